Background: an optimization exercise with open tools, aiming at a short achievable clock period and few clock cycles. Do not read the settings as production practice. Function was checked by simulation only, so behaviour that the tests miss may differ from the original. Runs are listed by start time; runs that overlapped did not see each other's results, and the first one shown may already differ from the original design. The series may have gaps, and a smaller design here may also do less where the tests do not look. No activity file was given, so power comes from the tool's default toggle rates.

==> flow/run.sh <==
#!/bin/bash
# synth_recipe.tcl (not shown) runs the flow's synth.tcl, then flattens the netlist and writes it again
# the make line also repeats each setting of config.mk as NAME=value (left out here)
make -C /OpenROAD-flow-scripts/flow DESIGN_CONFIG=/design/flow/config.mk WORK_HOME=/design/flow/orfs CLKGATE_MAP_FILE= SYNTH_SCRIPT=/design/flow/synth_recipe.tcl finish
==> flow/config.mk <==
export PLATFORM = sky130hd
export DESIGN_NAME = micro
export DESIGN_NICKNAME = micro
export VERILOG_FILES = /design/flow/design.v
export SDC_FILE = /design/flow/constraint.sdc
export NUM_CORES = 4
export LEC_CHECK = 0
export CAP_MARGIN = 20
export CORE_MARGIN = 2
export CORE_UTILIZATION = 40
export SLEW_MARGIN = 20
==> flow/constraint.sdc <==
create_clock -name core_clock -period 5.0 [get_ports {_iClk}]
set_input_delay 1.0000 -clock core_clock [delete_from_list [all_inputs] [get_ports {_iClk}]]
set_output_delay 1.0000 -clock core_clock [all_outputs]
set_load 0.01 [all_outputs]
==> flow/design.v <==
package cpu_pkg;
    localparam [1:0] OP_TYPE_MEM    = 'h0;
    localparam [1:0] OP_TYPE_ARITH  = 'h1;
    localparam [1:0] OP_TYPE_LOGIC  = 'h2;
    localparam [1:0] OP_TYPE_JUMP   = 'h3;
    localparam [7:0] OP_LOAD    = 'h00;
    localparam [7:0] OP_STORE   = 'h01;
    localparam [7:0] OP_LOADI   = 'h02;
    localparam [7:0] OP_STOREI  = 'h03;
    localparam [7:0] OP_ADD     = 'h40;
    localparam [7:0] OP_SUB     = 'h41;
    localparam [7:0] OP_ADDC    = 'h42;
    localparam [7:0] OP_SUBC    = 'h43;
    localparam [7:0] OP_ADDI    = 'h44;
    localparam [7:0] OP_SUBI    = 'h45;
    localparam [7:0] OP_ADDIC   = 'h46;
    localparam [7:0] OP_SUBIC   = 'h47;
    localparam [7:0] OP_NOR     = 'h80;
    localparam [7:0] OP_NAND    = 'h81;
    localparam [7:0] OP_XOR     = 'h82;
    localparam [7:0] OP_XNOR    = 'h83;
    localparam [7:0] OP_NORI    = 'h84;
    localparam [7:0] OP_NANDI   = 'h85;
    localparam [7:0] OP_XORI    = 'h86;
    localparam [7:0] OP_XNORI   = 'h87;
    localparam [7:0] OP_JUMP    = 'hC0;
    localparam [7:0] OP_JZ      = 'hC1;
    localparam [7:0] OP_JC      = 'hC2;
    localparam [7:0] OP_JN      = 'hC3;
    typedef enum logic [3:0]
    {
        Operation_LOAD = 'd0,
        Operation_STORE,
        Operation_ADD,
        Operation_SUB,
        Operation_NOR,
        Operation_NAND,
        Operation_XOR,
        Operation_XNOR,
        Operation_JUMP,
        Operation_JZ,
        Operation_JC,
        Operation_JN     
    } Operation;
endpackage
module reset_sync
(
    input logic         _iClk,
    input logic         _iReset,
    output logic        _oReset
);
    logic tmp;
    always_ff @(posedge _iClk, posedge _iReset) begin
        if (_iReset) begin
            tmp <= 1;
            _oReset <= 1;
        end
        else begin
            tmp <= 0;
            _oReset <= tmp;
        end
    end
endmodule
import cpu_pkg::*;
module decode
(
    input logic [7:0]   _iInst,
    output cpu_pkg::Operation    _oDecodeOp,
    output logic        _oDecodeValid,
    output logic        _oDecodeImm,
    output logic        _oDecodeCarry,
    output logic        _oDecodeALU
);
    always_comb begin
        _oDecodeValid = 1;
        case (_iInst)
            OP_LOAD, OP_LOADI:                  _oDecodeOp = Operation_LOAD;
            OP_STORE, OP_STOREI:                _oDecodeOp = Operation_STORE;
            OP_ADD, OP_ADDC, OP_ADDI, OP_ADDIC: _oDecodeOp = Operation_ADD;
            OP_SUB, OP_SUBC, OP_SUBI, OP_SUBIC: _oDecodeOp = Operation_SUB;
            OP_NOR, OP_NORI:                    _oDecodeOp = Operation_NOR;
            OP_NAND, OP_NANDI:                  _oDecodeOp = Operation_NAND;
            OP_XOR, OP_XORI:                    _oDecodeOp = Operation_XOR;
            OP_XNOR, OP_XNORI:                  _oDecodeOp = Operation_XNOR;
            OP_JUMP:                            _oDecodeOp = Operation_JUMP;
            OP_JZ:                              _oDecodeOp = Operation_JZ;
            OP_JC:                              _oDecodeOp = Operation_JC;
            OP_JN:                              _oDecodeOp = Operation_JN;
            default: begin
                _oDecodeOp = Operation_NOR;
                _oDecodeValid = 0;
            end
        endcase
        _oDecodeALU = (_iInst[7:6] == OP_TYPE_ARITH) ||
                      (_iInst[7:6] == OP_TYPE_LOGIC);
        case (_iInst)
            OP_LOADI, OP_STOREI,
            OP_ADDI, OP_SUBI, OP_ADDIC, OP_SUBIC,
            OP_NORI, OP_NANDI, OP_XORI, OP_XNORI:   _oDecodeImm = 1;
            default:                                _oDecodeImm = 0;
        endcase
        case (_iInst)
            OP_ADDC, OP_SUBC,
            OP_ADDIC, OP_SUBIC:     _oDecodeCarry = 1;
            default:                _oDecodeCarry = 0;
        endcase
    end
endmodule
import cpu_pkg::*;
module alu
(
    input logic [7:0]   _iA,     
    input logic [7:0]   _iB,     
    input logic         _iC,     
    input cpu_pkg::Operation     _iOp,
    output logic [7:0]  _oResult,
    output logic        _oFlagCarry,
    output logic        _oFlagZero,
    output logic        _oFlagNeg
);
    logic [8:0] tmp;
    always_comb begin
        case (_iOp)
            Operation_ADD: begin
                tmp = _iA + _iB + _iC;
            end
            Operation_SUB: begin
                tmp = _iA - _iB - _iC;
            end
            Operation_NOR: begin
                tmp = {1'b0, ~(_iA | _iB)};
            end
            Operation_NAND: begin
                tmp = {1'b0, ~(_iA & _iB)};
            end
            Operation_XOR: begin
                tmp = {1'b0, (_iA ^ _iB)};
            end
            Operation_XNOR: begin
                tmp = {1'b0, ~(_iA ^ _iB)};
            end
            default: begin
                tmp = 0;
            end
        endcase
        _oResult     = tmp[7:0];
        _oFlagCarry  = tmp[8];
        _oFlagNeg    = tmp[7];
        _oFlagZero   = (tmp[7:0] == 0);
    end
endmodule
import cpu_pkg::*;
module micro
(
    input logic         _iClk,
    input logic         _iReset,
    input  logic [7:0]  _iInstMemData,
    output logic [7:0]  _oInstMemAddr,
    input  logic [7:0]  _iDataMemRData,
    output logic [7:0]  _oDataMemAddr,
    output logic [7:0]  _oDataMemWData,
    output logic        _oDataMemWrite
);
    typedef enum logic [1:0]
    {
        State_IF = 'd0,      
        State_AFD,           
        State_MEM,           
        State_EXWB           
    } State;
    logic rst;
    logic [7:0] aluArgB;
    logic       aluArgC;     
    logic [7:0] aluRes;
    logic       aluFlagCarry;
    logic       aluFlagZero;
    logic       aluFlagNeg;
    logic [7:0] pc;
    logic [7:0] inst;
    logic [7:0] arg;
    logic [7:0] mem;
    logic [7:0] accumulator;
    logic       flagCarry;
    logic       flagZero;
    logic       flagNeg;
    State       state;
    cpu_pkg::Operation   decodeOp;
    logic       decodeValid;
    logic       decodeImm;
    logic       decodeCarry;
    logic       decodeALU;
    reset_sync resetSync
    (
        ._iClk          (_iClk),
        ._iReset        (_iReset),
        ._oReset        (rst)
    );
    decode decodeInst
    (
        ._iInst         (inst),
        ._oDecodeOp     (decodeOp),
        ._oDecodeValid  (decodeValid),
        ._oDecodeImm    (decodeImm),
        ._oDecodeCarry  (decodeCarry),
        ._oDecodeALU    (decodeALU)
    );
    always_ff @(posedge _iClk, posedge rst) begin
        if (rst) begin
            pc          <= 0;
            inst        <= 0;
            arg         <= 0;
            mem         <= 0;
            accumulator <= 0;
            flagCarry   <= 0;
            flagZero    <= 1;  
            flagNeg     <= 0;
            state       <= State_IF;
            _oInstMemAddr   <= 0;
            _oDataMemAddr   <= 0;
            _oDataMemWData  <= 0;
            _oDataMemWrite  <= 0;
        end
        else begin
            _oDataMemWrite <= 0;
            case (state)
                State_IF: begin
                    inst <= _iInstMemData;
                    _oInstMemAddr <= pc | 1'h1;
                    state <= State_AFD;
                end
                State_AFD: begin
                    arg <= _iInstMemData;
                    _oDataMemAddr <= _iInstMemData;
                    pc <= pc + 2'd2;
                    state <= State_MEM;
                end
                State_MEM: begin
                    mem <= _iDataMemRData;
                    if ((decodeOp == Operation_JUMP) ||
                        ((decodeOp == Operation_JZ) && flagZero) ||
                        ((decodeOp == Operation_JC) && flagCarry) ||
                        ((decodeOp == Operation_JN) && flagNeg)) begin
                        pc <= pc + arg;
                    end
                    if (decodeOp == Operation_STORE) begin
                        if (decodeImm) begin
                            _oDataMemAddr <= accumulator;
                            _oDataMemWData <= arg;
                        end
                        else begin
                            _oDataMemAddr <= arg;
                            _oDataMemWData <= accumulator;
                        end
                    end
                    state <= State_EXWB;
                end
                State_EXWB: begin
                    if (decodeOp == Operation_STORE) begin
                        _oDataMemWrite <= 1;
                    end
                    if (decodeOp == Operation_LOAD) begin
                        if (decodeImm) begin
                            accumulator <= arg;
                        end
                        else begin
                            accumulator <= mem;
                        end
                    end
                    else if (decodeALU && decodeValid) begin
                        accumulator <= aluRes;
                        flagCarry   <= aluFlagCarry;
                        flagZero    <= aluFlagZero;
                        flagNeg     <= aluFlagNeg;
                    end
                    _oInstMemAddr <= pc;
                    state <= State_IF;
                end
            endcase
        end
    end
    assign aluArgB = decodeImm   ? arg          : mem;
    assign aluArgC = decodeCarry ? flagCarry    : 0;
    alu aluInst
    (
        ._iA            (accumulator),
        ._iB            (aluArgB),
        ._iC            (aluArgC),
        ._iOp           (decodeOp),
        ._oResult       (aluRes),
        ._oFlagCarry    (aluFlagCarry),
        ._oFlagZero     (aluFlagZero),
        ._oFlagNeg      (aluFlagNeg)
    );
endmodule
==> key figures, run 1 <==
Status
  – Run status: complete, no violations

Floorplanning
  – Core ar.: 12200 sq um
  – Die Area: 13500 sq um
  – IO Pins: 43
  – Initial core utilization: 0.414
  – Die H: 116 um
  – Die width: 116 um
  – Site Rows: 40

Synth
  – Mean Syn Cell Area: 9.49 sq um
  – Sequential fraction of the synthesis area: 0.359
  – Yosys cell types: 65
  – Syn Inst Count: 530
  – Synthesized net count: 599
  – Leading area contributor after synthesis: dfrtp_1
  – Synth area leaders: dfrtp_1, ha_1, mux2_2
  – Syn. warnings: 4
  – Top FF cell, synth: dfrtp_1
  – Mapped Area: 5030 sq um
  – Area share of the largest cell type after synthesis: 0.343
  – Post-synth ARST share: 1.00
  – Post-synth EDFFs: 0
  – Seq cells post-synth: 72

STA
  – Final Cycle Share: 0.907
  – Setup violations, final: 0
  – Final WS setup: 0.465 ns
  – Setup TNS: 0 ns
  – Achievable Freq: 0.221 GHz
  – Rel. slew slack: 0.296
  – Measured slew at the worst slew-check pin: 1.05 ns
  – Tmin final: 4.53 ns
  – Fin. Hold Viols: 0
  – Slew Viols, Final: 0
  – RSZ-0062 raised after global routing: false
  – Post-Route Skew: 0.00792 ns

Route
  – DR DRC count: 0
  – Pre-Repair DR Iteration Count: 4
  – Number of DRC markers in iteration 0: 351
  – WL per Instance: 18.4 um
  – Vias per cell: 5.59
  – Via count: 4157
  – Post-DRT Antenna Nets: 0
  – Final wirelength: 13.7 mm

Finish
  – Most common cell after layout, fill and taps aside: dfrtp_1
  – Filler Cells Inserted: 1158
  – Antenna Cells: 0
  – Layout Utilization: 0.485
  – Layout cells sized above 1: 0.125
  – Nets: 641
  – Area growth from synthesis to layout: 17.2%
  – Design Area, Final: 5900 sq um
  – Commonest non-fill, non-tap cells in the layout: dfrtp_1, inv_1, ha_1, clkdlybuf4s50_1, nor2_1
  – Final std cells w/o fill: 743

Setup path
  – Crit path kind: flip-flop to flip-flop
  – Cell Chain, Critical Path: inv_1, ha_1, nor3b_1, nor3_4, buf_4, mux2i_1, ha_1, nor2b_1, o21bai_1, a211oi_1, o21ai_0, o2111ai_1, or4_1, o41ai_2
  – CP max-delay cell: mux2i_1
  – CP max FO: 21
  – Startpoint types: flip-flop
  – Cell family with most CP delay: simple AND/OR/NAND/NOR gates
  – Worst path most repeated cell: ha_1
  – WP buf/inv: 2
  – Crit end category: flip-flop
  – WP data arrival: 4.78 ns
  – CP Data Required Time: 5.25 ns
  – CP max stage delay: 0.65 ns

Clocking
  – TritonCTS Sinks: 72
  – Worst skew pair latency: 0.34 ns
  – Clock Pin Slew Worst Setup and Hold Paths: 0.06 ns
  – TritonCTS Buffers: 9
  – CTS-repair resized insts: 0
  – Hold-fix buffers, CTS: 0
  – CTS Root Cell: clkbuf_16
  – H-Tree Depth: 3
  – Clk buf depth: 2
  – CTS tree: done
  – Postcts setup bufs: 0

Power and ir drop
  – PD cells: 307 nW/um^2
  – Max IR drop VDD: 0.162 mV
  – Leak: 0.00253 uW

Global route
  – First-pass GRT wire length: 22.7 mm
  – Largest net degree at the start of global routing: 42
  – Total global-route track usage: 0.221
  – Remaining Overflow, GRT: 0
  – GR peak layer: met2
  – Met3 Track Usage GR: 0.0436
  – Initial antenna violation count: 0
  – Met2 Use GR: 0.349
  – GR met1 Demand/Resource: 0.307
  – Number of global-route vias before repair: 4285

Place
  – Cell Area, Placed: 5640 sq um
  – PortBufs: 42
  – Setup WS pre-CTS: 0.463 ns
  – Placed cells: 729
  – HPWL Detailed: 10.4 mm
  – Gpl congestion: 0.916

Hold path
  – Worst hold-check path type: flip-flop to asynchronous set/reset pin

Run
  – Max Cap Viol: 0
## logic make-up (layout without fill, tap and decap cells)
kind of cell,count (synthesis),in the layout,synth area share
AOI/OAI and AO/OA,135,135,0.179
adders and majority gates,51,51,0.133
xor gates and xnor gates,13,13,0.0226
DFF,72,72,0.359
muxes,55,55,0.118
buffers and inverters,65,110,0.0500
other,1,1,0.000746
and+or+nand+nor,138,138,0.137
## metal layers
metal	share of wire	vias up
met3	0.052	25
li1	-	1982
met4	0.022	0
met2	0.45	116
met5	0	-
met1	0.48	2034
## through the flow
stage | power [uW] | hold WS [ns]
2_1_floorplan | 1070 | 0.345
4_1_cts | 1820 | 0.357
6_report | 1810 | 0.339
5_1_grt | 1920 | 0.358
3_5_place_dp | 1240 | 0.350
3_3_place_gp | 1230 | 0.343
## registers in the layout, summed over array words and instances (netlist names)
register / flops
_oDataMemAddr: 8
_oDataMemWData: 8
_oInstMemAddr: 8
accumulator: 8
arg: 8
inst: 8
mem: 8
pc: 8
state: 2
_oDataMemWrite: 1
flagCarry: 1
flagNeg: 1
flagZero: 1
resetSync._oReset: 1
resetSync.tmp: 1
## area by class of cell
| cell class | count | area [sq um] | area share |
|---|---|---|---|
| Clock buffer | 13 | 250 | 0.0424 |
| Inverter | 48 | 180 | 0.0306 |
| Tap cell | 168 | 210 | 0.0357 |
| Clock inverter | 1 | 5.00 | 0.000849 |
| Timing Repair Buffer | 48 | 465 | 0.0789 |
| Multi-Input combinational cell | 393 | 2980 | 0.505 |
| Sequential cell | 72 | 1810 | 0.306 |
## final timing paths
check	startpoint	end	slack, ns	cells after the start
min in group core_clock	resetSync.tmp$_DFF_PP1_	resetSync._oReset$_DFF_PP1_	0.36	0
setup reg to reg	inst[7]$_DFFE_PP0N_	flagZero$_DFFE_PP1P_	0.47	14
hold reg to reg	resetSync._oReset$_DFF_PP1_	_oInstMemAddr[5]$_DFFE_PP0P_	0.34	1
hold / removal	resetSync._oReset$_DFF_PP1_	_oInstMemAddr[5]$_DFFE_PP0P_	0.34	1
setup / recovery	inst[7]$_DFFE_PP0N_	flagZero$_DFFE_PP1P_	0.47	14
max in group asynchronous	resetSync._oReset$_DFF_PP1_	flagZero$_DFFE_PP1P_	3.67	2
## cell usage after synthesis (2+ instances only)
| cell | number |
|---|---|
| o41ai_1 | 2 |
| a211oi_1 | 11 |
| mux2i_1 | 20 |
| buf_1 | 2 |
| nand3_1 | 10 |
| fa_1 | 4 |
| a21o_1 | 6 |
| o21ai_0 | 37 |
| dfstp_2 | 3 |
| nor3_1 | 13 |
| nor3_4 | 2 |
| nor2_1 | 40 |
| a21oi_1 | 36 |
| mux2_2 | 35 |
| buf_2 | 2 |
| nand2b_1 | 6 |
| a221oi_1 | 2 |
| o221ai_1 | 5 |
| a222oi_1 | 4 |
| o21a_1 | 2 |
| nor4_1 | 4 |
| a211o_1 | 3 |
| inv_1 | 48 |
| nand4_1 | 8 |
| o211ai_1 | 2 |
| nand2_1 | 33 |
| ha_1 | 47 |
| clkbuf_1 | 11 |
| nor3b_1 | 3 |
| xor2_1 | 5 |
| or3_1 | 2 |
| o31ai_1 | 4 |
| o21ai_1 | 2 |
| xnor2_1 | 8 |
| or2_2 | 4 |
| a31o_2 | 2 |
| nor2b_1 | 6 |
| dfrtp_1 | 69 |
## report_power, final
part           switching, uW  internal (uW)  leakage, uW  total [uW]
Sequential              58.0            629     0.000877         687
Combinational            307            242      0.00152         549
Clock                    228            343     0.000126         571
Testbench counts, summed over its fixed seeds: cycles 85,404.
==> inputs of run 2 (changes only) <==
==> flow/design.v (replaced) <==
module micro
(
    input  logic        _iClk,
    input  logic        _iReset,
    input  logic [7:0]  _iInstMemData,
    output logic [7:0]  _oInstMemAddr,
    input  logic [7:0]  _iDataMemRData,
    output logic [7:0]  _oDataMemAddr,
    output logic [7:0]  _oDataMemWData,
    output logic        _oDataMemWrite
);
    logic [7:0] romAddr;
    logic       ph;          
    logic       dLd, dSt, dAlu, dImm, dLg;
    logic [1:0] dF;
    logic       dJu, dJc;
    logic       xV, xLd, xAlu, xImm, xLg;
    logic [1:0] xF;
    logic [7:0] xK;
    logic [7:0] acc;
    logic       flagC, flagZ, flagN;
    wire [7:0] op = _iInstMemData;
    wire [7:0] k  = _iInstMemData;
    logic cond, taken;
    always_comb begin
        case (dF)
            2'd1: cond = flagZ;
            2'd2: cond = flagC;
            default: cond = flagN;
        endcase
        taken = dJu || (dJc && cond);
    end
    logic [7:0] aluB;
    logic [8:0] aluRes;
    always_comb begin
        aluB = xImm ? xK : _iDataMemRData;
        if (!xLg) begin
            if (xF[0])
                aluRes = {1'b0, acc} - {1'b0, aluB} - {8'd0, xF[1] & flagC};
            else
                aluRes = {1'b0, acc} + {1'b0, aluB} + {8'd0, xF[1] & flagC};
        end
        else begin
            case (xF)
                2'd0: aluRes = {1'b0, ~(acc | aluB)};
                2'd1: aluRes = {1'b0, ~(acc & aluB)};
                2'd2: aluRes = {1'b0, acc ^ aluB};
                default: aluRes = {1'b0, ~(acc ^ aluB)};
            endcase
        end
    end
    always_ff @(posedge _iClk, posedge _iReset) begin
        if (_iReset) begin
            romAddr        <= 8'd0;
            ph             <= 1'b0;
            xV             <= 1'b0;
            acc            <= 8'd0;
            flagC          <= 1'b0;
            flagZ          <= 1'b1;
            flagN          <= 1'b0;
            _oDataMemWrite <= 1'b0;
        end
        else begin
            ph <= !ph;
            if (!ph)
                romAddr <= romAddr + 8'd1;
            else
                romAddr <= romAddr + 8'd1 + (taken ? k : 8'd0);
            xV             <= ph;
            _oDataMemWrite <= ph && dSt;
            if (xV && xLd)
                acc <= aluB;
            if (xV && xAlu) begin
                acc   <= aluRes[7:0];
                flagC <= aluRes[8];
                flagZ <= (aluRes[7:0] == 8'd0);
                flagN <= aluRes[7];
            end
        end
    end
    always_ff @(posedge _iClk) begin
        if (!ph) begin
            dLd  <= (op == 8'h00) || (op == 8'h02);
            dSt  <= (op == 8'h01) || (op == 8'h03);
            dAlu <= ((op[7:6] == 2'b01) || (op[7:6] == 2'b10)) && (op[5:3] == 3'b000);
            dJu  <= (op == 8'hC0);
            dJc  <= (op[7:2] == 6'b110000) && (op[1:0] != 2'b00);
            dImm <= (op[7:6] == 2'b00) ? op[1] : op[2];
            dLg  <= op[7];
            dF   <= op[1:0];
        end
        else begin
            xLd  <= dLd;
            xAlu <= dAlu;
            xImm <= dImm;
            xLg  <= dLg;
            xF   <= dF;
            xK   <= k;
            _oDataMemAddr  <= (dSt && dImm) ? acc : k;
            _oDataMemWData <= (dSt && dImm) ? k : acc;
        end
    end
    assign _oInstMemAddr = romAddr;
endmodule
--- a/flow/config.mk
+++ b/flow/config.mk
@@ -5,7 +5,9 @@
 export SDC_FILE = /design/flow/constraint.sdc
 export NUM_CORES = 4
 export LEC_CHECK = 0
+export ABC_CLOCK_PERIOD_IN_PS = 1500
 export CAP_MARGIN = 20
 export CORE_MARGIN = 2
 export CORE_UTILIZATION = 40
+export SETUP_SLACK_MARGIN = 3.2
 export SLEW_MARGIN = 20
==> run 2 against run 1 <==
Effect of this change: first-iteration DRC count decreased by 61%; clock power decreased by 38%; sequential cell count decreased by 11; register-to-register slack improved by 1.3 ns; critical path depth decreased by 1; largest cell class unchanged; still clean on timing, DRC and antenna.
==> key figures, run 2 <==
Status
  – Run status: complete, no violations

Synth
  – Simple-gate share of the synthesized area: 0.120 (-0.0169)
  – Post-synth ARST share: 0.361 (-0.639)
  – Syn Inst Count: 423 (-20%)
  – Synth Area in XOR/XNOR: 0.0571 (+0.0345)
  – Synth area leaders: edfxtp_1, ha_1, dfrtp_1
  – Top FF cell, synth: edfxtp_1
  – Mean Syn Cell Area: 10.1 sq um (+6.9%)
  – Largest family of logic cells by synthesized area: compound AO/OA/AOI/OAI gates
  – Adder-cell share of the synthesized area: 0.144 (+0.0112)
  – Yosys cell types: 63 (-3.1%)
  – Syn. warnings: 1 (-3)
  – Leading area contributor after synthesis: edfxtp_1
  – Area share of the largest cell type after synthesis: 0.273 (-0.0704)
  – Synth top cells by count: ha_1, nand2_1, edfxtp_1, inv_1, nor2_1
  – Post-synth EDFFs: 39 (+39)
  – Sequential fraction of the synthesis area: 0.401 (+0.0425)
  – Mapped Area: 4290 sq um (-15%)
  – Seq cells post-synth: 61 (-15%)
  – Synthesized net count: 488 (-19%)
  – Compound-Gate Fraction of Synth Area: 0.170 (-0.00938)
  – Multiplexer share of the synthesized area: 0.0499 (-0.0683)
  – Top-count cell post-synth: ha_1

STA
  – Fin. Hold Viols: 0 (unchanged)
  – Post-Route Skew: 0.00532 ns (-0.00260 ns)
  – Achievable Freq: 0.299 GHz (+36%)
  – Setup TNS: 0 ns (unchanged)
  – RSZ-0062 raised after global routing: true
  – Tmin final: 3.34 ns (-1.20 ns)
  – Rel. slew slack: 0.433 (+0.138)
  – Slew Viols, Final: 0 (unchanged)
  – Setup violations, final: 0 (unchanged)
  – Final Cycle Share: 0.668 (-0.239)
  – WHS: 0.421 ns (+0.0821 ns)
  – Measured slew at the worst slew-check pin: 0.850 ns (-0.199 ns)

Route
  – Number of DRC markers in iteration 0: 138 (-61%)
  – Via count: 3429 (-18%)
  – Vias per cell: 5.33 (-4.7%)
  – Pre-Repair DR Iteration Count: 4 (unchanged)
  – Post-DRT Antenna Nets: 0 (unchanged)
  – WL per Instance: 17.7 um (-3.9%)
  – DR DRC count: 0 (unchanged)
  – Final wirelength: 11.4 mm (-17%)

Run
  – Max Cap Viol: 0 (unchanged)

Floorplanning
  – Site Rows: 37 (-7.5%)
  – IO Pins: 43 (unchanged)
  – Die H: 108 um (-7.4%)
  – Die width: 108 um (-7.4%)
  – Core ar.: 10400 sq um (-15%)
  – Initial core utilization: 0.414 (about the same)
  – Die Area: 11600 sq um (-14%)

Hold path
  – Hold path depth: 0
  – Worst hold endpoint: xLd$_DFFE_PP_
  – Hold path start: dLd$_DFFE_PN_
  – Worst hold-check path type: flip-flop to flip-flop

Global route
  – Number of global-route vias before repair: 3468 (-19%)
  – Largest net degree at the start of global routing: 40 (-4.8%)
  – First-pass GRT wire length: 17.9 mm (-21%)
  – Total global-route track usage: 0.199 (-0.0215)
  – Remaining Overflow, GRT: 0 (unchanged)
  – Initial antenna violation count: 0 (unchanged)

Clocking
  – Worst skew pair latency: 0.33 ns (about the same)
  – Clk buf depth: 2 (unchanged)
  – CTS tree: done
  – CTS Root Cell: clkbuf_8
  – TritonCTS Buffers: 9 (unchanged)
  – Hold-fix buffers, CTS: 0 (unchanged)
  – Clock Pin Slew Worst Setup and Hold Paths: 0.06 ns (about the same)
  – TritonCTS Sinks: 61 (-15%)
  – H-Tree Depth: 3 (unchanged)

Setup path
  – R2R Path End: flagZ$_DFFE_PP1P_
  – Reg2reg start: xImm$_DFFE_PP_
  – Crit end category: flip-flop
  – R2R Setup Slk: 1.78 ns (+1.31 ns)
  – Crit path kind: input port to flip-flop
  – WP data arrival: 3.57 ns (-1.21 ns)
  – CP Data Required Time: 5.23 ns (-0.02 ns)
  – Worst Reg2Reg Path Length in Cells: 10 (-4)
  – CP max FO: 3 (-86%)
  – Startpoint types: input port

Power and ir drop
  – P_int: 1440 uW (+18%)
  – PD cells: 406 nW/um^2 (+32%)
  – Comb power frac: 0.556 (+0.252)
  – Leak: 0.00239 uW (-5.3%)
  – Switching Share: 0.385 (+0.0572)
  – Max IR drop VDD: 0.239 mV (+47%)
  – Switching power total: 902 uW (+52%)
  – Power Total: 2340 uW (+30%)
  – Clock power share: 0.151 (-0.165)
  – Sequential share of power: 0.293 (-0.087)

Finish
  – Layout Utilization: 0.556 (+0.0717)
  – Antenna Cells: 0 (unchanged)
  – Area growth from synthesis to layout: 34.5%
  – Most common cell after layout, fill and taps aside: nand2_1
  – Layout cells sized above 1: 0.355 (+0.230)
  – Final std cells w/o fill: 643 (-13%)
  – Nets: 567 (-12%)
  – Commonest non-fill, non-tap cells in the layout: nand2_1, edfxtp_1, buf_4, inv_1, nor2_1

Place
  – HPWL Detailed: 7.55 mm (-27%)
  – PortBufs: 42 (unchanged)
  – Gpl congestion: 0.831 (-9.3%)
  – Placed cells: 589 (-19%)
## run 2: kinds of logic after synthesis
kind of cell | Yosys count
AOI/OAI and AO/OA | 107
xor gates and xnor gates | 28
adders and majority gates | 47
buffers and inverters | 51
DFF | 61
muxes | 20
and+or+nand+nor | 109
## run 2: cell type report
type                    instances  area [sq um]
clock buffers                  13           139
clock inverters                 3          13.8
fillers                       906          4600
inverters                      37           145
multi-input cells             311          2930
flip-flops and latches         61          1720
well taps                     136           170
repair buffers                 82           651
## run 2: repair_timing
item                                   CTS  global route
buffers inserted                        26            12
resized for setup                      177            56
setup endpoints to repair               71            48
pin swaps                               29            43
endpoints found under the hold margin    0             0
## run 2: power groups by stage
stage / logic (uW) / registers (uW) / clock network (uW)
after floorplan: 652 / 690 / 0
after global placement: 878 / 701 / 0
after detailed placement: 889 / 702 / 0
after CTS: 1100 / 684 / 366
after global routing: 1430 / 696 / 386
final: 1300 / 686 / 353
## run 2: worst max path at each step
| stage | end | slack [ns] | start |
|---|---|---|---|
| 4_1_cts | flagZ$_DFFE_PP1P_ | 1.64 | _iDataMemRData[0] |
| 3_3_place_gp | flagZ$_DFFE_PP1P_ | 0.98 | _iDataMemRData[0] |
| 6_report | flagZ$_DFFE_PP1P_ | 1.66 | _iDataMemRData[0] |
| 5_1_grt | flagZ$_DFFE_PP1P_ | 1.60 | _iDataMemRData[0] |
| 2_1_floorplan | flagZ$_DFFE_PP1P_ | 1.54 | _iDataMemRData[0] |
| 3_5_place_dp | flagZ$_DFFE_PP1P_ | 0.89 | _iDataMemRData[0] |
## run 2: layer usage
metal | vias up | track usage | wire length [um]
li1 | 1664 | - | -
met1 | 1686 | 0.264 | 5040
met2 | 66 | 0.329 | 5760
met3 | 13 | 0.0303 | 406
met4 | 0 | 0.0760 | 161
met5 | - | 0 | 0
## run 2: worst max-delay path: stages
cell and delay (ns):
buf_8 0.10, mux2i_4 0.17, inv_2 0.08, xnor2_2 0.13, ha_2 0.17, a21o_1 0.19
fa_2 0.35, o21a_1 0.20, nor2_2 0.13, xnor2_1 0.07, o211a_1 0.22, or4b_4 0.48
o41ai_2 0.29
## run 2: through the flow
stage	area, sq um	worst slack [ns]
finish	5770	1.66
global route	5770	1.60
CTS	5390	1.64
detailed placement	4840	0.892
global placement	4840	0.975
floorplan	4340	1.54
Testbench counts for the RTL of run 2, summed over its fixed seeds: cycles 42,654.
==> inputs of run 3 (changes only) <==
--- a/flow/design.v
+++ b/flow/design.v
@@ -1,3 +1,61 @@
+module alu
+(
+    input  logic [7:0]  a,
+    input  logic [7:0]  bIn,
+    input  logic [1:0]  f,
+    input  logic        lg,
+    input  logic        cFlag,
+    output logic [10:0] y
+);
+    logic       sub, ci, co, za, zl;
+    logic [7:0] aa, b, g, p, c, sum, lres, res;
+    logic       G10, P10, G32, P32, G54, P54, G76, P76;
+    logic       G20, P20, G30, P30, G64, P64, G74, P74;
+    logic       G40, P40, G50, P50, G60, P60, G70, P70;
+    always_comb begin
+        sub = f[0];
+        ci  = f[1] & cFlag;
+        aa  = a ^ {8{sub}};
+        b   = bIn;
+        g   = aa & b;
+        p   = aa ^ b;
+        G10 = g[1] | (p[1] & g[0]);   P10 = p[1] & p[0];
+        G32 = g[3] | (p[3] & g[2]);   P32 = p[3] & p[2];
+        G54 = g[5] | (p[5] & g[4]);   P54 = p[5] & p[4];
+        G76 = g[7] | (p[7] & g[6]);   P76 = p[7] & p[6];
+        G20 = g[2] | (p[2] & G10);    P20 = p[2] & P10;
+        G30 = G32  | (P32  & G10);    P30 = P32  & P10;
+        G64 = g[6] | (p[6] & G54);    P64 = p[6] & P54;
+        G74 = G76  | (P76  & G54);    P74 = P76  & P54;
+        G40 = g[4] | (p[4] & G30);    P40 = p[4] & P30;
+        G50 = G54  | (P54  & G30);    P50 = P54  & P30;
+        G60 = G64  | (P64  & G30);    P60 = P64  & P30;
+        G70 = G74  | (P74  & G30);    P70 = P74  & P30;
+        c[0] = ci;
+        c[1] = g[0] | (p[0] & ci);
+        c[2] = G10  | (P10  & ci);
+        c[3] = G20  | (P20  & ci);
+        c[4] = G30  | (P30  & ci);
+        c[5] = G40  | (P40  & ci);
+        c[6] = G50  | (P50  & ci);
+        c[7] = G60  | (P60  & ci);
+        co   = G70  | (P70  & ci);
+        sum  = p ^ c ^ {8{sub}};
+        if (sub)
+            za = ((a ^ ~bIn) == {a[6:0] | ~bIn[6:0], !ci});
+        else
+            za = ((a ^ bIn) == {a[6:0] | bIn[6:0], ci});
+        case (f)
+            2'd0:    lres = ~(a | bIn);
+            2'd1:    lres = ~(a & bIn);
+            2'd2:    lres = a ^ bIn;
+            default: lres = ~(a ^ bIn);
+        endcase
+        zl  = (lres == 8'd0);
+        res = lg ? lres : sum;
+        y   = {lg ? 1'b0 : co, lg ? zl : za, res[7], res};
+    end
+endmodule
 module micro
 (
     input  logic        _iClk,
@@ -30,25 +88,10 @@
         endcase
         taken = dJu || (dJc && cond);
     end
-    logic [7:0] aluB;
-    logic [8:0] aluRes;
-    always_comb begin
-        aluB = xImm ? xK : _iDataMemRData;
-        if (!xLg) begin
-            if (xF[0])
-                aluRes = {1'b0, acc} - {1'b0, aluB} - {8'd0, xF[1] & flagC};
-            else
-                aluRes = {1'b0, acc} + {1'b0, aluB} + {8'd0, xF[1] & flagC};
-        end
-        else begin
-            case (xF)
-                2'd0: aluRes = {1'b0, ~(acc | aluB)};
-                2'd1: aluRes = {1'b0, ~(acc & aluB)};
-                2'd2: aluRes = {1'b0, acc ^ aluB};
-                default: aluRes = {1'b0, ~(acc ^ aluB)};
-            endcase
-        end
-    end
+    logic [7:0]  aluB;
+    logic [10:0] aluY;
+    assign aluB = xImm ? xK : _iDataMemRData;
+    alu aluInst (.a(acc), .bIn(aluB), .f(xF), .lg(xLg), .cFlag(flagC), .y(aluY));
     always_ff @(posedge _iClk, posedge _iReset) begin
         if (_iReset) begin
             romAddr        <= 8'd0;
@@ -71,10 +114,10 @@
             if (xV && xLd)
                 acc <= aluB;
             if (xV && xAlu) begin
-                acc   <= aluRes[7:0];
-                flagC <= aluRes[8];
-                flagZ <= (aluRes[7:0] == 8'd0);
-                flagN <= aluRes[7];
+                acc   <= aluY[7:0];
+                flagC <= aluY[10];
+                flagZ <= aluY[9];
+                flagN <= aluY[8];
             end
         end
     end
==> run 3 against run 2 <==
Effect of this change: sequential share of layout area decreased by 0.90 points; synthesized cell count fell by 6.9%; sequential cell count did not move; sequential power down 1%; utilization up 2.6 points; worst hold slack improved by 0.015 ns; clock-buffer cell count is 4 lower.
==> key figures, run 3 <==
Route
  – DR DRC count: 0 (unchanged)
  – Via count: 3321 (-3.1%)
  – Final wirelength: 11.3 mm (-0.57%)
  – WL per Instance: 17.7 um (about the same)
  – Number of DRC markers in iteration 0: 138 (unchanged)
  – Post-DRT Antenna Nets: 0 (unchanged)
  – Pre-Repair DR Iteration Count: 5 (+1)
  – Vias per cell: 5.20 (-2.5%)

Finish
  – Area growth from synthesis to layout: 43.2%
  – Layout Utilization: 0.583 (+0.0264)
  – Antenna Cells: 0 (unchanged)
  – Layout cells sized above 1: 0.433 (+0.0784)
  – Filler Cells Inserted: 869 (-4.1%)
  – Most common cell after layout, fill and taps aside: buf_4
  – Nets: 561 (-1.1%)
  – Commonest non-fill, non-tap cells in the layout: buf_4, edfxtp_1, nand2_1, nor2_1, buf_6

Floorplanning
  – Die width: 106 um (-1.4%)
  – Die Area: 11200 sq um (-2.9%)
  – Initial core utilization: 0.407 (-0.00686)
  – Core ar.: 10200 sq um (-1.3%)
  – IO Pins: 43 (unchanged)
  – Site Rows: 37 (unchanged)
  – Die H: 106 um (-1.4%)

Setup path
  – WP buf/inv: 1 (-1)
  – Crit end category: flip-flop
  – Crit path kind: flip-flop to flip-flop
  – CP max stage delay: 0.46 ns (-0.02 ns)
  – Cell Chain, Critical Path: ha_4, a221o_1, a31oi_4, buf_6, nor2b_4, ha_4, a21oi_4, o211ai_1, o41ai_2, xnor2_1, nand2_1, xnor2_1
  – CP max FO: 3 (unchanged)
  – WP data arrival: 3.09 ns (-0.48 ns)
  – CP max-delay cell: edfxtp_1
  – R2R Setup Slk: 2.15 ns (+0.37 ns)
  – Cell family with most CP delay: compound AO/OA/AOI/OAI gates
  – Startpoint types: flip-flop
  – CP Data Required Time: 5.24 ns (about the same)

STA
  – Setup TNS: 0 ns (unchanged)
  – Achievable Freq: 0.351 GHz (+17%)
  – Fin. Hold Viols: 0 (unchanged)
  – Final Cycle Share: 0.570 (-0.0975)
  – Setup violations, final: 0 (unchanged)
  – Measured slew at the worst slew-check pin: 0.664 ns (-0.186 ns)
  – Post-Route Skew: 0.0155 ns (+0.0102 ns)
  – Tmin final: 2.85 ns (-0.487 ns)
  – Slew Viols, Final: 0 (unchanged)
  – Rel. slew slack: 0.554 (+0.121)
  – RSZ-0062 raised after global routing: true

Power and ir drop
  – Power Total: 2260 uW (-3.6%)
  – Sequential share of power: 0.300 (+0.007)
  – Comb power frac: 0.517 (-0.039)
  – Switching power total: 849 uW (-5.9%)
  – Clock power share: 0.183 (+0.032)
  – Leak: 0.00255 uW (+6.7%)
  – Switching Share: 0.376 (-0.00918)
  – Max IR drop VDD: 0.253 mV (+6.1%)
  – P_int: 1410 uW (-2.2%)
  – PD cells: 378 nW/um^2 (-6.7%)

Clocking
  – TritonCTS Sinks: 61 (unchanged)
  – Clk buf depth: 2 (unchanged)
  – Hold-fix buffers, CTS: 0 (unchanged)
  – H-Tree Depth: 3 (unchanged)
  – Worst skew pair latency: 0.35 ns (+0.02 ns)
  – CTS tree: done
  – CTS Root Cell: clkbuf_8
  – Clock Pin Slew Worst Setup and Hold Paths: 0.08 ns (+0.02 ns)
  – TritonCTS Buffers: 9 (unchanged)

Run
  – Max Cap Viol: 0 (unchanged)

Hold path
  – Worst hold-check path type: flip-flop to flip-flop

Synth
  – Sequential fraction of the synthesis area: 0.414 (+0.0123)
  – Mean Syn Cell Area: 10.6 sq um (+4.2%)
  – Synth top cells by count: ha_1, edfxtp_1, nand2_1, xnor2_1, inv_1
  – Area share of the largest cell type after synthesis: 0.281 (+0.00836)
  – Leading area contributor after synthesis: edfxtp_1
  – Syn Inst Count: 394 (-6.9%)
  – Compound-Gate Fraction of Synth Area: 0.110 (-0.0600)
  – Seq cells post-synth: 61 (unchanged)
  – Post-synth ARST share: 0.361 (unchanged)
  – Multiplexer share of the synthesized area: 0.0871 (+0.0373)
  – Simple-gate share of the synthesized area: 0.104 (-0.0161)
  – Post-synth EDFFs: 39 (unchanged)
  – Largest family of logic cells by synthesized area: adder cells
  – Adder-cell share of the synthesized area: 0.139 (-0.00520)
  – Syn. warnings: 2 (+1)
  – Top FF cell, synth: edfxtp_1
  – Synth area leaders: edfxtp_1, ha_1, dfrtp_1
  – Mapped Area: 4160 sq um (-3.0%)
  – Top-count cell post-synth: ha_1
  – Synth Area in XOR/XNOR: 0.105 (+0.0480)
  – Yosys cell types: 47 (-25%)
  – Synthesized net count: 457 (-6.4%)

Global route
  – Total global-route track usage: 0.207 (+0.00719)
  – Remaining Overflow, GRT: 0 (unchanged)
  – First-pass GRT wire length: 17.8 mm (-0.65%)
  – Number of global-route vias before repair: 3455 (-0.37%)
  – Largest net degree at the start of global routing: 46 (+15%)
  – Initial antenna violation count: 0 (unchanged)

Place
  – HPWL Detailed: 7.00 mm (-7.3%)
  – PortBufs: 42 (unchanged)
  – Gpl congestion: 0.836 (+0.65%)

Status
  – Run status: complete, no violations
-- run 3: cell count changes in the layout (fill, tap and decap cells not counted), moves of 7 or more --
cell	change
mux2i_1	+14
buf_4	+15
nand2_1	-8
buf_6	+13
inv_1	-12
xnor2_2	+9
a21oi_2	+7
-- run 3: per-stage QoR --
stage	setup WS [ns]	cells	hold slack, ns	cell area (sq um)
floorplan	2.35	394	0.400	4360
global placement	1.71	560	0.403	4890
detailed placement	1.66	560	0.408	4890
CTS	2.19	625	0.437	5670
global route	1.96	639	0.451	5960
finish	2.15	639	0.436	5960
-- run 3: cell type report --
type / count / area [sq um] / share of cell area
Multi-Input combinational cell: 292 / 2910 / 0.488
Clock buffer: 9 / 124 / 0.0208
Timing Repair Buffer: 107 / 875 / 0.147
Sequential cell: 61 / 1730 / 0.290
Tap cell: 136 / 170 / 0.0285
Inverter: 27 / 110 / 0.0185
Clock inverter: 7 / 50.0 / 0.00839
-- run 3: logic make-up (layout without fill, tap and decap cells) --
logic type	count (synthesis)	count (layout)
DFF	61	61
buffers and inverters	41	150
muxes	35	35
AOI/OAI and AO/OA	67	67
and+or+nand+nor	95	95
adders and majority gates	45	45
xor gates and xnor gates	50	50
-- run 3: metal layers --
| layer | track usage | share of wire |
|---|---|---|
| met2 | 0.348 | 0.49 |
| met3 | 0.0460 | 0.048 |
| met5 | 0 | 0 |
| met1 | 0.259 | 0.44 |
| met4 | 0.0780 | 0.022 |
-- run 3: power groups by stage --
stage	clock network, uW	logic, uW	registers [uW]
final	413	1170	678
after global routing	439	1270	689
after CTS	416	1020	676
after detailed placement	0	814	698
after global placement	0	803	700
after floorplan	0	599	692
-- run 3: final timing paths --
| path | cells after the start | to | startpoint |
|---|---|---|---|
| min in group asynchronous | 2 | acc[1]$_DFFE_PP0P_ | _iReset |
| worst max-delay path | 12 | romAddr[7]$_DFF_PP0_ | dF[1]$_DFFE_PN_ |
| worst min-delay path | 0 | xAlu$_DFFE_PP_ | dAlu$_DFFE_PN_ |
| worst min register to register | 0 | xAlu$_DFFE_PP_ | dAlu$_DFFE_PN_ |
| max in group asynchronous | 2 | ph$_DFF_PP0_ | _iReset |
| worst max register to register | 12 | romAddr[7]$_DFF_PP0_ | dF[1]$_DFFE_PN_ |
-- run 3: worst reg2reg max path: stages, from the launching register on --
cell and delay, ns:
edfxtp_1 0.46, ha_4 0.27, a221o_1 0.30, a31oi_4 0.21
buf_6 0.14, nor2b_4 0.05, ha_4 0.24, a21oi_4 0.14
o211ai_1 0.16, o41ai_2 0.39, xnor2_1 0.16, nand2_1 0.08
xnor2_1 0.15
-- run 3: what timing repair did --
action / 4_1_cts / 5_1_grt
gates cloned: 0 / 0
setup endpoints to repair: 87 / 46
hold endpoints to repair: 0 / 0
pin swaps: 40 / 41
resized for setup: 186 / 45
buffers inserted: 49 / 14
Testbench counts for the RTL of run 3, summed over its fixed seeds: cycles 42,654.
==> inputs of run 4 (changes only) <==
--- a/flow/design.v
+++ b/flow/design.v
@@ -67,35 +67,196 @@
     output logic [7:0]  _oDataMemWData,
     output logic        _oDataMemWrite
 );
-    logic [7:0] romAddr;
-    logic       ph;          
-    logic       dLd, dSt, dAlu, dImm, dLg;
-    logic [1:0] dF;
-    logic       dJu, dJc;
-    logic       xV, xLd, xAlu, xImm, xLg;
-    logic [1:0] xF;
-    logic [7:0] xK;
-    logic [7:0] acc;
-    logic       flagC, flagZ, flagN;
-    wire [7:0] op = _iInstMemData;
-    wire [7:0] k  = _iInstMemData;
-    logic cond, taken;
-    always_comb begin
-        case (dF)
-            2'd1: cond = flagZ;
-            2'd2: cond = flagC;
-            default: cond = flagN;
-        endcase
-        taken = dJu || (dJc && cond);
-    end
+    localparam int CW = 8;
+    logic [7:0]        romAddr;
+    logic [7:0]        opTmp;
+    logic              f1V;
+    logic [6:0]        f1Idx;
+    logic [7:0]        f1Op;
+    logic [7:0]        f1Arg;
+    logic              f2V;
+    logic              f2Free;
+    logic              f2Same;
+    logic [6:0]        f2Idx;
+    logic [CW-1:0]     f2C;
+    logic              f2Ju;
+    logic              f2Plain;
+    logic [7:0]        f2Pn;
+    logic [7:0]        f2Ka;
+    logic              f2Pt;
+    localparam int NE = 64;
+    logic [NE-1:0]     cValid;
+    logic [NE-1:0]     cTag;         
+    logic [NE-1:0]     cPlain;       
+    logic [NE-1:0]     cPt;          
+    logic [CW*NE-1:0]  cCtl;
+    logic [8*NE-1:0]   cPn;          
+    logic [8*NE-1:0]   cKa;          
+    logic [7:0]        pc;
+    logic [CW-1:0]     fC;
+    logic [7:0]        fPn;
+    logic [7:0]        fKa;
+    logic              fPt;
+    logic              fHit;
+    assign fC   = cCtl[pc[6:1]*CW +: CW];
+    assign fPn  = cPn[pc[6:1]*8 +: 8];
+    assign fKa  = cKa[pc[6:1]*8 +: 8];
+    assign fPt  = cPt[pc[6:1]];
+    assign fHit = cValid[pc[6:1]] && (cTag[pc[6:1]] == pc[7]);
+    logic              xRedirect;
+    logic [6:0]        xIdx;
+    logic [7:0]        xPn;
+    logic [7:0]        xKa;
+    logic              xPt;
+    logic              uV;
+    logic [6:0]        uIdx;
+    logic [7:0]        uPn;
+    logic [7:0]        uKa;
+    logic              uPt;
+    logic inFlight;
+    assign inFlight = (romAddr[7:1] == pc[7:1]) ||
+                      (f1V && (f1Idx == pc[7:1])) ||
+                      (f2V && (f2Idx == pc[7:1]));
+    always_ff @(posedge _iClk) begin
+        logic ld, st, alu, ju, jc, imm, lg;
+        logic [7:0] op, tgt, fall;
+        op   = f1Op;
+        ld   = (op == 8'h00) || (op == 8'h02);
+        st   = (op == 8'h01) || (op == 8'h03);
+        alu  = ((op[7:6] == 2'b01) || (op[7:6] == 2'b10)) && (op[5:3] == 3'b000);
+        ju   = (op == 8'hC0);
+        jc   = (op[7:2] == 6'b110000) && (op[1:0] != 2'b00);
+        imm  = (op[7:6] == 2'b00) ? op[1] : op[2];
+        lg   = op[7];
+        fall = {f1Idx, 1'b0} + 8'd2;
+        tgt  = fall + f1Arg;
+        f2Idx   <= f1Idx;
+        f2Free  <= !cValid[f1Idx[5:0]];
+        f2Same  <= cValid[f1Idx[5:0]] && (cTag[f1Idx[5:0]] == f1Idx[6]);
+        f2C     <= {op[1:0], lg, imm, jc, alu, st, ld};
+        f2Ju    <= ju;
+        f2Plain <= !ju && !jc;
+        f2Pt    <= f1Arg[7];
+        f2Pn    <= (ju || (jc && f1Arg[7])) ? tgt : fall;
+        f2Ka    <= !jc ? f1Arg : (f1Arg[7] ? fall : tgt);
+    end
+    always_ff @(posedge _iClk, posedge _iReset) begin
+        if (_iReset) begin
+            romAddr <= 8'd0;
+            f1V     <= 1'b0;
+            f2V     <= 1'b0;
+            cValid  <= '0;
+        end
+        else begin
+            if (!fHit && !inFlight && !xRedirect)
+                romAddr <= pc;
+            else
+                romAddr <= romAddr + 8'd1;
+            f1V <= romAddr[0];
+            f2V <= f1V;
+            if (f2Wr)
+                cValid[f2Idx[5:0]] <= 1'b1;
+        end
+    end
+    logic       f2Wr;
+    logic [6:0] f2Prev;
+    assign f2Wr   = f2V && !f2Same && (f2Free || (f2Idx == pc[7:1]));
+    assign f2Prev = f2Idx - 7'd1;
+    always_ff @(posedge _iClk) begin
+        if (!romAddr[0])
+            opTmp <= _iInstMemData;
+        if (romAddr[0]) begin
+            f1Idx <= romAddr[7:1];
+            f1Op  <= opTmp;
+            f1Arg <= _iInstMemData;
+        end
+        for (int i = 0; i < NE; i++) begin
+            if (f2Wr && f2Idx[5:0] == i) begin
+                cTag[i]          <= f2Idx[6];
+                cCtl[i*CW +: CW] <= f2C;
+                cPlain[i]        <= f2Plain;
+                cPn[i*8 +: 8]    <= f2Pn;
+                cKa[i*8 +: 8]    <= f2Ka;
+                cPt[i]           <= f2Pt;
+            end
+            else if (uV && uIdx[5:0] == i && cTag[i] == uIdx[6]) begin
+                cPn[i*8 +: 8]    <= uPn;
+                cKa[i*8 +: 8]    <= uKa;
+                cPt[i]           <= uPt;
+            end
+            else if (f2V && f2Ju && f2Prev[5:0] == i && cValid[i] &&
+                     cTag[i] == f2Prev[6] && cPlain[i]) begin
+                cPn[i*8 +: 8]    <= f2Pn;
+            end
+        end
+    end
+    always_ff @(posedge _iClk, posedge _iReset) begin
+        if (_iReset)
+            uV <= 1'b0;
+        else
+            uV <= xRedirect;
+    end
+    always_ff @(posedge _iClk) begin
+        uIdx <= xIdx;
+        uPn  <= xKa;
+        uKa  <= xPn;
+        uPt  <= !xPt;
+    end
+    assign _oInstMemAddr = romAddr;
+    logic          xV;
+    logic [CW-1:0] xC;
+    logic [7:0]    acc;
+    logic          flagC, flagZ, flagN;
+    wire        xLd  = xC[0];
+    wire        xAlu = xC[2];
+    wire        xJc  = xC[3];
+    wire        xImm = xC[4];
+    wire        xLg  = xC[5];
+    wire [1:0]  xF   = xC[7:6];
     logic [7:0]  aluB;
     logic [10:0] aluY;
-    assign aluB = xImm ? xK : _iDataMemRData;
+    assign aluB = xImm ? xKa : _iDataMemRData;
     alu aluInst (.a(acc), .bIn(aluB), .f(xF), .lg(xLg), .cFlag(flagC), .y(aluY));
+    logic [7:0] accNext;
+    logic       cNext, zNext, nNext;
+    always_comb begin
+        accNext = acc;
+        cNext   = flagC;
+        zNext   = flagZ;
+        nNext   = flagN;
+        if (xV && xLd)
+            accNext = aluB;
+        if (xV && xAlu) begin
+            accNext = aluY[7:0];
+            cNext   = aluY[10];
+            zNext   = aluY[9];
+            nNext   = aluY[8];
+        end
+    end
+    logic xTaken;
+    always_comb begin
+        case (xF)
+            2'd1: xTaken = flagZ;
+            2'd2: xTaken = flagC;
+            default: xTaken = flagN;
+        endcase
+        xRedirect = xV && xJc && (xTaken != xPt);
+    end
+    wire        fSt  = fC[1];
+    wire        fImm = fC[4];
+    wire        fIssue = fHit && !xRedirect;
+    logic [7:0] pcNext;
+    always_comb begin
+        if (xRedirect)
+            pcNext = xKa;
+        else if (fHit)
+            pcNext = fPn;
+        else
+            pcNext = pc;
+    end
     always_ff @(posedge _iClk, posedge _iReset) begin
         if (_iReset) begin
-            romAddr        <= 8'd0;
-            ph             <= 1'b0;
+            pc             <= 8'd0;
             xV             <= 1'b0;
             acc            <= 8'd0;
             flagC          <= 1'b0;
@@ -104,44 +265,22 @@
             _oDataMemWrite <= 1'b0;
         end
         else begin
-            ph <= !ph;
-            if (!ph)
-                romAddr <= romAddr + 8'd1;
-            else
-                romAddr <= romAddr + 8'd1 + (taken ? k : 8'd0);
-            xV             <= ph;
-            _oDataMemWrite <= ph && dSt;
-            if (xV && xLd)
-                acc <= aluB;
-            if (xV && xAlu) begin
-                acc   <= aluY[7:0];
-                flagC <= aluY[10];
-                flagZ <= aluY[9];
-                flagN <= aluY[8];
-            end
-        end
-    end
-    always_ff @(posedge _iClk) begin
-        if (!ph) begin
-            dLd  <= (op == 8'h00) || (op == 8'h02);
-            dSt  <= (op == 8'h01) || (op == 8'h03);
-            dAlu <= ((op[7:6] == 2'b01) || (op[7:6] == 2'b10)) && (op[5:3] == 3'b000);
-            dJu  <= (op == 8'hC0);
-            dJc  <= (op[7:2] == 6'b110000) && (op[1:0] != 2'b00);
-            dImm <= (op[7:6] == 2'b00) ? op[1] : op[2];
-            dLg  <= op[7];
-            dF   <= op[1:0];
-        end
-        else begin
-            xLd  <= dLd;
-            xAlu <= dAlu;
-            xImm <= dImm;
-            xLg  <= dLg;
-            xF   <= dF;
-            xK   <= k;
-            _oDataMemAddr  <= (dSt && dImm) ? acc : k;
-            _oDataMemWData <= (dSt && dImm) ? k : acc;
-        end
-    end
-    assign _oInstMemAddr = romAddr;
+            acc   <= accNext;
+            flagC <= cNext;
+            flagZ <= zNext;
+            flagN <= nNext;
+            xV <= fIssue;
+            _oDataMemWrite <= fIssue && fSt;
+            pc   <= pcNext;
+        end
+    end
+    always_ff @(posedge _iClk) begin
+        xC    <= fC;
+        xPn   <= fPn;
+        xKa   <= fKa;
+        xPt   <= fPt;
+        xIdx  <= pc[7:1];
+        _oDataMemAddr  <= (fSt && fImm) ? accNext : fKa;
+        _oDataMemWData <= (fSt && fImm) ? fKa : accNext;
+    end
 endmodule
==> flow/config.mk (replaced) <==
export PLATFORM = sky130hd
export DESIGN_NAME = micro
export DESIGN_NICKNAME = micro
export VERILOG_FILES = /design/flow/design.v
export SDC_FILE = /design/flow/constraint.sdc
export NUM_CORES = 4
export LEC_CHECK = 0
export CAP_MARGIN = 20
export CORE_MARGIN = 2
export CORE_UTILIZATION = 40
export SETUP_SLACK_MARGIN = 2.4
export SLEW_MARGIN = 20
export TNS_END_PERCENT = 10
==> run 4 against run 3 <==
Effect of this change: largest power group unchanged; still clean on timing, DRC and antenna; sequential power grew to 33 times the previous value; largest cell class is now flip-flops and latches; first-iteration DRC count rose to 49 times the previous value; die area rose to 21 times the previous value; clock skew up 0.041 ns; critical endpoint is now pc[4]$_DFFE_PP0P_.
==> key figures, run 4 <==
Setup path
  – Crit path kind: flip-flop to flip-flop
  – Worst Reg2Reg Path Length in Cells: 12 (unchanged)
  – Reg2reg start: pc[2]$_DFFE_PP0P_
  – WP data arrival: 4.04 ns (+0.95 ns)
  – CP max FO: 28 (+25)
  – Worst Setup EP: pc[4]$_DFFE_PP0P_
  – Crit end category: flip-flop
  – CP max stage delay: 0.53 ns (+0.07 ns)
  – R2R Path End: pc[4]$_DFFE_PP0P_
  – Startpoint types: flip-flop
  – CP Data Required Time: 5.73 ns (+0.49 ns)
  – Cell Chain, Critical Path: buf_12, buf_16, and2_1, a22oi_1, nand3_1, a21o_1, a211o_1, nand4_1, buf_12, buf_16, mux2i_1, o21ai_1
  – CP max-delay cell: dfrtp_4
  – CP Launch Point: pc[2]$_DFFE_PP0P_
  – R2R Setup Slk: 1.70 ns (-0.45 ns)

Global route
  – First-pass GRT wire length: 436 mm (+2400%)
  – Initial antenna violation count: 17 (+17)
  – Number of global-route vias before repair: 54.3k (+1500%)
  – Remaining Overflow, GRT: 0 (unchanged)
  – Largest net degree at the start of global routing: 65 (+41%)
  – Total global-route track usage: 0.261 (+0.0544)

Synth
  – Post-synth ARST share: 0.0489 (-0.312)
  – Mean Syn Cell Area: 17.0 sq um (+61%)
  – Yosys cell types: 65 (+38%)
  – Post-synth EDFFs: 1759 (+4400%)
  – Top FF cell, synth: edfxtp_1
  – Synth area leaders: edfxtp_1, mux4_2, mux2_2
  – Syn Inst Count: 5486 (+1300%)
  – Synthesized net count: 5557 (+1100%)
  – Synth top cells by count: edfxtp_1, mux2_2, mux4_2, clkbuf_1, nand2_1
  – Syn. warnings: 2 (unchanged)
  – Seq cells post-synth: 1962 (+3100%)
  – Top-count cell post-synth: edfxtp_1
  – Leading area contributor after synthesis: edfxtp_1
  – Sequential fraction of the synthesis area: 0.615 (+0.201)
  – Mapped Area: 93300 sq um (+2100%)
  – Area share of the largest cell type after synthesis: 0.566 (+0.285)

Finish
  – Layout cells sized above 1: 0.481 (+0.0479)
  – Filler Cells Inserted: 19.4k (+2100%)
  – Most common cell after layout, fill and taps aside: edfxtp_1
  – Area growth from synthesis to layout: 19.6%
  – Commonest non-fill, non-tap cells in the layout: edfxtp_1, mux2_2, mux4_2, buf_4, nand2_1
  – Nets: 5865 (+950%)
  – Layout Utilization: 0.480 (-0.103)
  – Largest regs: cCtl: 512 flops, cKa: 512 flops, cPn: 512 flops

Clocking
  – Clk buf depth: 3 (+1)
  – Clock Pin Slew Worst Setup and Hold Paths: 0.06 ns (-0.02 ns)
  – Hold-fix buffers, CTS: 0 (unchanged)
  – Worst skew pair latency: 0.87 ns (+0.52 ns)
  – TritonCTS Buffers: 204 (+195)
  – CTS Root Cell: clkbuf_16
  – H-Tree Depth: 4 (+1)
  – CTS tree: done
  – TritonCTS Sinks: 1962 (+3100%)

Run
  – Max Cap Viol: 0 (unchanged)

STA
  – Setup TNS: 0 ns (unchanged)
  – Fin. Hold Viols: 0 (unchanged)
  – Setup violations, final: 0 (unchanged)
  – Achievable Freq: 0.303 GHz (-14%)
  – Post-Route Skew: 0.0561 ns (+0.0405 ns)
  – RSZ-0062 raised after global routing: true
  – Rel. slew slack: 0.310 (-0.244)
  – Slew Viols, Final: 0 (unchanged)
  – Final Cycle Share: 0.661 (+0.0906)
  – Tmin final: 3.30 ns (+0.453 ns)
  – Measured slew at the worst slew-check pin: 1.03 ns (+0.370 ns)

Power and ir drop
  – PD cells: 619 nW/um^2 (+64%)
  – Sequential share of power: 0.329 (+0.029)
  – Switching power total: 25200 uW (+2900%)
  – Clock power share: 0.223 (+0.040)
  – Max IR drop VDD: 0.416 mV (+64%)
  – Switching Share: 0.365 (-0.0116)
  – Leak: 0.0376 uW (+1400%)
  – Comb power frac: 0.449 (-0.068)
  – P_int: 43900 uW (+3000%)
  – Power Total: 69000 uW (+3000%)

Floorplanning
  – Site Rows: 177 (+380%)
  – IO Pins: 43 (unchanged)
  – Core ar.: 232000 sq um (+2200%)
  – Die width: 487 um (+360%)
  – Die H: 487 um (+360%)
  – Die Area: 237000 sq um (+2000%)
  – Initial core utilization: 0.402 (-0.00528)

Hold path
  – Worst hold-check path type: flip-flop to flip-flop

Place
  – Gpl congestion: 0.989 (+18%)
  – HPWL Detailed: 195 mm (+2700%)
  – PortBufs: 42 (unchanged)

Route
  – DR DRC count: 0 (unchanged)
  – Final wirelength: 318 mm (+2700%)
  – Pre-Repair DR Iteration Count: 5 (unchanged)
  – Vias per cell: 6.16 (+19%)
  – WL per Instance: 35.2 um (+99%)
  – Number of DRC markers in iteration 0: 6782 (+4800%)
  – Post-DRT Antenna Nets: 0 (unchanged)
  – Via count: 55.5k (+1600%)

Status
  – Run status: complete, no violations
==> run 4: power by group through the flow <==
stage / Clock, uW / Combinational [uW] / Sequential, uW
3_5_place_dp: 0 / 26000 / 23000
3_3_place_gp: 0 / 25600 / 23000
6_report: 15400 / 31000 / 22700
4_1_cts: 15600 / 29200 / 22700
2_1_floorplan: 0 / 17800 / 22000
5_1_grt: 16200 / 32200 / 22800
==> run 4: final cells by class <==
| type | count | area (sq um) | share of cell area |
|---|---|---|---|
| diodes | 4 | 10.0 | 0.0000897 |
| clock buffers | 273 | 5550 | 0.0497 |
| clock inverters | 106 | 1100 | 0.00988 |
| inverters | 43 | 170 | 0.00152 |
| multi-input cells | 2959 | 35800 | 0.321 |
| flip-flops and latches | 1962 | 57500 | 0.515 |
| well taps | 3043 | 3810 | 0.0341 |
| repair buffers | 624 | 7650 | 0.0686 |
==> run 4: logic make-up after synthesis <==
logic type | count (synthesis) | synth area share
flip-flops | 1962 | 0.615
multiplexers | 1691 | 0.275
AND/OR/NAND/NOR | 683 | 0.0333
buffers and inverters | 566 | 0.0256
AO/OA/AOI/OAI | 318 | 0.0240
XOR/XNOR | 213 | 0.0200
adder cells (fa/ha/maj) | 53 | 0.00727
==> run 4: worst min path at each step <==
| stage | startpoint | endpoint | slack, ns | cells after the start |
|---|---|---|---|---|
| after CTS | xIdx[3]$_DFF_P_ | uIdx[3]$_DFF_P_ | 0.33 | 0 |
| after global routing | xPn[3]$_DFF_P_ | uKa[3]$_DFF_P_ | 0.33 | 0 |
| after floorplan | xIdx[0]$_DFF_P_ | uIdx[0]$_DFF_P_ | 0.31 | 0 |
| final | xPn[6]$_DFF_P_ | uKa[6]$_DFF_P_ | 0.33 | 0 |
| after global placement | xPn[0]$_DFF_P_ | uKa[0]$_DFF_P_ | 0.31 | 0 |
| after detailed placement | xIdx[3]$_DFF_P_ | uIdx[3]$_DFF_P_ | 0.31 | 0 |
==> run 4: timing repair <==
action,4_1_cts,5_1_grt
pin swaps,67,40
gates cloned,33,16
endpoints found under the setup margin,2980,2923
resized for setup,332,269
setup buffers,137,127
endpoints found under the hold margin,0,0
==> run 4: layer usage <==
| layer | GRT usage | up-vias | wire length [um] |
|---|---|---|---|
| li1 | - | 22300 | - |
| met1 | 0.365 | 29800 | 129000 |
| met3 | 0.0482 | 627 | 26700 |
| met2 | 0.407 | 2788 | 148000 |
| met4 | 0.0946 | 4 | 13600 |
| met5 | 0 | - | 23 |
==> run 4: critical path, delay by kind of cell (launching register included) <==
| family | cells | cell delay [ns] |
|---|---|---|
| and+or+nand+nor | 3 | 0.81 |
| muxes | 1 | 0.20 |
| buffers and inverters | 4 | 0.75 |
| AOI/OAI and AO/OA | 4 | 0.89 |
| DFF | 1 | 0.53 |
==> run 4: per-stage QoR <==
step	hold WS (ns)	cell area [sq um]	cells	worst slack, ns
after detailed placement	0.312	98400	8318	0.640
final	0.326	112000	9014	1.70
after CTS	0.326	109000	8867	1.75
after floorplan	0.310	94000	5486	1.50
after global routing	0.330	112000	9011	1.70
after global placement	0.311	98400	8318	0.544
Testbench counts for the RTL of run 4, summed over its fixed seeds: cycles 24,082.
==> inputs of run 5 (changes only) <==
--- a/flow/design.v
+++ b/flow/design.v
@@ -77,6 +77,7 @@
     logic              f2V;
     logic              f2Free;
     logic              f2Same;
+    logic              f2Dem;
     logic [6:0]        f2Idx;
     logic [CW-1:0]     f2C;
     logic              f2Ju;
@@ -98,10 +99,12 @@
     logic [7:0]        fKa;
     logic              fPt;
     logic              fHit;
-    assign fC   = cCtl[pc[6:1]*CW +: CW];
+    logic [7:0] pcN;
+    wire  [7:0] pcB = ~pcN;
+    assign fC   = cCtl[pcB[6:1]*CW +: CW];
     assign fPn  = cPn[pc[6:1]*8 +: 8];
-    assign fKa  = cKa[pc[6:1]*8 +: 8];
-    assign fPt  = cPt[pc[6:1]];
+    assign fKa  = cKa[pcB[6:1]*8 +: 8];
+    assign fPt  = cPt[pcB[6:1]];
     assign fHit = cValid[pc[6:1]] && (cTag[pc[6:1]] == pc[7]);
     logic              xRedirect;
     logic [6:0]        xIdx;
@@ -113,10 +116,15 @@
     logic [7:0]        uPn;
     logic [7:0]        uKa;
     logic              uPt;
-    logic inFlight;
-    assign inFlight = (romAddr[7:1] == pc[7:1]) ||
-                      (f1V && (f1Idx == pc[7:1])) ||
-                      (f2V && (f2Idx == pc[7:1]));
+    logic       missV;
+    logic       f3V;
+    logic [6:0] f3Idx;
+    logic [7:0] missPc;
+    logic       inFlight;
+    assign inFlight = (romAddr[7:1] == missPc[7:1]) ||
+                      (f1V && (f1Idx == missPc[7:1])) ||
+                      (f2V && (f2Idx == missPc[7:1])) ||
+                      (f3V && (f3Idx == missPc[7:1]));
     always_ff @(posedge _iClk) begin
         logic ld, st, alu, ju, jc, imm, lg;
         logic [7:0] op, tgt, fall;
@@ -133,6 +141,7 @@
         f2Idx   <= f1Idx;
         f2Free  <= !cValid[f1Idx[5:0]];
         f2Same  <= cValid[f1Idx[5:0]] && (cTag[f1Idx[5:0]] == f1Idx[6]);
+        f2Dem   <= (f1Idx == pc[7:1]);
         f2C     <= {op[1:0], lg, imm, jc, alu, st, ld};
         f2Ju    <= ju;
         f2Plain <= !ju && !jc;
@@ -143,13 +152,17 @@
     always_ff @(posedge _iClk, posedge _iReset) begin
         if (_iReset) begin
             romAddr <= 8'd0;
+            missV   <= 1'b0;
+            f3V     <= 1'b0;
             f1V     <= 1'b0;
             f2V     <= 1'b0;
             cValid  <= '0;
         end
         else begin
-            if (!fHit && !inFlight && !xRedirect)
-                romAddr <= pc;
+            missV <= !fHit && !xRedirect;
+            f3V   <= f2V;
+            if (missV && !inFlight)
+                romAddr <= missPc;
             else
                 romAddr <= romAddr + 8'd1;
             f1V <= romAddr[0];
@@ -160,9 +173,11 @@
     end
     logic       f2Wr;
     logic [6:0] f2Prev;
-    assign f2Wr   = f2V && !f2Same && (f2Free || (f2Idx == pc[7:1]));
+    assign f2Wr   = f2V && !f2Same && (f2Free || f2Dem);
     assign f2Prev = f2Idx - 7'd1;
     always_ff @(posedge _iClk) begin
+        missPc <= pc;
+        f3Idx  <= f2Idx;
         if (!romAddr[0])
             opTmp <= _iInstMemData;
         if (romAddr[0]) begin
@@ -274,6 +289,8 @@
             pc   <= pcNext;
         end
     end
+    always_ff @(posedge _iClk)
+        pcN <= ~pcNext;
     always_ff @(posedge _iClk) begin
         xC    <= fC;
         xPn   <= fPn;
==> run 5 against run 4 <==
Effect of this change: setup slack improved by 0.19 ns; sequential share of layout area rose by 1.3 points; non-clock buffer count fell by 129; design area fell by 1.8%; area after synthesis rose by 0.88%; critical path depth fell by 5; first-iteration DRC count rose by 9.8%; via count rose by 3.2%; maximum frequency rose by 6.0%; clock power barely moved; die area rose by 0.87%; combinational power fell by 3%.
==> key figures, run 5 <==
Synth
  – Synth area leaders: edfxtp_1, mux4_2, mux2_2
  – Syn Inst Count: 5872 (+7.0%)
  – Synth top cells by count: edfxtp_1, mux2_2, mux4_2, nand2_1, clkbuf_1
  – Post-synth ARST share: 0.0495 (+0.000590)
  – Top-count cell post-synth: edfxtp_1
  – Synthesized net count: 5943 (+6.9%)
  – Leading area contributor after synthesis: edfxtp_1
  – Top FF cell, synth: edfxtp_1
  – Seq cells post-synth: 1979 (+0.87%)
  – Area share of the largest cell type after synthesis: 0.561 (-0.00494)
  – Mean Syn Cell Area: 16.0 sq um (-5.8%)
  – Yosys cell types: 73 (+12%)
  – Post-synth EDFFs: 1759 (unchanged)
  – Sequential fraction of the synthesis area: 0.613 (-0.00165)
  – Syn. warnings: 2 (unchanged)
  – Mapped Area: 94100 sq um (+0.88%)

Hold path
  – Worst hold endpoint: uKa[2]$_DFF_P_
  – Hold path depth: 0 (unchanged)
  – Hold path start: xPn[2]$_DFF_P_
  – Worst hold-check path type: flip-flop to flip-flop

STA
  – WHS: 0.328 ns (+0.00116 ns)
  – Final WS setup: 1.88 ns (+0.188 ns)
  – Rel. slew slack: 0.254 (-0.0565)
  – Setup violations, final: 0 (unchanged)
  – RSZ-0062 raised after global routing: true
  – Setup TNS: 0 ns (unchanged)
  – Final Cycle Share: 0.623 (-0.0375)
  – Tmin final: 3.12 ns (-0.188 ns)
  – Fin. Hold Viols: 0 (unchanged)
  – Post-Route Skew: 0.0440 ns (-0.0121 ns)
  – Measured slew at the worst slew-check pin: 1.12 ns (+0.0818 ns)
  – Achievable Freq: 0.321 GHz (+6.0%)
  – Slew Viols, Final: 0 (unchanged)

Route
  – Via count: 57.3k (+3.2%)
  – Vias per cell: 6.11 (-0.80%)
  – DR top layer: met5
  – WL met3: 29.9 mm (+12%)
  – DR DRC count: 0 (unchanged)
  – Pre-Repair DR Iteration Count: 6 (+1)
  – Post-DRT Antenna Nets: 0 (unchanged)
  – M1 WL: 130 mm (+0.54%)
  – Met2 Wirelength: 148 mm (about the same)
  – WL per Instance: 34.5 um (-2.2%)
  – Number of DRC markers in iteration 0: 7449 (+9.8%)
  – Final wirelength: 323 mm (+1.7%)

Power and ir drop
  – PD cells: 623 nW/um^2 (+0.77%)
  – Leak: 0.0371 uW (-1.3%)
  – Max IR drop VDD: 0.427 mV (+2.6%)

Status
  – Run status: complete, no violations

Clocking
  – TritonCTS Sinks: 1979 (+0.87%)
  – H-Tree Depth: 4 (unchanged)
  – CTS tree: done
  – Clock Pin Slew Worst Setup and Hold Paths: 0.06 ns (about the same)
  – Clk buf depth: 3 (unchanged)
  – TritonCTS Buffers: 206 (+0.98%)
  – Worst skew pair latency: 0.88 ns (about the same)
  – CTS Root Cell: clkbuf_16

Place
  – PortBufs: 42 (unchanged)
  – HPWL Detailed: 209 mm (+7.0%)
  – Placed cells: 8816 (+6.0%)
  – Gpl congestion: 1.02 (+2.8%)
  – Setup WS pre-CTS: 0.640 ns (-0.0000640 ns)

Finish
  – Largest regs: cCtl: 512 flops, cKa: 512 flops, cPn: 512 flops
  – Commonest non-fill, non-tap cells in the layout: edfxtp_1, mux2_2, mux4_2, nand2_1, buf_4
  – Area growth from synthesis to layout: 16.4%
  – Layout Utilization: 0.467 (-0.0137)
  – Most common cell after layout, fill and taps aside: edfxtp_1
  – Filler Cells Inserted: 20.2k (+4.1%)
  – Final std cells w/o fill: 9376 (+4.0%)
  – Area of the multi-input gates: 35500 sq um (-0.80%)
  – Nets: 6106 (+4.1%)
  – Layout cells sized above 1: 0.435 (-0.0460)
  – Register area: 57800 sq um (+0.64%)

Setup path
  – CP Data Required Time: 5.75 ns (+0.02 ns)
  – Reg2reg start: pcN[1]$_DFF_P_
  – Startpoint types: flip-flop
  – Crit path kind: flip-flop to flip-flop
  – R2R Path End: _oDataMemAddr[5]$_DFF_P_
  – R2R Setup Slk: 1.88 ns (+0.19 ns)
  – WP data arrival: 3.87 ns (-0.17 ns)
  – Worst Reg2Reg Path Length in Cells: 7 (-5)
  – Crit end category: flip-flop
  – CP max FO: 6 (-79%)

Floorplanning
  – Initial core utilization: 0.401 (-0.000650)
  – IO Pins: 43 (unchanged)
  – Core ar.: 235000 sq um (+1.0%)
  – Die Area: 239000 sq um (+0.87%)
  – Die width: 489 um (+0.44%)
  – Site Rows: 178 (+0.56%)
  – Die H: 489 um (+0.44%)

Global route
  – Total global-route track usage: 0.267 (+0.00630)
  – Initial antenna violation count: 20 (+3)
  – Remaining Overflow, GRT: 0 (unchanged)
  – First-pass GRT wire length: 448 mm (+2.7%)
  – Largest net degree at the start of global routing: 79 (+22%)
  – Number of global-route vias before repair: 56.0k (+3.1%)

Run
  – Max Cap Viol: 0 (unchanged)
-- run 5: changes by cell type in the layout (fill, tap and decap cells not counted), sizes merged, moves of 17 or more --
cell and delta:
a211oi +17, buf -110, mux2 -44, mux2i +38, mux4 -75, nand2 +205, nor3 +40, o21ai +17
o22ai +30, or2 +35, xnor2 -32, xor2 +45
-- run 5: kinds of logic after synthesis --
logic type / synth area share
XOR/XNOR: 0.0210
flip-flops: 0.613
AND/OR/NAND/NOR: 0.0453
AO/OA/AOI/OAI: 0.0332
buffers and inverters: 0.0271
adder cells (fa/ha/maj): 0.00720
multiplexers: 0.253
-- run 5: how the worst max path moves through the flow --
| stage | start | endpoint | slack, ns | cells past startpoint |
|---|---|---|---|---|
| final | pcN[1]$_DFF_P_ | _oDataMemAddr[5]$_DFF_P_ | 1.88 | 7 |
| after floorplan | f1Idx[0]$_DFFE_PP_ | f2Ka[7]$_DFF_P_ | 1.49 | 14 |
| after global placement | _iDataMemRData[3] | _oDataMemWData[7]$_DFF_P_ | 0.62 | 11 |
| after global routing | pc[1]$_DFF_PP0_ | pc[4]$_DFF_PP0_ | 1.85 | 10 |
| after CTS | pcN[1]$_DFF_P_ | _oDataMemAddr[0]$_DFF_P_ | 1.94 | 7 |
| after detailed placement | _iDataMemRData[0] | _oDataMemAddr[7]$_DFF_P_ | 0.64 | 11 |
-- run 5: routing by layer --
layer	up-vias	track usage
li1	23300	-
met1	30500	0.368
met2	2952	0.413
met3	599	0.0564
met4	12	0.110
met5	-	0
-- run 5: critical path: stages, from the launching register on --
cell and delay [ns]:
dfxtp_4 0.39, buf_12 0.13, buf_16 0.18, buf_16 0.16, mux4_2 0.54, mux4_2 0.63
mux4_2 0.65, mux2_4 0.30
-- run 5: power by group --
| part | switching (uW) | internal, uW | total, uW |
|---|---|---|---|
| sequential | 1930 | 21000 | 22900 |
| combinational | 16800 | 13400 | 30200 |
| clock | 6670 | 8550 | 15200 |
-- run 5: area by class of cell --
type	count	share of cell area
antenna	10	0.000228
tap	3150	0.0360
clock inverter	97	0.00738
timing repair buffer	495	0.0489
inverter	58	0.00219
sequential	1979	0.528
clock buffer	292	0.0529
multi-input combinational	3295	0.324
-- run 5: per-stage QoR --
stage	cell area (sq um)	total power (uW)
after floorplan	94100	39400
after global placement	98900	48500
after detailed placement	98900	48800
after CTS	108000	66700
after global routing	110000	70400
final	110000	68300
-- run 5: what timing repair did --
item                       4_1_cts  5_1_grt
pin swaps                       36       43
hold buffers                     0        0
setup buffers                   85       50
hold endpoints to repair         0        0
setup endpoints to repair     2275     1659
gates resized for setup        296      178
gates cloned                    22        4
Testbench counts for the RTL of run 5, summed over its fixed seeds: cycles 24,402.
==> inputs of run 6 (changes only) <==
--- a/flow/config.mk
+++ b/flow/config.mk
@@ -7,7 +7,8 @@
 export LEC_CHECK = 0
 export CAP_MARGIN = 20
 export CORE_MARGIN = 2
-export CORE_UTILIZATION = 40
+export CORE_UTILIZATION = 55
+export PLACE_DENSITY = 0.75
 export SETUP_SLACK_MARGIN = 2.4
 export SLEW_MARGIN = 20
 export TNS_END_PERCENT = 10
==> run 6 against run 5 <==
Effect of this change: still clean on timing, DRC and antenna; clock-buffer cell count fell by 11; combinational power is 4% lower; register-to-register slack worse by 0.09 ns; total power barely moved; clock skew grew 0.024 ns; die area down 27%; global-route usage up 7.7 points; sequential power grew 5%; first-iteration DRC count up 23%; critical path type unchanged; largest power group unchanged; highest routed layer unchanged.
==> key figures, run 6 <==
Status
  – Run status: complete, no violations

Finish
  – Largest regs: cCtl: 512 flops, cKa: 512 flops, cPn: 512 flops
  – Nets: 6089 (-0.28%)
  – Commonest non-fill, non-tap cells in the layout: edfxtp_1, mux2_2, mux4_2, nand2_1, buf_4
  – Most common cell after layout, fill and taps aside: edfxtp_1
  – Design Area, Final: 108000 sq um (-0.96%)
  – Layout cells sized above 1: 0.431 (-0.00410)
  – Filler Cells Inserted: 11.7k (-42%)
  – Area growth from synthesis to layout: 15.2%

Power and ir drop
  – Leak: 0.0371 uW (about the same)
  – PD cells: 630 nW/um^2 (+0.98%)
  – Max IR drop VDD: 0.509 mV (+19%)

Global route
  – Remaining Overflow, GRT: 0 (unchanged)
  – Total global-route track usage: 0.344 (+0.0769)
  – First-pass GRT wire length: 425 mm (-5.0%)
  – Largest net degree at the start of global routing: 99 (+25%)
  – Number of global-route vias before repair: 56.6k (+1.1%)
  – Initial antenna violation count: 23 (+15%)

STA
  – Fin. Hold Viols: 0 (unchanged)
  – Setup violations, final: 0 (unchanged)
  – Setup TNS: 0 ns (unchanged)
  – Post-Route Skew: 0.0678 ns (+0.0238 ns)
  – Rel. slew slack: 0.300 (+0.0457)
  – RSZ-0062 raised after global routing: true
  – Final Cycle Share: 0.642 (+0.0188)
  – Slew Viols, Final: 0 (unchanged)
  – Tmin final: 3.21 ns (+0.0938 ns)
  – Measured slew at the worst slew-check pin: 1.04 ns (-0.0726 ns)
  – Achievable Freq: 0.311 GHz (-2.9%)

Synth
  – Post-synth ARST share: 0.0495 (unchanged)
  – Synthesized net count: 5943 (unchanged)
  – Mean Syn Cell Area: 16.0 sq um (unchanged)
  – Mapped Area: 94100 sq um (unchanged)
  – Leading area contributor after synthesis: edfxtp_1
  – Syn. warnings: 2 (unchanged)
  – Post-synth EDFFs: 1759 (unchanged)
  – Synth top cells by count: edfxtp_1, mux2_2, mux4_2, nand2_1, clkbuf_1
  – Syn Inst Count: 5872 (unchanged)
  – Yosys cell types: 73 (unchanged)
  – Top FF cell, synth: edfxtp_1
  – Area share of the largest cell type after synthesis: 0.561 (unchanged)
  – Top-count cell post-synth: edfxtp_1
  – Sequential fraction of the synthesis area: 0.613 (unchanged)
  – Synth area leaders: edfxtp_1, mux4_2, mux2_2
  – Seq cells post-synth: 1979 (unchanged)

Place
  – Gpl congestion: 1.02 (about the same)
  – PortBufs: 42 (unchanged)
  – Cell Area, Placed: 97300 sq um (-1.6%)
  – HPWL Detailed: 191 mm (-8.6%)

Route
  – Via count: 58.4k (+1.9%)
  – Post-DRT Antenna Nets: 0 (unchanged)
  – Number of DRC markers in iteration 0: 9174 (+23%)
  – Pre-Repair DR Iteration Count: 8 (+2)
  – Vias per cell: 6.94 (+13%)
  – Final wirelength: 303 mm (-6.3%)
  – DR DRC count: 0 (unchanged)
  – WL per Instance: 36.0 um (+4.4%)

Setup path
  – Cell Chain, Critical Path: buf_12, buf_4, buf_16, nand3b_2, o22ai_1, a221oi_1, a211oi_1, buf_4, nor3_2, mux2i_2, o21a_1
  – CP max-delay cell: dfrtp_4
  – WP buf/inv: 4 (+1)
  – Worst path most repeated cell: buf_4
  – WP data arrival: 3.93 ns (+0.06 ns)
  – Crit end category: flip-flop
  – Crit path kind: flip-flop to flip-flop
  – CP Data Required Time: 5.72 ns (-0.03 ns)
  – Cell family with most CP delay: compound AO/OA/AOI/OAI gates
  – CP max stage delay: 0.56 ns (-0.09 ns)
  – Startpoint types: flip-flop
  – CP max FO: 13 (+7)

Clocking
  – Worst skew pair latency: 0.89 ns (about the same)
  – TritonCTS Sinks: 1979 (unchanged)
  – TritonCTS Buffers: 201 (-2.4%)
  – H-Tree Depth: 4 (unchanged)
  – CTS Root Cell: clkbuf_16
  – Clk buf depth: 3 (unchanged)
  – CTS tree: done
  – Hold-fix buffers, CTS: 0 (unchanged)
  – Clock Pin Slew Worst Setup and Hold Paths: 0.06 ns (about the same)

Floorplanning
  – Die H: 418 um (-15%)
  – Site Rows: 151 (-15%)
  – Initial core utilization: 0.555 (+0.154)
  – IO Pins: 43 (unchanged)
  – Die Area: 174000 sq um (-27%)
  – Die width: 418 um (-15%)
  – Core ar.: 170000 sq um (-28%)

Run
  – Max Cap Viol: 0 (unchanged)

Hold path
  – Worst hold-check path type: flip-flop to flip-flop
-- run 6: cell families (layout without fill, tap and decap cells) --
logic type	after synthesis	after routing	synth area share
xor gates and xnor gates	226	226	0.0210
muxes	1610	1610	0.253
other	0	4	0
adders and majority gates	53	53	0.00720
buffers and inverters	599	918	0.0271
AOI/OAI and AO/OA	448	448	0.0332
DFF	1979	1979	0.613
and+or+nand+nor	957	960	0.0453
-- run 6: power by group --
| part | leakage (uW) | switching, uW | internal (uW) |
|---|---|---|---|
| clock | 0.00321 | 6700 | 8450 |
| sequential | 0.0181 | 3000 | 21000 |
| combinational | 0.0158 | 15700 | 13500 |
-- run 6: per-stage QoR --
step | setup WS, ns | std cells | power, uW | utilization | hold slack, ns
6_report | 1.79 | 8416 | 68300 | 0.639 | 0.309
3_3_place_gp | 0.920 | 7835 | 47600 | 0.573 | 0.316
4_1_cts | 1.92 | 8348 | 66000 | 0.631 | 0.304
5_1_grt | 1.83 | 8413 | 70100 | 0.639 | 0.294
3_5_place_dp | 0.830 | 7835 | 48100 | 0.573 | 0.316
2_1_floorplan | 1.49 | 5872 | 39400 | - | 0.310
-- run 6: area by class of cell --
class / count / area (sq um) / area share
repair buffers: 481 / 5560 / 0.0512
inverters: 58 / 231 / 0.00213
clock buffers: 281 / 5600 / 0.0516
multi-input cells: 3297 / 35400 / 0.327
well taps: 2218 / 2780 / 0.0256
flip-flops and latches: 1979 / 57900 / 0.534
clock inverters: 98 / 1000 / 0.00926
diodes: 4 / 10.0 / 0.0000923
-- run 6: metal layers --
layer | part of all wire | vias to the layer above | track usage
met5 | 0.00073 | - | 0.00639
met4 | 0.039 | 12 | 0.124
met3 | 0.13 | 667 | 0.104
met2 | 0.45 | 4203 | 0.516
met1 | 0.37 | 30300 | 0.480
li1 | - | 23200 | -
-- run 6: worst paths after layout --
kind	from	endpoint	slack, ns	cells past startpoint
worst max-delay path	pc[1]$_DFF_PP0_	pcN[3]$_DFF_P_	1.79	11
worst min-delay path	xPn[5]$_DFF_P_	uKa[5]$_DFF_P_	0.31	0
worst max register to register	pc[1]$_DFF_PP0_	pcN[3]$_DFF_P_	1.79	11
worst min register to register	xPn[5]$_DFF_P_	uKa[5]$_DFF_P_	0.31	0
max in group asynchronous	_iReset	f2V$_DFF_PP0_	3.62	3
min in group asynchronous	_iReset	acc[0]$_DFF_PP0_	0.58	3
-- run 6: worst reg2reg max path, delay by kind of cell, from the launching register on --
kind / cells / cell delay, ns
AND/OR/NAND/NOR: 2 / 0.77
buffers and inverters: 4 / 0.69
flip-flops: 1 / 0.56
multiplexers: 1 / 0.17
AO/OA/AOI/OAI: 4 / 0.90
-- run 6: timing repair --
| item | in CTS | in global routing |
|---|---|---|
| pin swaps | 46 | 26 |
| setup buffers | 104 | 52 |
| gates cloned | 30 | 12 |
| gates resized for setup | 328 | 139 |
| endpoints found under the setup margin | 2565 | 1435 |
==> inputs of run 7 (changes only) <==
--- a/flow/design.v
+++ b/flow/design.v
@@ -70,10 +70,6 @@
     localparam int CW = 8;
     logic [7:0]        romAddr;
     logic [7:0]        opTmp;
-    logic              f1V;
-    logic [6:0]        f1Idx;
-    logic [7:0]        f1Op;
-    logic [7:0]        f1Arg;
     logic              f2V;
     logic              f2Free;
     logic              f2Same;
@@ -106,6 +102,10 @@
     assign fKa  = cKa[pcB[6:1]*8 +: 8];
     assign fPt  = cPt[pcB[6:1]];
     assign fHit = cValid[pc[6:1]] && (cTag[pc[6:1]] == pc[7]);
+    logic       fBad;
+    logic       badLast;
+    logic [7:0] pcPrev;
+    assign fBad = !fHit && (cValid[pc[6:1]] || pc[7]);
     logic              xRedirect;
     logic [6:0]        xIdx;
     logic [7:0]        xPn;
@@ -119,16 +119,20 @@
     logic       missV;
     logic       f3V;
     logic [6:0] f3Idx;
+    logic       wantV;
+    logic [6:0] wantIdx;
     logic [7:0] missPc;
     logic       inFlight;
     assign inFlight = (romAddr[7:1] == missPc[7:1]) ||
-                      (f1V && (f1Idx == missPc[7:1])) ||
                       (f2V && (f2Idx == missPc[7:1])) ||
                       (f3V && (f3Idx == missPc[7:1]));
     always_ff @(posedge _iClk) begin
         logic ld, st, alu, ju, jc, imm, lg;
-        logic [7:0] op, tgt, fall;
-        op   = f1Op;
+        logic [7:0] op, arg, tgt, fall;
+        logic [6:0] idx;
+        op   = opTmp;
+        arg  = _iInstMemData;
+        idx  = romAddr[7:1];
         ld   = (op == 8'h00) || (op == 8'h02);
         st   = (op == 8'h01) || (op == 8'h03);
         alu  = ((op[7:6] == 2'b01) || (op[7:6] == 2'b10)) && (op[5:3] == 3'b000);
@@ -136,37 +140,40 @@
         jc   = (op[7:2] == 6'b110000) && (op[1:0] != 2'b00);
         imm  = (op[7:6] == 2'b00) ? op[1] : op[2];
         lg   = op[7];
-        fall = {f1Idx, 1'b0} + 8'd2;
-        tgt  = fall + f1Arg;
-        f2Idx   <= f1Idx;
-        f2Free  <= !cValid[f1Idx[5:0]];
-        f2Same  <= cValid[f1Idx[5:0]] && (cTag[f1Idx[5:0]] == f1Idx[6]);
-        f2Dem   <= (f1Idx == pc[7:1]);
+        fall = {idx, 1'b0} + 8'd2;
+        tgt  = fall + arg;
+        f2Idx   <= idx;
+        f2Free  <= !cValid[idx[5:0]];
+        f2Same  <= cValid[idx[5:0]] && (cTag[idx[5:0]] == idx[6]);
+        f2Dem   <= wantV && (idx == wantIdx);
         f2C     <= {op[1:0], lg, imm, jc, alu, st, ld};
         f2Ju    <= ju;
         f2Plain <= !ju && !jc;
-        f2Pt    <= f1Arg[7];
-        f2Pn    <= (ju || (jc && f1Arg[7])) ? tgt : fall;
-        f2Ka    <= !jc ? f1Arg : (f1Arg[7] ? fall : tgt);
+        f2Pt    <= arg[7];
+        f2Pn    <= (ju || (jc && arg[7])) ? tgt : fall;
+        f2Ka    <= !jc ? arg : (arg[7] ? fall : tgt);
     end
     always_ff @(posedge _iClk, posedge _iReset) begin
         if (_iReset) begin
             romAddr <= 8'd0;
             missV   <= 1'b0;
             f3V     <= 1'b0;
-            f1V     <= 1'b0;
+            wantV   <= 1'b0;
             f2V     <= 1'b0;
             cValid  <= '0;
         end
         else begin
-            missV <= !fHit && !xRedirect;
+            missV <= !fHit && !xRedirect && !badLast;
+            if (!fHit && !xRedirect && !badLast)
+                wantV <= 1'b1;
+            else if (f2V && f2Dem)
+                wantV <= 1'b0;
             f3V   <= f2V;
             if (missV && !inFlight)
                 romAddr <= missPc;
             else
                 romAddr <= romAddr + 8'd1;
-            f1V <= romAddr[0];
-            f2V <= f1V;
+            f2V <= romAddr[0];
             if (f2Wr)
                 cValid[f2Idx[5:0]] <= 1'b1;
         end
@@ -177,31 +184,39 @@
     assign f2Prev = f2Idx - 7'd1;
     always_ff @(posedge _iClk) begin
         missPc <= pc;
+        if (!fHit && !xRedirect && !badLast)
+            wantIdx <= pc[7:1];
         f3Idx  <= f2Idx;
         if (!romAddr[0])
             opTmp <= _iInstMemData;
-        if (romAddr[0]) begin
-            f1Idx <= romAddr[7:1];
-            f1Op  <= opTmp;
-            f1Arg <= _iInstMemData;
-        end
         for (int i = 0; i < NE; i++) begin
             if (f2Wr && f2Idx[5:0] == i) begin
                 cTag[i]          <= f2Idx[6];
                 cCtl[i*CW +: CW] <= f2C;
                 cPlain[i]        <= f2Plain;
-                cPn[i*8 +: 8]    <= f2Pn;
                 cKa[i*8 +: 8]    <= f2Ka;
                 cPt[i]           <= f2Pt;
             end
             else if (uV && uIdx[5:0] == i && cTag[i] == uIdx[6]) begin
-                cPn[i*8 +: 8]    <= uPn;
                 cKa[i*8 +: 8]    <= uKa;
                 cPt[i]           <= uPt;
             end
-            else if (f2V && f2Ju && f2Prev[5:0] == i && cValid[i] &&
-                     cTag[i] == f2Prev[6] && cPlain[i]) begin
-                cPn[i*8 +: 8]    <= f2Pn;
+        end
+    end
+    always_ff @(posedge _iClk, posedge _iReset) begin
+        if (_iReset) begin
+            for (int i = 0; i < NE; i++)
+                cPn[i*8 +: 8] <= 8'(2 * i);
+        end
+        else begin
+            for (int i = 0; i < NE; i++) begin
+                if (f2Wr && f2Idx[5:0] == i)
+                    cPn[i*8 +: 8] <= f2Pn;
+                else if (uV && uIdx[5:0] == i && cTag[i] == uIdx[6])
+                    cPn[i*8 +: 8] <= uPn;
+                else if (f2V && f2Ju && f2Prev[5:0] == i && cValid[i] &&
+                         cTag[i] == f2Prev[6] && cPlain[i])
+                    cPn[i*8 +: 8] <= f2Pn;
             end
         end
     end
@@ -259,19 +274,20 @@
     end
     wire        fSt  = fC[1];
     wire        fImm = fC[4];
-    wire        fIssue = fHit && !xRedirect;
+    wire        fIssue = fHit && !xRedirect && !badLast;
     logic [7:0] pcNext;
     always_comb begin
         if (xRedirect)
             pcNext = xKa;
-        else if (fHit)
-            pcNext = fPn;
+        else if (badLast)
+            pcNext = pcPrev;
         else
-            pcNext = pc;
+            pcNext = fPn;
     end
     always_ff @(posedge _iClk, posedge _iReset) begin
         if (_iReset) begin
             pc             <= 8'd0;
+            badLast        <= 1'b0;
             xV             <= 1'b0;
             acc            <= 8'd0;
             flagC          <= 1'b0;
@@ -287,10 +303,13 @@
             xV <= fIssue;
             _oDataMemWrite <= fIssue && fSt;
             pc   <= pcNext;
+            badLast <= fBad && !xRedirect && !badLast;
         end
     end
-    always_ff @(posedge _iClk)
-        pcN <= ~pcNext;
+    always_ff @(posedge _iClk) begin
+        pcN    <= ~pcNext;
+        pcPrev <= pc;
+    end
     always_ff @(posedge _iClk) begin
         xC    <= fC;
         xPn   <= fPn;
--- a/flow/config.mk
+++ b/flow/config.mk
@@ -7,8 +7,7 @@
 export LEC_CHECK = 0
 export CAP_MARGIN = 20
 export CORE_MARGIN = 2
-export CORE_UTILIZATION = 55
-export PLACE_DENSITY = 0.75
+export CORE_UTILIZATION = 40
 export SETUP_SLACK_MARGIN = 2.4
 export SLEW_MARGIN = 20
 export TNS_END_PERCENT = 10
==> run 7 against run 6 <==
Effect of this change: utilization is 15 points lower; worst hold slack better by 0.018 ns; total power is 4.2% lower; design area is 7.5% higher; maximum frequency is 3.4% higher; setup slack better by 0.11 ns; sequential cell count is 15 lower; combinational power is 9.3% lower; non-clock buffer count is 165 higher; area after synthesis is 2.5% higher; first-iteration DRC count is 17% lower; synthesized cell count is 16% higher; critical endpoint is now cPn[121]$_DFFE_PP1P_; largest power group unchanged; highest routed layer unchanged.
==> key figures, run 7 <==
Place
  – Cell Area, Placed: 101000 sq um (+4.1%)
  – Placed cells: 9758 (+25%)
  – PortBufs: 42 (unchanged)
  – Gpl congestion: 1.00 (-1.3%)
  – HPWL Detailed: 217 mm (+14%)

Global route
  – Remaining Overflow, GRT: 0 (unchanged)
  – Largest net degree at the start of global routing: 81 (-18%)
  – First-pass GRT wire length: 484 mm (+14%)
  – Initial antenna violation count: 10 (-57%)
  – Number of global-route vias before repair: 62.5k (+10%)
  – Total global-route track usage: 0.277 (-0.0676)

Finish
  – Most common cell after layout, fill and taps aside: edfxtp_1
  – Commonest non-fill, non-tap cells in the layout: edfxtp_1, nand2_1, mux2_2, mux4_2, dfrtp_1
  – Layout cells sized above 1: 0.418 (-0.0137)
  – Filler Cells Inserted: 20.3k (+74%)
  – Design Area, Final: 117000 sq um (+7.5%)
  – Area growth from synthesis to layout: 20.9%
  – Final std cells w/o fill: 10.5k (+25%)
  – Nets: 7174 (+18%)
  – Largest regs: cCtl: 512 flops, cKa: 512 flops, cPn: 512 flops
  – Register area: 55100 sq um (-4.8%)
  – Layout Utilization: 0.485 (-0.154)
  – Area of the multi-input gates: 42200 sq um (+19%)

Synth
  – Synthesized net count: 6909 (+16%)
  – Seq cells post-synth: 1964 (-0.76%)
  – Synth top cells by count: edfxtp_1, mux2_2, nand2_1, mux4_2, nor2_1
  – Top-count cell post-synth: edfxtp_1
  – Leading area contributor after synthesis: edfxtp_1
  – Post-synth ARST share: 0.311 (+0.262)
  – Top FF cell, synth: edfxtp_1
  – Area share of the largest cell type after synthesis: 0.383 (-0.178)
  – Mapped Area: 96500 sq um (+2.5%)
  – Synth area leaders: edfxtp_1, mux4_2, dfrtp_1
  – Sequential fraction of the synthesis area: 0.569 (-0.0439)
  – Post-synth EDFFs: 1231 (-30%)
  – Syn. warnings: 2 (unchanged)
  – Yosys cell types: 79 (+8.2%)
  – Mean Syn Cell Area: 14.1 sq um (-12%)
  – Syn Inst Count: 6838 (+16%)

Run
  – Max Cap Viol: 0 (unchanged)

Clocking
  – TritonCTS Buffers: 211 (+5.0%)
  – Clk buf depth: 3 (unchanged)
  – Hold-fix buffers, CTS: 0 (unchanged)
  – CTS Root Cell: clkbuf_16
  – CTS tree: done
  – Worst skew pair latency: 0.90 ns (about the same)
  – Clock Pin Slew Worst Setup and Hold Paths: 0.06 ns (about the same)
  – TritonCTS Sinks: 1964 (-0.76%)
  – H-Tree Depth: 4 (unchanged)

Floorplanning
  – Die Area: 245000 sq um (+41%)
  – Site Rows: 180 (+19%)
  – Die width: 495 um (+19%)
  – IO Pins: 43 (unchanged)
  – Initial core utilization: 0.402 (-0.153)
  – Core ar.: 240000 sq um (+42%)
  – Die H: 495 um (+19%)

Setup path
  – CP max FO: 16 (+3)
  – R2R Setup Slk: 1.90 ns (+0.11 ns)
  – Crit path kind: flip-flop to flip-flop
  – Cell family with most CP delay: simple AND/OR/NAND/NOR gates
  – CP Data Required Time: 5.82 ns (+0.10 ns)
  – R2R Path End: cPn[121]$_DFFE_PP1P_
  – Reg2reg start: f2Idx[1]$_DFF_P_
  – WP buf/inv: 1 (-3)
  – Cell Chain, Critical Path: buf_4, or4_4, o21ai_4, nand2_8, nor3_2, a31o_2, nor2_1, a21oi_1
  – CP max-delay cell: nor3_2
  – Startpoint types: flip-flop
  – Crit end category: flip-flop
  – CP max stage delay: 0.76 ns (+0.20 ns)
  – WP data arrival: 3.93 ns (about the same)
  – Worst Reg2Reg Path Length in Cells: 8 (-3)

STA
  – Final Cycle Share: 0.621 (-0.0213)
  – Post-Route Skew: 0.0648 ns (-0.00300 ns)
  – Tmin final: 3.10 ns (-0.106 ns)
  – Measured slew at the worst slew-check pin: 1.13 ns (+0.0883 ns)
  – Achievable Freq: 0.322 GHz (+3.4%)
  – Slew Viols, Final: 0 (unchanged)
  – RSZ-0062 raised after global routing: true
  – Rel. slew slack: 0.245 (-0.0542)
  – Setup violations, final: 0 (unchanged)
  – Fin. Hold Viols: 0 (unchanged)

Power and ir drop
  – PD cells: 561 nW/um^2 (-11%)
  – Leak: 0.0447 uW (+21%)
  – Max IR drop VDD: 0.333 mV (-35%)

Status
  – Run status: complete, no violations

Route
  – DR DRC count: 0 (unchanged)
  – Post-DRT Antenna Nets: 0 (unchanged)
  – Number of DRC markers in iteration 0: 7626 (-17%)
  – Pre-Repair DR Iteration Count: 6 (-2)
  – Vias per cell: 6.11 (-12%)
  – Final wirelength: 349 mm (+15%)
  – WL per Instance: 33.3 um (-7.4%)
  – Via count: 64.0k (+9.7%)

Hold path
  – Hold path start: xPn[4]$_DFF_P_
  – Worst hold-check path type: flip-flop to flip-flop
  – Worst hold endpoint: uKa[4]$_DFF_P_
  – Hold path depth: 0 (unchanged)
[run 7: cell types whose count changed after synthesis, sizes merged, moves of 168 or more]
cell / delta
dfrtp: +321
mux2: -338
dfstp: +192
edfxtp: -528
a21oi: +396
nor2: +407
mux2i: +336
nand2: +168
[run 7: per-layer routing]
metal,wire [um],vias up,track usage
li1,-,26200,-
met1,140000,33700,0.379
met2,161000,3462,0.427
met3,31900,712,0.0554
met4,16700,10,0.123
met5,69,-,0
[run 7: power breakdown]
group          total, uW  leakage (uW)  switching (uW)  internal [uW]
combinational      26400        0.0214           14300          12200
clock              16500       0.00354            6980           9510
sequential         22500        0.0198            2530          20000
[run 7: worst max path at each step]
stage,slack [ns],endpoint,start,cells past startpoint
global placement,1.05,cPn[475]$_DFFE_PP0P_,f2Idx[0]$_DFF_P_,8
finish,1.90,cPn[121]$_DFFE_PP1P_,f2Idx[1]$_DFF_P_,8
detailed placement,0.96,cPn[400]$_DFFE_PP0P_,f2Idx[0]$_DFF_P_,10
floorplan,-4.18,_oDataMemWrite$_DFF_PP0_,_iReset,1
CTS,1.99,wantIdx[1]$_DFFE_PP_,pc[1]$_DFF_PP0_,8
global route,1.92,cPn[123]$_DFFE_PP1P_,f2Idx[1]$_DFF_P_,8
[run 7: what timing repair did]
| item | CTS | global route |
|---|---|---|
| setup endpoints to repair | 2349 | 2053 |
| pin swaps | 65 | 62 |
| setup buffers | 140 | 115 |
| resized for setup | 603 | 372 |
| gates cloned | 40 | 22 |
[run 7: kinds of logic (layout without fill, tap and decap cells)]
group,count (synthesis),after routing,share of synthesized area
AO/OA/AOI/OAI,766,776,0.0542
XOR/XNOR,218,218,0.0202
adder cells (fa/ha/maj),53,53,0.00703
buffers and inverters,699,1143,0.0299
flip-flops,1964,1964,0.569
multiplexers,1667,1667,0.256
other,0,3,0
AND/OR/NAND/NOR,1471,1472,0.0635
[run 7: final cells by class]
type,instances,area share
Antenna cell,3,0.0000643
Tap cell,3185,0.0342
Timing Repair Buffer,646,0.0659
Sequential cell,1964,0.472
Clock inverter,91,0.0100
Inverter,94,0.00326
Clock buffer,312,0.0524
Multi-Input combinational cell,4186,0.362
[run 7: through the flow]
stage | TNS (ns) | total power, uW | setup slack [ns] | hold WS [ns]
CTS | 0 | 62900 | 1.99 | 0.311
finish | 0 | 65500 | 1.90 | 0.327
global route | 0 | 67600 | 1.92 | 0.313
detailed placement | 0 | 43400 | 0.960 | 0.313
floorplan | -2109.08 | 35700 | -4.18 | 0.310
global placement | 0 | 43100 | 1.05 | 0.312
Testbench counts for the RTL of run 7, summed over its fixed seeds: cycles 24,178.
==> inputs of run 8 (changes only) <==
--- a/flow/design.v
+++ b/flow/design.v
@@ -95,17 +95,19 @@
     logic [7:0]        fKa;
     logic              fPt;
     logic              fHit;
-    logic [7:0] pcN;
-    wire  [7:0] pcB = ~pcN;
-    assign fC   = cCtl[pcB[6:1]*CW +: CW];
-    assign fPn  = cPn[pc[6:1]*8 +: 8];
-    assign fKa  = cKa[pcB[6:1]*8 +: 8];
-    assign fPt  = cPt[pcB[6:1]];
-    assign fHit = cValid[pc[6:1]] && (cTag[pc[6:1]] == pc[7]);
+    logic [7:0] pcA, pcN, pcK;
+    wire  [7:0] pcNt = ~pcN;
+    wire  [7:0] pcKt = ~pcK;
+    assign fPn[3:0] = cPn[pc[6:1]*8 +: 4];
+    assign fPn[7:4] = cPn[pcA[6:1]*8 + 4 +: 4];
+    assign fHit = cValid[pcA[6:1]] && (cTag[pcA[6:1]] == pcA[7]);
+    assign fC   = cCtl[pcNt[6:1]*CW +: CW];
+    assign fKa  = cKa[pcKt[6:1]*8 +: 8];
+    assign fPt  = cPt[pcKt[6:1]];
     logic       fBad;
     logic       badLast;
     logic [7:0] pcPrev;
-    assign fBad = !fHit && (cValid[pc[6:1]] || pc[7]);
+    assign fBad = !fHit && (cValid[pcA[6:1]] || pcA[7]);
     logic              xRedirect;
     logic [6:0]        xIdx;
     logic [7:0]        xPn;
@@ -287,6 +289,8 @@
     always_ff @(posedge _iClk, posedge _iReset) begin
         if (_iReset) begin
             pc             <= 8'd0;
+            pcA            <= 8'd0;
+            pcK            <= 8'd0;
             badLast        <= 1'b0;
             xV             <= 1'b0;
             acc            <= 8'd0;
@@ -303,6 +307,8 @@
             xV <= fIssue;
             _oDataMemWrite <= fIssue && fSt;
             pc   <= pcNext;
+            pcA  <= (xRedirect || badLast) ? (xRedirect ? xKa : pcPrev) : fPn;
+            pcK  <= ~pcNext;
             badLast <= fBad && !xRedirect && !badLast;
         end
     end
==> run 8 against run 7 <==
Effect of this change: still clean; synthesized cell count decreased by 6.2%; clock-buffer cell count down 23; setup slack got worse by 0.19 ns; wire length fell by 3.7%; maximum frequency down 5.8%; global-route usage decreased by 1.4 points; sequential cell count grew 13; total power decreased by 1.8%; non-clock buffer count shrank 20; critical endpoint is now cPn[33]$_DFFE_PP0P_; largest cell class unchanged.
==> key figures, run 8 <==
Route
  – WL per Instance: 33.4 um (+0.19%)
  – Final wirelength: 336 mm (-3.7%)
  – Post-DRT Antenna Nets: 0 (unchanged)
  – Pre-Repair DR Iteration Count: 5 (-1)
  – DR DRC count: 0 (unchanged)
  – Vias per cell: 6.17 (+0.93%)
  – Number of DRC markers in iteration 0: 7256 (-4.9%)
  – Via count: 62.1k (-3.0%)

Place
  – Gpl congestion: 1.01 (+0.82%)
  – HPWL Detailed: 211 mm (-3.0%)
  – PortBufs: 42 (unchanged)
  – Cell Area, Placed: 102000 sq um (+0.91%)
  – Placed cells: 9381 (-3.9%)

Synth
  – Mean Syn Cell Area: 15.2 sq um (+7.4%)
  – Top-count cell post-synth: edfxtp_1
  – Synth area leaders: edfxtp_1, mux4_2, mux2_2
  – Synth Area in XOR/XNOR: 0.0196 (-0.000530)
  – Post-synth ARST share: 0.316 (+0.00453)
  – Post-synth EDFFs: 1231 (unchanged)
  – Area share of the largest cell type after synthesis: 0.380 (-0.00248)
  – Simple-gate share of the synthesized area: 0.0420 (-0.0215)
  – Leading area contributor after synthesis: edfxtp_1
  – Multiplexer share of the synthesized area: 0.287 (+0.0310)
  – Synth top cells by count: edfxtp_1, mux2_2, mux4_2, nand2_1, dfrtp_1
  – Adder-cell share of the synthesized area: 0.00698 (-0.0000455)
  – Compound-Gate Fraction of Synth Area: 0.0496 (-0.00461)
  – Sequential fraction of the synthesis area: 0.569 (about the same)
  – Synthesized net count: 6482 (-6.2%)
  – Yosys cell types: 86 (+8.9%)
  – Syn Inst Count: 6411 (-6.2%)
  – Seq cells post-synth: 1977 (+0.66%)
  – Largest family of logic cells by synthesized area: multiplexers
  – Mapped Area: 97200 sq um (+0.65%)
  – Top FF cell, synth: edfxtp_1
  – Syn. warnings: 2 (unchanged)

Setup path
  – Cell Chain, Critical Path: nand2b_1, nor3_2, nand3_1, nor2_2, mux2_2, mux2_2
  – Crit end category: flip-flop
  – CP max stage delay: 0.83 ns (+0.07 ns)
  – Cell family with most CP delay: simple AND/OR/NAND/NOR gates
  – WP data arrival: 4.03 ns (+0.10 ns)
  – Worst path most repeated cell: mux2_2
  – WP buf/inv: 0 (-1)
  – CP Data Required Time: 5.74 ns (-0.08 ns)
  – CP max-delay cell: nor3_2
  – Startpoint types: flip-flop
  – CP max FO: 8 (-8)
  – Crit path kind: flip-flop to flip-flop

Run
  – Max Cap Viol: 0 (unchanged)

STA
  – Measured slew at the worst slew-check pin: 1.16 ns (+0.0240 ns)
  – WHS: 0.327 ns (+0.000605 ns)
  – Setup violations, final: 0 (unchanged)
  – Achievable Freq: 0.303 GHz (-5.8%)
  – Slew Viols, Final: 0 (unchanged)
  – Rel. slew slack: 0.229 (-0.0160)
  – RSZ-0062 raised after global routing: true
  – Post-Route Skew: 0.0693 ns (+0.00446 ns)
  – Fin. Hold Viols: 0 (unchanged)
  – Final Cycle Share: 0.659 (+0.0383)
  – Tmin final: 3.30 ns (+0.191 ns)
  – Setup TNS: 0 ns (unchanged)

Floorplanning
  – IO Pins: 43 (unchanged)
  – Initial core utilization: 0.403 (+0.00149)
  – Die H: 497 um (+0.32%)
  – Die width: 497 um (+0.32%)
  – Site Rows: 180 (unchanged)
  – Die Area: 247000 sq um (+0.65%)
  – Core ar.: 241000 sq um (+0.28%)

Global route
  – Remaining Overflow, GRT: 0 (unchanged)
  – GR peak layer: met2
  – GR met1 Demand/Resource: 0.362 (-0.0169)
  – Number of global-route vias before repair: 61.4k (-1.8%)
  – Initial antenna violation count: 6 (-4)
  – Met3 Track Usage GR: 0.0496 (-0.00577)
  – First-pass GRT wire length: 469 mm (-3.0%)
  – Largest net degree at the start of global routing: 125 (+54%)
  – Total global-route track usage: 0.263 (-0.0135)
  – Met2 Use GR: 0.408 (-0.0191)

Clocking
  – TritonCTS Buffers: 210 (-0.47%)
  – Clk buf depth: 3 (unchanged)
  – Worst skew pair latency: 0.88 ns (-0.02 ns)
  – CTS tree: done
  – Clock Pin Slew Worst Setup and Hold Paths: 0.06 ns (about the same)
  – H-Tree Depth: 4 (unchanged)
  – TritonCTS Sinks: 1977 (+0.66%)
  – CTS Root Cell: clkbuf_16

Finish
  – Design Area, Final: 116000 sq um (-0.93%)
  – Nets: 6767 (-5.7%)
  – Area growth from synthesis to layout: 19.0%
  – Most common cell after layout, fill and taps aside: edfxtp_1
  – Final std cells w/o fill: 10.1k (-3.9%)
  – Commonest non-fill, non-tap cells in the layout: edfxtp_1, mux2_2, mux4_2, nand2_1, dfrtp_1
  – Layout cells sized above 1: 0.481 (+0.0634)
  – Largest regs: cCtl: 512 flops, cKa: 512 flops, cPn: 512 flops

Status
  – Run status: complete, no violations

Power and ir drop
  – Leak: 0.0421 uW (-5.8%)
  – P_int: 40800 uW (-2.2%)
  – PD cells: 556 nW/um^2 (-0.90%)
  – Switching power total: 23500 uW (-1.2%)
  – Max IR drop VDD: 0.470 mV (+41%)
  – Sequential share of power: 0.343 (about the same)
  – Switching Share: 0.366 (+0.00242)
  – Power Total: 64300 uW (-1.8%)
  – Clock power share: 0.249 (-0.003)
  – Comb power frac: 0.409 (+0.005)

Hold path
  – Worst hold-check path type: flip-flop to flip-flop
[run 8: final timing paths]
path	startpoint	end	slack [ns]	cells after the start
min in group asynchronous	_iReset	cPn[487]$_DFFE_PP0P_	0.82	3
worst max-delay path	uIdx[2]$_DFF_P_	cPn[33]$_DFFE_PP0P_	1.70	6
worst min register to register	xPn[7]$_DFF_P_	uKa[7]$_DFF_P_	0.33	0
worst max register to register	uIdx[2]$_DFF_P_	cPn[33]$_DFFE_PP0P_	1.70	6
worst min-delay path	xPn[7]$_DFF_P_	uKa[7]$_DFF_P_	0.33	0
max in group asynchronous	_iReset	cPn[33]$_DFFE_PP0P_	3.31	3
[run 8: cell type report]
cell class / instances / area, sq um
clock inverter: 108 / 1130
clock buffer: 289 / 5920
timing repair buffer: 626 / 6990
fill: 20600 / 125000
tap: 3185 / 3990
inverter: 56 / 228
multi-input combinational: 3825 / 41900
sequential: 1977 / 55400
antenna: 7 / 17.5
[run 8: metal layers]
| metal | part of all wire | vias up |
|---|---|---|
| met3 | 0.085 | 745 |
| li1 | - | 25200 |
| met4 | 0.049 | 0 |
| met1 | 0.40 | 33000 |
| met5 | 0 | - |
| met2 | 0.46 | 3165 |
[run 8: kinds of logic after synthesis]
logic type | count (synthesis)
DFF | 1977
muxes | 1946
xor gates and xnor gates | 217
and+or+nand+nor | 932
AOI/OAI and AO/OA | 664
buffers and inverters | 622
adders and majority gates | 53
[run 8: power by group through the flow]
stage / Clock, uW / Combinational [uW] / Sequential [uW]
floorplan: 0 / 14200 / 20600
global placement: 0 / 19600 / 22600
detailed placement: 0 / 19900 / 22700
CTS: 16200 / 23500 / 21900
global route: 16800 / 27300 / 22100
finish: 16000 / 26300 / 22000
[run 8: repair_timing]
action / in CTS / in global routing
cloned: 24 / 16
hold buffers: 0 / 0
pin swaps: 71 / 80
resized for setup: 247 / 347
buffers inserted: 123 / 125
setup endpoints to repair: 2148 / 1804
[run 8: through the flow]
stage                     utilization  setup slack, ns
after floorplan                     -            -4.36
after global placement          0.424             1.07
after detailed placement        0.424            0.993
after CTS                       0.468             1.92
after global routing            0.480             1.82
final                           0.480             1.70
Testbench counts for the RTL of run 8, summed over its fixed seeds: cycles 24,178.
==> inputs of run 9 (changes only) <==
--- a/flow/design.v
+++ b/flow/design.v
@@ -276,6 +276,10 @@
     end
     wire        fSt  = fC[1];
     wire        fImm = fC[4];
+    logic [7:0] dAddr;
+    logic       xSI;         
+    assign _oDataMemAddr  = xSI ? acc : dAddr;
+    assign _oDataMemWData = xSI ? xKa : acc;
     wire        fIssue = fHit && !xRedirect && !badLast;
     logic [7:0] pcNext;
     always_comb begin
@@ -322,7 +326,7 @@
         xKa   <= fKa;
         xPt   <= fPt;
         xIdx  <= pc[7:1];
-        _oDataMemAddr  <= (fSt && fImm) ? accNext : fKa;
-        _oDataMemWData <= (fSt && fImm) ? fKa : accNext;
+        dAddr <= fKa;
+        xSI   <= fSt && fImm;
     end
 endmodule
==> run 9 against run 8 <==
Effect of this change: first-iteration DRC count shrank 0.25%; largest power group unchanged; non-clock buffer count grew 93; die area shrank 1.4%; maximum frequency grew 6.1%; combinational power shrank 2%; design area grew 0.28%; cell count grew 0.41%; register-to-register slack gained 0.19 ns; global-route usage grew 0.89 points; clock power shrank 3%; synthesized cell count is essentially flat.
==> key figures, run 9 <==
Status
  – Run status: complete, no violations

Route
  – DR DRC count: 0 (unchanged)
  – Vias per cell: 6.12 (-0.82%)
  – Pre-Repair DR Iteration Count: 6 (+1)
  – Via count: 61.9k (-0.42%)
  – Number of DRC markers in iteration 0: 7238 (-0.25%)
  – Post-DRT Antenna Nets: 0 (unchanged)
  – Final wirelength: 342 mm (+1.8%)
  – WL per Instance: 33.9 um (+1.4%)

Synth
  – Synth top cells by count: edfxtp_1, mux2_2, mux4_2, dfrtp_1, mux2i_1
  – Area share of the largest cell type after synthesis: 0.386 (+0.00551)
  – Yosys cell types: 81 (-5.8%)
  – Top FF cell, synth: edfxtp_1
  – Seq cells post-synth: 1962 (-0.76%)
  – Mean Syn Cell Area: 14.9 sq um (-1.4%)
  – Post-synth ARST share: 0.318 (+0.00241)
  – Sequential fraction of the synthesis area: 0.574 (+0.00510)
  – Syn. warnings: 2 (unchanged)
  – Post-synth EDFFs: 1231 (unchanged)
  – Mapped Area: 95800 sq um (-1.4%)
  – Synthesized net count: 6477 (-0.077%)
  – Top-count cell post-synth: edfxtp_1
  – Leading area contributor after synthesis: edfxtp_1
  – Synth area leaders: edfxtp_1, mux4_2, dfrtp_1
  – Syn Inst Count: 6406 (-0.078%)

Finish
  – Nets: 6834 (+0.99%)
  – Area growth from synthesis to layout: 21.0%
  – Design Area, Final: 116000 sq um (+0.28%)
  – Most common cell after layout, fill and taps aside: edfxtp_1
  – Filler Cells Inserted: 20.2k (-2.2%)
  – Layout cells sized above 1: 0.462 (-0.0186)
  – Register area: 55200 sq um (-0.46%)
  – Layout Utilization: 0.487 (+0.00723)
  – Largest regs: cCtl: 512 flops, cKa: 512 flops, cPn: 512 flops
  – Area of the multi-input gates: 41700 sq um (-0.45%)
  – Commonest non-fill, non-tap cells in the layout: edfxtp_1, mux2_2, mux4_2, buf_4, mux2i_1

STA
  – Final Cycle Share: 0.621 (-0.0379)
  – Rel. slew slack: 0.233 (+0.00400)
  – Achievable Freq: 0.322 GHz (+6.1%)
  – RSZ-0062 raised after global routing: true
  – Measured slew at the worst slew-check pin: 1.15 ns (-0.00600 ns)
  – Fin. Hold Viols: 0 (unchanged)
  – WHS: 0.311 ns (-0.0163 ns)
  – Post-Route Skew: 0.0605 ns (-0.00875 ns)
  – Setup TNS: 0 ns (unchanged)
  – Tmin final: 3.11 ns (-0.189 ns)
  – Setup violations, final: 0 (unchanged)
  – Slew Viols, Final: 0 (unchanged)

Run
  – Max Cap Viol: 0 (unchanged)

Clocking
  – CTS Root Cell: clkbuf_16
  – Clk buf depth: 3 (unchanged)
  – CTS tree: done
  – Worst skew pair latency: 0.89 ns (about the same)
  – H-Tree Depth: 4 (unchanged)
  – Clock Pin Slew Worst Setup and Hold Paths: 0.07 ns (about the same)
  – TritonCTS Sinks: 1962 (-0.76%)
  – TritonCTS Buffers: 206 (-1.9%)

Global route
  – Number of global-route vias before repair: 61.1k (-0.44%)
  – Remaining Overflow, GRT: 0 (unchanged)
  – Initial antenna violation count: 11 (+5)
  – Largest net degree at the start of global routing: 140 (+12%)
  – First-pass GRT wire length: 474 mm (+1.1%)
  – Total global-route track usage: 0.272 (+0.00890)

Floorplanning
  – Die Area: 243000 sq um (-1.4%)
  – Die H: 493 um (-0.71%)
  – IO Pins: 43 (unchanged)
  – Die width: 493 um (-0.71%)
  – Site Rows: 179 (-0.56%)
  – Initial core utilization: 0.402 (-0.000901)
  – Core ar.: 238000 sq um (-1.2%)

Power and ir drop
  – Power Total: 63900 uW (-0.62%)
  – PD cells: 551 nW/um^2 (-0.90%)
  – Leak: 0.0417 uW (-0.99%)
  – Max IR drop VDD: 0.439 mV (-6.5%)

Setup path
  – Crit path kind: flip-flop to flip-flop
  – WP data arrival: 3.84 ns (-0.19 ns)
  – Startpoint types: flip-flop
  – CP max FO: 7 (-1)
  – Crit end category: flip-flop
  – CP Data Required Time: 5.73 ns (about the same)
  – R2R Setup Slk: 1.89 ns (+0.19 ns)

Place
  – Cell Area, Placed: 101000 sq um (-1.1%)
  – HPWL Detailed: 218 mm (+3.6%)
  – PortBufs: 42 (unchanged)
  – Gpl congestion: 0.994 (-1.8%)

Hold path
  – Worst hold-check path type: flip-flop to flip-flop
run 9: cell count changes in the layout (fill, tap and decap cells not counted), moves of 41 or more:
| cell | change |
|---|---|
| mux2_2 | -300 |
| o21ai_0 | +60 |
| mux2i_1 | +155 |
| o21ai_2 | +43 |
| and3_1 | +41 |
| nand2_1 | -66 |
run 9: final cells by class:
| class | instances | area share |
|---|---|---|
| Sequential cell | 1962 | 0.476 |
| Clock buffer | 302 | 0.0513 |
| Antenna cell | 4 | 0.0000864 |
| Multi-Input combinational cell | 3818 | 0.360 |
| Tap cell | 3167 | 0.0342 |
| Timing Repair Buffer | 719 | 0.0691 |
| Timing Repair inverter | 1 | 0.0000648 |
| Clock inverter | 86 | 0.00752 |
| Inverter | 55 | 0.00195 |
run 9: per-stage QoR:
step / setup WS [ns] / cells
2_1_floorplan: -4.36 / 6406
5_1_grt: 1.93 / 10100
3_3_place_gp: 0.682 / 9391
3_5_place_dp: 0.971 / 9392
6_report: 1.89 / 10100
4_1_cts: 1.95 / 9986
run 9: where the power goes:
part           switching [uW]  internal, uW
Clock                    6840          8710
Sequential               2670         19700
Combinational           13800         12100
run 9: final timing paths:
kind | endpoint | from | cells past startpoint
worst max-delay path | pc[0]$_DFF_PP0_ | pc[1]$_DFF_PP0_ | 10
max in group asynchronous | pcK[1]$_DFF_PP0_ | _iReset | 3
min in group asynchronous | cPn[25]$_DFFE_PP1P_ | _iReset | 2
worst min-delay path | uKa[4]$_DFF_P_ | xPn[4]$_DFF_P_ | 0
worst min register to register | uKa[4]$_DFF_P_ | xPn[4]$_DFF_P_ | 0
worst max register to register | pc[0]$_DFF_PP0_ | pc[1]$_DFF_PP0_ | 10
run 9: timing repair:
action,4_1_cts,5_1_grt
resized for setup,672,326
gates cloned,29,25
setup endpoints to repair,2363,1363
pin swaps,132,87
hold buffers,0,0
buffers inserted,177,99
run 9: worst max-delay path, cell delays in order (launching register included):
cell	delay, ns
dfrtp_4	0.51
buf_12	0.17
buf_12	0.15
buf_16	0.15
buf_4	0.13
mux4_2	0.44
mux4_2	0.64
a22oi_2	0.30
a21oi_1	0.20
a211oi_2	0.21
a21oi_1	0.06
run 9: cells by family (layout without fill, tap and decap cells):
| logic type | count (synthesis) | in the layout | share of synthesized area |
|---|---|---|---|
| other | 0 | 4 | 0 |
| XOR/XNOR | 218 | 218 | 0.0201 |
| buffers and inverters | 637 | 1163 | 0.0266 |
| multiplexers | 1828 | 1828 | 0.278 |
| AND/OR/NAND/NOR | 918 | 919 | 0.0413 |
| adder cells (fa/ha/maj) | 53 | 53 | 0.00708 |
| AO/OA/AOI/OAI | 790 | 800 | 0.0529 |
| flip-flops | 1962 | 1962 | 0.574 |
run 9: layer usage:
layer	track usage	wire, um	share of wire
met5	0	44	0.00013
met3	0.0574	30200	0.088
met1	0.370	138000	0.40
met4	0.119	17600	0.051
met2	0.422	157000	0.46
Testbench counts for the RTL of run 9, summed over its fixed seeds: cycles 24,178.
==> inputs of run 10 (changes only) <==
--- a/flow/config.mk
+++ b/flow/config.mk
@@ -8,6 +8,6 @@
 export CAP_MARGIN = 20
 export CORE_MARGIN = 2
 export CORE_UTILIZATION = 40
-export SETUP_SLACK_MARGIN = 2.4
+export SETUP_SLACK_MARGIN = 2.6
 export SLEW_MARGIN = 20
-export TNS_END_PERCENT = 10
+export TNS_END_PERCENT = 100
==> run 10 against run 9 <==
Effect of this change: wire length is 5.9% higher; sequential share of layout area is 4.0 points lower; clock-buffer cell count is 32 lower; highest routed layer unchanged.
==> key figures, run 10 <==
Hold path
  – Worst hold endpoint: missPc[0]$_DFF_P_
  – Hold path depth: 0 (unchanged)
  – Worst hold-check path type: flip-flop to flip-flop
  – Hold path start: pc[0]$_DFF_PP0_

Setup path
  – R2R Setup Slk: 1.91 ns (about the same)
  – CP max FO: 6 (-1)
  – CP Data Required Time: 5.79 ns (+0.06 ns)
  – R2R Path End: pcK[6]$_DFF_PP0_
  – Crit path kind: flip-flop to flip-flop
  – Crit end category: flip-flop
  – Startpoint types: flip-flop
  – WP data arrival: 3.89 ns (+0.05 ns)
  – CP max-delay cell: mux4_2
  – Cell Chain, Critical Path: buf_12, buf_16, buf_12, buf_12, mux4_2, mux4_2, a22oi_2, buf_6, a21oi_2, a21oi_2, o21ai_2, inv_1
  – Worst path most repeated cell: buf_12
  – Worst Reg2Reg Path Length in Cells: 12 (+2)
  – Reg2reg start: pcA[1]$_DFF_PP0_
  – CP max stage delay: 0.59 ns (-0.05 ns)

Finish
  – Nets: 7199 (+5.3%)
  – Most common cell after layout, fill and taps aside: edfxtp_1
  – Area growth from synthesis to layout: 32.3%
  – Register area: 55200 sq um (about the same)
  – Largest regs: cCtl: 512 flops, cKa: 512 flops, cPn: 512 flops
  – Area of the multi-input gates: 45700 sq um (+9.5%)
  – Filler Cells Inserted: 18.7k (-7.3%)
  – Final std cells w/o fill: 10.5k (+3.5%)
  – Commonest non-fill, non-tap cells in the layout: edfxtp_1, mux4_2, mux2_2, buf_4, mux2i_1
  – Layout cells sized above 1: 0.557 (+0.0946)

Synth
  – Yosys cell types: 81 (unchanged)
  – Largest family of logic cells by synthesized area: multiplexers
  – Multiplexer share of the synthesized area: 0.278 (unchanged)
  – Synthesized net count: 6477 (unchanged)
  – Top FF cell, synth: edfxtp_1
  – Synth Area in XOR/XNOR: 0.0201 (unchanged)
  – Leading area contributor after synthesis: edfxtp_1
  – Mean Syn Cell Area: 14.9 sq um (unchanged)
  – Adder-cell share of the synthesized area: 0.00708 (unchanged)
  – Simple-gate share of the synthesized area: 0.0413 (unchanged)
  – Compound-Gate Fraction of Synth Area: 0.0529 (unchanged)
  – Syn. warnings: 2 (unchanged)
  – Post-synth ARST share: 0.318 (unchanged)
  – Mapped Area: 95800 sq um (unchanged)
  – Sequential fraction of the synthesis area: 0.574 (unchanged)
  – Post-synth EDFFs: 1231 (unchanged)
  – Area share of the largest cell type after synthesis: 0.386 (unchanged)
  – Top-count cell post-synth: edfxtp_1
  – Seq cells post-synth: 1962 (unchanged)
  – Synth area leaders: edfxtp_1, mux4_2, dfrtp_1
  – Syn Inst Count: 6406 (unchanged)
  – Synth top cells by count: edfxtp_1, mux2_2, mux4_2, dfrtp_1, mux2i_1

Clocking
  – H-Tree Depth: 4 (unchanged)
  – Worst skew pair latency: 0.88 ns (about the same)
  – CTS Root Cell: clkbuf_16
  – Clock Pin Slew Worst Setup and Hold Paths: 0.07 ns (about the same)
  – Clk buf depth: 3 (unchanged)
  – TritonCTS Buffers: 203 (-1.5%)
  – CTS tree: done
  – TritonCTS Sinks: 1962 (unchanged)

STA
  – Setup violations, final: 0 (unchanged)
  – Tmin final: 3.09 ns (-0.0134 ns)
  – Achievable Freq: 0.323 GHz (+0.43%)
  – Slew Viols, Final: 0 (unchanged)
  – Measured slew at the worst slew-check pin: 1.15 ns (-0.00420 ns)
  – Fin. Hold Viols: 0 (unchanged)
  – Setup TNS: 0 ns (unchanged)
  – RSZ-0062 raised after global routing: true
  – Rel. slew slack: 0.235 (+0.00175)
  – Final Cycle Share: 0.619 (-0.00268)
  – WHS: 0.319 ns (+0.00781 ns)
  – Post-Route Skew: 0.0525 ns (-0.00799 ns)

Power and ir drop
  – Clock power share: 0.235 (-0.009)
  – Switching Share: 0.362 (-0.00328)
  – P_int: 43600 uW (+7.6%)
  – Switching power total: 24800 uW (+6.1%)
  – Comb power frac: 0.437 (+0.031)
  – PD cells: 540 nW/um^2 (-2.0%)
  – Leak: 0.0462 uW (+11%)
  – Max IR drop VDD: 0.453 mV (+3.1%)
  – Sequential share of power: 0.328 (-0.022)

Global route
  – Remaining Overflow, GRT: 0 (unchanged)
  – Total global-route track usage: 0.280 (+0.00776)
  – Number of global-route vias before repair: 63.0k (+3.0%)
  – First-pass GRT wire length: 487 mm (+2.7%)
  – Largest net degree at the start of global routing: 109 (-22%)
  – Initial antenna violation count: 10 (-1)

Floorplanning
  – Die width: 493 um (unchanged)
  – Initial core utilization: 0.402 (unchanged)
  – Die H: 493 um (unchanged)
  – Die Area: 243000 sq um (unchanged)
  – Site Rows: 179 (unchanged)
  – IO Pins: 43 (unchanged)
  – Core ar.: 238000 sq um (unchanged)

Run
  – Max Cap Viol: 0 (unchanged)

Route
  – Post-DRT Antenna Nets: 0 (unchanged)
  – Vias per cell: 6.25 (+2.2%)
  – Number of DRC markers in iteration 0: 7706 (+6.5%)
  – DR DRC count: 0 (unchanged)
  – Pre-Repair DR Iteration Count: 6 (unchanged)
  – WL per Instance: 34.6 um (+2.3%)
  – Final wirelength: 363 mm (+5.9%)
  – Via count: 65.5k (+5.8%)

Place
  – PortBufs: 42 (unchanged)
  – Gpl congestion: 0.993 (about the same)
  – Placed cells: 9355 (-0.39%)
  – HPWL Detailed: 209 mm (-4.4%)

Status
  – Run status: complete, no violations
-- run 10: cell counts after synthesis --
No cell type changed its count.
-- run 10: critical path, delay by kind of cell, from the launching register on --
family | cells | cell delay, ns
compound gates | 4 | 0.67
mux | 2 | 1.01
buf+inv | 6 | 0.82
flops | 1 | 0.50
-- run 10: timing repair --
| item | in CTS | in global routing |
|---|---|---|
| pin swaps | 263 | 291 |
| gates resized for setup | 1526 | 1093 |
| buffers inserted | 397 | 229 |
| endpoints found under the setup margin | 2470 | 1495 |
| hold buffers | 0 | 0 |
| cloned | 65 | 44 |
-- run 10: layout make-up --
class / count / area share
flip-flops and latches: 1962 / 0.436
repair buffers: 1090 / 0.116
multi-input cells: 3815 / 0.360
inverters: 55 / 0.00189
diodes: 4 / 0.0000790
clock inverters: 109 / 0.0107
clock buffers: 270 / 0.0443
well taps: 3167 / 0.0313
repair inverters: 1 / 0.0000593
-- run 10: power groups by stage --
stage	Clock, uW	Sequential [uW]	Combinational [uW]
floorplan	0	20700	14800
global placement	0	22900	19300
detailed placement	0	23000	19600
CTS	16200	22200	26700
global route	16800	22500	30900
finish	16100	22400	29900
-- run 10: logic make-up (layout without fill, tap and decap cells) --
group | after synthesis | after routing
compound gates | 790 | 796
xor+xnor | 218 | 218
fa+ha+maj | 53 | 53
buf+inv | 637 | 1525
flops | 1962 | 1962
mux | 1828 | 1828
other cells | 0 | 4
simple gates | 918 | 920
-- run 10: worst max-delay path by stage --
stage | depth (start not counted) | slack, ns | endpoint | startpoint
6_report | 12 | 1.91 | pcK[6]$_DFF_PP0_ | pcA[1]$_DFF_PP0_
5_1_grt | 12 | 1.92 | pcK[6]$_DFF_PP0_ | pcA[1]$_DFF_PP0_
4_1_cts | 12 | 2.03 | pcK[6]$_DFF_PP0_ | pcA[1]$_DFF_PP0_
3_5_place_dp | 7 | 1.24 | cPn[143]$_DFFE_PP0P_ | f2Idx[1]$_DFF_P_
3_3_place_gp | 8 | 1.19 | cPn[292]$_DFFE_PP0P_ | f2Idx[4]$_DFF_P_
2_1_floorplan | 1 | -4.36 | _oDataMemWrite$_DFF_PP0_ | _iReset
-- run 10: through the flow --
step	total power [uW]	instance area [sq um]	worst slack [ns]	utilization
after floorplan	35500	96500	-4.36	-
after global placement	42300	101000	1.19	0.425
after detailed placement	42500	101000	1.24	0.425
after CTS	65000	119000	2.03	0.501
after global routing	70200	127000	1.92	0.532
final	68400	127000	1.91	0.532
-- run 10: metal layers --
| metal | share of wire | global-route usage |
|---|---|---|
| met1 | 0.39 | 0.378 |
| met2 | 0.45 | 0.426 |
| met3 | 0.11 | 0.0702 |
| met4 | 0.054 | 0.127 |
| met5 | 0.00012 | 0 |
==> inputs of run 11 (changes only) <==
--- a/flow/design.v
+++ b/flow/design.v
@@ -95,19 +95,25 @@
     logic [7:0]        fKa;
     logic              fPt;
     logic              fHit;
-    logic [7:0] pcA, pcN, pcK;
-    wire  [7:0] pcNt = ~pcN;
-    wire  [7:0] pcKt = ~pcK;
-    assign fPn[3:0] = cPn[pc[6:1]*8 +: 4];
-    assign fPn[7:4] = cPn[pcA[6:1]*8 + 4 +: 4];
-    assign fHit = cValid[pcA[6:1]] && (cTag[pcA[6:1]] == pcA[7]);
-    assign fC   = cCtl[pcNt[6:1]*CW +: CW];
-    assign fKa  = cKa[pcKt[6:1]*8 +: 8];
+    logic [7:0] pcA, pcB, pcD, pcN, pcN2, pcK, pcK2;
+    wire  [7:0] pcNt  = ~pcN;
+    wire  [7:0] pcN2t = ~pcN2;
+    wire  [7:0] pcKt  = ~pcK;
+    wire  [7:0] pcK2t = ~pcK2;
+    assign fPn[1:0] = cPn[pc[6:1]*8 +: 2];
+    assign fPn[3:2] = cPn[pcA[6:1]*8 + 2 +: 2];
+    assign fPn[5:4] = cPn[pcB[6:1]*8 + 4 +: 2];
+    assign fPn[7:6] = cPn[pcD[6:1]*8 + 6 +: 2];
+    assign fHit = cValid[pc[6:1]] && (cTag[pc[6:1]] == pc[7]);
+    assign fC[3:0]  = cCtl[pcNt[6:1]*CW +: 4];
+    assign fC[7:4]  = cCtl[pcN2t[6:1]*CW + 4 +: 4];
+    assign fKa[3:0] = cKa[pcKt[6:1]*8 +: 4];
+    assign fKa[7:4] = cKa[pcK2t[6:1]*8 + 4 +: 4];
     assign fPt  = cPt[pcKt[6:1]];
     logic       fBad;
     logic       badLast;
     logic [7:0] pcPrev;
-    assign fBad = !fHit && (cValid[pcA[6:1]] || pcA[7]);
+    assign fBad = !fHit && (cValid[pc[6:1]] || pc[7]);
     logic              xRedirect;
     logic [6:0]        xIdx;
     logic [7:0]        xPn;
@@ -294,7 +300,10 @@
         if (_iReset) begin
             pc             <= 8'd0;
             pcA            <= 8'd0;
+            pcB            <= 8'd0;
+            pcD            <= 8'd0;
             pcK            <= 8'd0;
+            pcK2           <= 8'd0;
             badLast        <= 1'b0;
             xV             <= 1'b0;
             acc            <= 8'd0;
@@ -312,12 +321,17 @@
             _oDataMemWrite <= fIssue && fSt;
             pc   <= pcNext;
             pcA  <= (xRedirect || badLast) ? (xRedirect ? xKa : pcPrev) : fPn;
+            pcB  <= badLast ? pcPrev : (xRedirect ? xKa : fPn);
+            pcD  <= ({8{xRedirect}} & xKa) | ({8{badLast}} & pcPrev) |
+                    ({8{!xRedirect && !badLast}} & fPn);
             pcK  <= ~pcNext;
+            pcK2 <= ~((xRedirect || badLast) ? (xRedirect ? xKa : pcPrev) : fPn);
             badLast <= fBad && !xRedirect && !badLast;
         end
     end
     always_ff @(posedge _iClk) begin
         pcN    <= ~pcNext;
+        pcN2   <= ~(badLast ? pcPrev : (xRedirect ? xKa : fPn));
         pcPrev <= pc;
     end
     always_ff @(posedge _iClk) begin
==> run 11 against run 10 <==
Effect of this change: first-iteration DRC count fell by 9.7%; critical path depth fell by 1; cell count fell by 2.2%; critical path type unchanged; clock-buffer cell count rose by 16; design area fell by 2.0%; largest cell class unchanged.
==> key figures, run 11 <==
Route
  – Post-DRT Antenna Nets: 0 (unchanged)
  – WL per Instance: 34.2 um (-1.3%)
  – DR DRC count: 0 (unchanged)
  – Final wirelength: 350 mm (-3.4%)
  – Vias per cell: 6.17 (-1.3%)
  – Pre-Repair DR Iteration Count: 5 (-1)
  – Via count: 63.2k (-3.4%)
  – Number of DRC markers in iteration 0: 6957 (-9.7%)

Setup path
  – Crit end category: flip-flop
  – WP data arrival: 3.70 ns (-0.19 ns)
  – CP max FO: 8 (+2)
  – Crit path kind: flip-flop to flip-flop
  – CP Data Required Time: 5.56 ns (-0.23 ns)
  – Startpoint types: flip-flop

Finish
  – Nets: 6921 (-3.9%)
  – Filler Cells Inserted: 19.6k (+4.8%)
  – Final std cells w/o fill: 10.2k (-2.2%)
  – Most common cell after layout, fill and taps aside: edfxtp_1
  – Commonest non-fill, non-tap cells in the layout: edfxtp_1, mux2_2, mux4_2, dfrtp_1, buf_4
  – Design Area, Final: 124000 sq um (-2.0%)
  – Layout cells sized above 1: 0.566 (+0.00908)
  – Largest regs: cCtl: 512 flops, cKa: 512 flops, cPn: 512 flops
  – Layout Utilization: 0.512 (-0.0203)
  – Area growth from synthesis to layout: 27.6%

Synth
  – Synth area leaders: edfxtp_1, mux4_2, mux2_2
  – Synth top cells by count: edfxtp_1, mux2_2, mux4_2, dfrtp_1, clkbuf_1
  – Leading area contributor after synthesis: edfxtp_1
  – Post-synth ARST share: 0.323 (+0.00488)
  – Mean Syn Cell Area: 15.4 sq um (+3.1%)
  – Yosys cell types: 78 (-3.7%)
  – Mapped Area: 97300 sq um (+1.6%)
  – Area share of the largest cell type after synthesis: 0.380 (-0.00610)
  – Sequential fraction of the synthesis area: 0.570 (-0.00346)
  – Syn Inst Count: 6315 (-1.4%)
  – Top-count cell post-synth: edfxtp_1
  – Top FF cell, synth: edfxtp_1
  – Post-synth EDFFs: 1231 (unchanged)
  – Synthesized net count: 6386 (-1.4%)
  – Syn. warnings: 2 (unchanged)
  – Seq cells post-synth: 1985 (+1.2%)

Clocking
  – CTS Root Cell: clkbuf_16
  – TritonCTS Buffers: 211 (+3.9%)
  – H-Tree Depth: 4 (unchanged)
  – Clk buf depth: 3 (unchanged)
  – Hold-fix buffers, CTS: 0 (unchanged)
  – TritonCTS Sinks: 1985 (+1.2%)
  – Worst skew pair latency: 0.90 ns (+0.02 ns)
  – CTS tree: done
  – Clock Pin Slew Worst Setup and Hold Paths: 0.06 ns (about the same)

Run
  – Max Cap Viol: 0 (unchanged)

Power and ir drop
  – Power Total: 71000 uW (+3.8%)
  – Max IR drop VDD: 0.417 mV (-7.8%)
  – Switching Share: 0.365 (+0.00245)
  – Switching power total: 25900 uW (+4.5%)
  – Comb power frac: 0.448 (+0.011)
  – Sequential share of power: 0.320 (-0.008)
  – PD cells: 572 nW/um^2 (+6.0%)
  – Clock power share: 0.232 (-0.003)
  – P_int: 45100 uW (+3.4%)
  – Leak: 0.0456 uW (-1.2%)

Place
  – PortBufs: 42 (unchanged)
  – Placed cells: 9291 (-0.68%)
  – Cell Area, Placed: 103000 sq um (+1.9%)
  – HPWL Detailed: 212 mm (+1.8%)
  – Gpl congestion: 0.999 (+0.64%)

Global route
  – Total global-route track usage: 0.275 (-0.00504)
  – Remaining Overflow, GRT: 0 (unchanged)
  – First-pass GRT wire length: 488 mm (+0.18%)
  – Number of global-route vias before repair: 63.0k (+0.11%)
  – Initial antenna violation count: 11 (+1)
  – Largest net degree at the start of global routing: 133 (+22%)

STA
  – Rel. slew slack: 0.282 (+0.0469)
  – Setup TNS: 0 ns (unchanged)
  – Slew Viols, Final: 0 (unchanged)
  – Fin. Hold Viols: 0 (unchanged)
  – Setup violations, final: 0 (unchanged)
  – Tmin final: 3.14 ns (+0.0458 ns)
  – Measured slew at the worst slew-check pin: 1.08 ns (-0.0688 ns)
  – RSZ-0062 raised after global routing: true
  – Final Cycle Share: 0.628 (+0.00917)
  – Achievable Freq: 0.319 GHz (-1.5%)
  – Post-Route Skew: 0.0785 ns (+0.0260 ns)

Hold path
  – Worst hold-check path type: flip-flop to flip-flop

Floorplanning
  – Initial core utilization: 0.401 (-0.00108)
  – Die H: 497 um (+0.79%)
  – Core ar.: 243000 sq um (+1.9%)
  – Site Rows: 181 (+1.1%)
  – Die width: 497 um (+0.79%)
  – Die Area: 247000 sq um (+1.6%)
  – IO Pins: 43 (unchanged)

Status
  – Run status: complete, no violations
==> run 11: layout make-up <==
type	instances	area, sq um	share of cell area
sequential	1985	55800	0.449
multi-input combinational	3745	45700	0.368
timing repair buffer	865	11200	0.0899
clock buffer	286	6110	0.0492
tap	3202	4010	0.0323
clock inverter	117	1200	0.00970
inverter	42	169	0.00136
antenna	3	7.51	0.0000605
==> run 11: worst max-delay path, cell delays in order, from the launching register on <==
cell	delay, ns
dfrtp_4	0.43
buf_12	0.15
buf_12	0.14
buf_16	0.15
nor2b_1	0.18
buf_4	0.28
a221oi_1	0.13
o21ai_1	0.15
nand4_1	0.44
xnor2_2	0.35
o22ai_4	0.14
nor2_4	0.25
==> run 11: cells by family after synthesis <==
group           after synthesis  synth area share
compound gates              638            0.0459
buf+inv                     605            0.0248
simple gates                813            0.0365
flops                      1985             0.570
mux                        2005             0.295
fa+ha+maj                    53           0.00697
xor+xnor                    216            0.0198
==> run 11: power groups by stage <==
stage | Clock, uW | Sequential [uW] | Combinational, uW
global placement | 0 | 23900 | 19900
floorplan | 0 | 21000 | 15400
global route | 17300 | 22900 | 33000
CTS | 16600 | 22600 | 28500
finish | 16500 | 22700 | 31800
detailed placement | 0 | 23900 | 20300
==> run 11: metal layers <==
| layer | GRT usage | wire [um] | up-vias |
|---|---|---|---|
| met5 | 0 | 24 | - |
| met4 | 0.138 | 21600 | 4 |
| met3 | 0.0580 | 31600 | 807 |
| met2 | 0.426 | 161000 | 3196 |
| met1 | 0.366 | 137000 | 33700 |
| li1 | - | - | 25500 |
==> run 11: stage by stage <==
stage	worst slack, ns	hold slack [ns]
3_5_place_dp	1.21	0.312
2_1_floorplan	-4.60	0.310
4_1_cts	2.05	0.321
6_report	1.86	0.326
3_3_place_gp	1.29	0.312
5_1_grt	1.87	0.327
==> run 11: timing repair <==
| action | 4_1_cts | 5_1_grt |
|---|---|---|
| pin swaps | 258 | 266 |
| setup endpoints to repair | 2371 | 1171 |
| gates cloned | 50 | 19 |
| setup buffers | 341 | 138 |
| resized for setup | 1173 | 642 |
==> run 11: worst paths after layout <==
check / from / end / slack [ns] / cells after the start
setup / recovery: pc[1]$_DFF_PP0_ / wantIdx[0]$_DFFE_PP_ / 1.86 / 11
hold / removal: xPn[1]$_DFF_P_ / uKa[1]$_DFF_P_ / 0.33 / 0
setup reg to reg: pc[1]$_DFF_PP0_ / wantIdx[0]$_DFFE_PP_ / 1.86 / 11
hold reg to reg: xPn[1]$_DFF_P_ / uKa[1]$_DFF_P_ / 0.33 / 0
max in group asynchronous: _iReset / acc[7]$_DFFE_PP0P_ / 3.01 / 3
min in group asynchronous: _iReset / pcD[5]$_DFF_PP0_ / 0.59 / 2
Testbench counts for the RTL of run 11, summed over its fixed seeds: cycles 24,178.

## afterwards: timing with drivers on the ports
In the flow no input, the clock included, has a driving cell. The finished layouts below were timed again as built, in two steps.
Step 1 (the two cells are an assumption about what drives the block):
set clk [get_ports {_iClk}]
set_driving_cell -lib_cell sky130_fd_sc_hd__clkbuf_16 $clk
set_driving_cell -lib_cell sky130_fd_sc_hd__buf_2 [delete_from_list [all_inputs] $clk]
Step 2 adds t to the input delays and takes it off the output delays; t is the mean of the earliest and latest rising clock arrival at the registers after step 1. Input paths then give back, and output paths get back, about the clock's delay inside the block.
Slacks: no drivers / after step 1 / after step 2; pairs: no drivers / after step 1.
run	t, ns	setup WS [ns]	latest minus earliest clock arrival (ns)
run 1	0.372	0.465 / 0.465 / 0.465	0.008 / 0.008
run 2	0.360	1.661 / 1.652 / 1.291	0.005 / 0.005
run 3	0.378	2.149 / 2.149 / 1.928	0.016 / 0.016
run 4	0.936	1.695 / 1.695 / 0.968	0.062 / 0.062
run 5	0.953	1.883 / 1.883 / 1.086	0.045 / 0.045
run 6	0.938	1.789 / 1.789 / 1.239	0.069 / 0.070
run 7	0.967	1.896 / 1.896 / 1.550	0.068 / 0.068
run 8	0.943	1.704 / 1.704 / 1.395	0.071 / 0.071
run 9	0.951	1.894 / 1.894 / 1.547	0.065 / 0.065
run 10	0.954	1.907 / 1.907 / 1.779	0.060 / 0.060
run 11	0.963	1.861 / 1.861 / 1.542	0.078 / 0.079
After both steps every run listed still meets setup and hold. The setup slack of run 5, which loses most, moves by 0.000 ns with the drivers and by -0.797 ns with both steps.
